Context: an optimization exercise on an open-source flow, tuned for small area. The choices shown serve that exercise and are no tape-out recipe. Only simulation tests tie the RTL to the original design; equivalence was not proved. Runs are listed by start time; runs that overlapped did not see each other's results, and the first one shown may already differ from the original design. The series may have gaps, and a smaller design here may also do less where the tests do not look. Power figures rest on the tool's default switching activity, not on a simulated workload.

==> flow/design.v <==
module F_pipe_reg (
    input  wire        clk_i,
    input  wire        F_stall_i,
    input  wire        F_bubble_i,
    input  wire [63:0] f_predPC_i,
    output reg  [63:0] F_predPC_o
);
always @(posedge clk_i) begin
    if (F_bubble_i) F_predPC_o <= 64'b0;
    else if (~F_stall_i) F_predPC_o <= f_predPC_i;
end 
endmodule
module fetch_D_pipe_reg(
    input wire        clk_i,
    input wire        D_bubble_i,
    input wire        D_stall_i,
    input wire [63:0] f_PC_i,
    input wire [ 2:0] f_stat_i,
    input wire [ 3:0] f_icode_i,
    input wire [ 3:0] f_ifun_i,
    input wire [ 3:0] f_rA_i,
    input wire [ 3:0] f_rB_i,
    input wire [63:0] f_valC_i,
    input wire [63:0] f_valP_i,
    input wire        f_branch_taken_i,
    output reg [63:0] D_PC_o,
    output reg [ 2:0] D_stat_o,
    output reg [ 3:0] D_icode_o,
    output reg [ 3:0] D_ifun_o,
    output reg [ 3:0] D_rA_o,
    output reg [ 3:0] D_rB_o,
    output reg [63:0] D_valC_o,
    output reg [63:0] D_valP_o,
    output reg        D_branch_taken_o
);
always @(posedge clk_i) begin
    if (D_bubble_i) begin
        D_PC_o    <= 64'b0;
        D_stat_o  <= 3'b0;
        D_icode_o <= 4'H1; 
        D_ifun_o  <= 4'H0;
        D_rA_o    <= 4'b0;
        D_rB_o    <= 4'b0;
        D_valC_o  <= 64'b0;
        D_valP_o  <= 64'b0;
        D_branch_taken_o <= 1'b0;
    end
    else if (~D_stall_i) begin
        D_PC_o    <= f_PC_i;
        D_stat_o  <= f_stat_i;
        D_icode_o <= f_icode_i;
        D_ifun_o  <= f_ifun_i;
        D_rA_o    <= f_rA_i;
        D_rB_o    <= f_rB_i;
        D_valC_o  <= f_valC_i;
        D_valP_o  <= f_valP_i;
        D_branch_taken_o <= f_branch_taken_i;
    end
end
endmodule
module decode_E_pipe_reg (
    input  wire        clk_i,
    input  wire        E_stall_i,
    input  wire        E_bubble_i,
    input  wire [63:0] D_PC_i,
    input  wire [ 2:0] D_stat_i,
    input  wire [ 3:0] D_icode_i,
    input  wire [ 3:0] D_ifun_i,
    input  wire        D_branch_taken_i,
    input  wire [63:0] D_valC_i,
    input  wire [63:0] d_valA_i,
    input  wire [63:0] d_valB_i,
    input  wire [ 3:0] d_dstE_i,
    input  wire [ 3:0] d_dstM_i,
    input  wire [ 3:0] d_srcA_i,
    input  wire [ 3:0] d_srcB_i,
    output reg  [63:0] E_PC_o,
    output reg  [ 2:0] E_stat_o,
    output reg  [ 3:0] E_icode_o,
    output reg  [ 3:0] E_ifun_o,
    output reg         E_branch_taken_o,
    output reg  [63:0] E_valC_o,
    output reg  [63:0] E_valA_o,
    output reg  [63:0] E_valB_o,
    output reg  [ 3:0] E_dstM_o,
    output reg  [ 3:0] E_dstE_o,
    output reg  [ 3:0] E_srcA_o,
    output reg  [ 3:0] E_srcB_o
);
always @(posedge clk_i) begin
    if (E_bubble_i) begin
        E_PC_o    <= 64'b0;
        E_stat_o  <= 3'b0;
        E_icode_o <= 4'H1;
        E_ifun_o  <= 4'b0;
        E_valC_o  <= 64'b0;
        E_valA_o  <= 64'b0;
        E_valB_o  <= 64'b0;
        E_dstM_o  <= 4'HF;
        E_dstE_o  <= 4'HF;
        E_srcA_o  <= 4'HF;
        E_srcB_o  <= 4'HF; 
        E_branch_taken_o <= 1'b0;
    end else if (~E_stall_i) begin
        E_PC_o    <= D_PC_i;
        E_stat_o  <= D_stat_i;
        E_icode_o <= D_icode_i;
        E_ifun_o  <= D_ifun_i;
        E_valC_o  <= D_valC_i;
        E_valA_o  <= d_valA_i;
        E_valB_o  <= d_valB_i;
        E_dstM_o  <= d_dstM_i;
        E_dstE_o  <= d_dstE_i;
        E_srcA_o  <= d_srcA_i;
        E_srcB_o  <= d_srcB_i;
        E_branch_taken_o <= D_branch_taken_i;
    end
end
endmodule
module execute_M_pipe_reg (
    input  wire        clk_i,
    input  wire        M_stall_i,
    input  wire        M_bubble_i,
    input  wire [ 2:0] E_stat_i,
    input  wire [ 3:0] E_icode_i,
    input  wire        E_branch_taken_i,
    input  wire        e_Cnd_i,
    input  wire [63:0] e_valE_i,
    input  wire [63:0] e_valA_i,
    input  wire [ 3:0] e_dstE_i,
    input  wire [ 3:0] E_dstM_i,
    output reg  [ 2:0] M_stat_o,
    output reg  [ 3:0] M_icode_o,
    output reg         M_branch_taken_o,
    output reg         M_Cnd_o,
    output reg  [63:0] M_valE_o,
    output reg  [63:0] M_valA_o,
    output reg  [ 3:0] M_dstE_o,
    output reg  [ 3:0] M_dstM_o
);
always @(posedge clk_i) begin
    if (M_bubble_i) begin
        M_stat_o   <= 3'b0;
        M_icode_o  <= 4'H1;
        M_Cnd_o    <= 1'b0;
        M_valE_o   <= 64'b0;
        M_valA_o   <= 64'b0;
        M_dstE_o   <= 4'HF;
        M_dstM_o   <= 4'HF;
        M_branch_taken_o <= 1'b0;
    end else if (~M_stall_i) begin
        M_stat_o   <= E_stat_i;
        M_icode_o  <= E_icode_i;
        M_Cnd_o    <= e_Cnd_i;
        M_valE_o   <= e_valE_i;
        M_valA_o   <= e_valA_i;
        M_dstE_o   <= e_dstE_i;
        M_dstM_o   <= E_dstM_i;
        M_branch_taken_o <= E_branch_taken_i;
    end
end
endmodule
module memory_W_pipe_reg(
  input wire        clk_i,
  input wire        W_stall_i,
  input wire        W_bubble_i,
  input wire [ 2:0] m_stat_i,
  input wire [ 3:0] M_icode_i,
  input wire [63:0] M_valE_i,
  input wire [63:0] m_valM_i,
  input wire [ 3:0] M_dstE_i,
  input wire [ 3:0] M_dstM_i,
  output reg [ 2:0] W_stat_o,
  output reg [ 3:0] W_icode_o,
  output reg [63:0] W_valE_o,
  output reg [63:0] W_valM_o,
  output reg [ 3:0] W_dstE_o,
  output reg [ 3:0] W_dstM_o 
);
always @(posedge clk_i) begin
  if (W_bubble_i) begin
     W_stat_o  <= 3'b0;
     W_icode_o <= 4'H1;
     W_valE_o  <= 64'b0;
     W_valM_o  <= 64'b0;
     W_dstE_o  <= 4'HF;
     W_dstM_o  <= 4'HF; 
  end
  else if (~W_stall_i) begin
     W_stat_o  <= m_stat_i;
     W_icode_o <= M_icode_i;
     W_valE_o  <= M_valE_i;
     W_valM_o  <= m_valM_i;
     W_dstE_o  <= M_dstE_i;
     W_dstM_o  <= M_dstM_i; 
  end
end
endmodule
module fetch(
  input   wire [63:0] f_PC_i,
  input   wire [79:0] f_instr_i,
  output  wire [3:0]  f_icode_o,
  output  wire [3:0]  f_ifun_o,
  output  wire [3:0]  f_rA_o,
  output  wire [3:0]  f_rB_o,
  output  wire [63:0] f_valC_o,
  output  wire [63:0] f_valP_o,
  output  wire [2:0]  f_stat_o
);
wire [79:0] instr;
wire        instr_valid;
wire        imem_error;
wire        need_regids;
wire        need_valC;
localparam MEM_MAX_SIZE = 2048;
assign instr = f_instr_i;
assign imem_error = (f_PC_i >= MEM_MAX_SIZE);
assign f_icode_o    = instr[7:4];
assign f_ifun_o     = instr[3:0];
assign instr_valid  = (f_icode_o < 4'hC);
assign need_regids  = (f_icode_o == 4'H2) || (f_icode_o == 4'H3) || 
    (f_icode_o == 4'H5) || (f_icode_o == 4'H6) || 
    (f_icode_o == 4'H4) || (f_icode_o == 4'HA) || (f_icode_o == 4'HB);
assign need_valC = (f_icode_o == 4'H3) || (f_icode_o == 4'H4) || 
    (f_icode_o == 4'H5) || (f_icode_o == 4'H7) || (f_icode_o == 4'H8);
assign f_rA_o = need_regids ? instr[15:12] : 4'hF;
assign f_rB_o = need_regids ? instr[11: 8] : 4'hF;    
assign f_valC_o = need_regids ? instr[79:16] : instr[71:8];
assign f_valP_o = f_PC_i + 1 + 8 * need_valC + need_regids;
assign f_stat_o = imem_error ? 3'H3 : 
    ~instr_valid ? 3'H2 : 
    f_icode_o == 4'H0 ? 3'H4 : 3'H1;
endmodule
module select_pc(
    input  wire [ 3:0] M_icode_i,
    input  wire        M_Cnd_i,
    input  wire [63:0] M_valA_i,
    input  wire [63:0] M_valE_i,
    input  wire        M_branch_taken_i,
    input  wire [ 3:0] W_icode_i,
    input  wire [63:0] W_valM_i,
    input  wire [63:0] F_predPC_i,
    output wire [63:0] f_PC_o
);
wire mispredict = M_Cnd_i ^ M_branch_taken_i;
assign f_PC_o = (M_icode_i == 4'H7 && mispredict) ? 
        (M_branch_taken_i ? M_valA_i : M_valE_i) : 
    (W_icode_i == 4'H9) ? W_valM_i : F_predPC_i;
endmodule
module predictor(
  input  wire        clk_i,
  input  wire        rst_n_i,
  input  wire [63:0] f_PC_i,
  input  wire [3:0]  f_icode_i,
  input  wire [63:0] f_valC_i,
  input  wire [63:0] f_valP_i,
  input  wire [63:0] E_PC_i,
  input  wire [3:0]  E_icode_i,
  input  wire        E_branch_taken_i,
  input  wire        e_Cnd_i,
  output wire [63:0] f_predPC_o,
  output wire        f_branch_taken_o
);
wire predict_taken;
wire predict_valid;
wire train_mispredicted;
wire train_valid;
wire train_taken;
assign predict_valid  = (f_icode_i == 4'H7);
assign train_mispredicted = train_valid & (e_Cnd_i ^ E_branch_taken_i);
assign train_valid    = (E_icode_i == 4'H7);
assign train_taken    = E_branch_taken_i ^ train_mispredicted;
assign f_branch_taken_o = predict_taken;
assign f_predPC_o = ((f_icode_i == 4'H7 && predict_taken) || f_icode_i == 4'H8) ? f_valC_i : f_valP_i;
pred_gshare gshare(
  .clk(clk_i),
  .reset(~rst_n_i),
  .predict_valid(predict_valid),
  .train_valid(train_valid),
  .train_taken(train_taken),
  .train_mispredicted(train_mispredicted),
  .f_PC(f_PC_i),
  .E_PC(E_PC_i),
  .predict_taken(predict_taken)
);
endmodule
module pred_gshare (
  input wire        clk,
  input wire        reset,
  input wire        predict_valid,
  input wire        train_valid,
  input wire        train_taken,
  input wire        train_mispredicted,
  input wire [63:0] E_PC,
  input wire [63:0] f_PC,
  output wire predict_taken
);
localparam INDEX_BITS = 7, PHT_SIZE = (1 << INDEX_BITS);
localparam SNT = 2'b00, WNT = 2'b01, WT = 2'b10, ST = 2'b11;
reg [2*PHT_SIZE-1:0] PHT;   
reg [INDEX_BITS-1:0] predict_history, train_history;
wire [INDEX_BITS-1:0] train_pc    = E_PC[0+:INDEX_BITS];
wire [INDEX_BITS-1:0] predict_pc  = f_PC[0+:INDEX_BITS];
always @(posedge clk) begin
  if (reset) begin
    predict_history <= {INDEX_BITS{1'b0}};
  end
  else if (train_valid & train_mispredicted)
    predict_history <= { train_history[INDEX_BITS-2:0], train_taken };
  else if (predict_valid)
    predict_history <= { predict_history[INDEX_BITS-2:0], predict_taken };
end
wire [INDEX_BITS-1:0] train_idx = train_pc ^ train_history;
wire [1:0] train_old = reset ? WNT : PHT[2*train_idx +: 2];
reg  [1:0] train_new;
always @(*) begin
  case (train_old)
    SNT: train_new = (train_valid & train_taken) ? WNT : SNT;
    WNT: train_new = train_valid ? train_taken ? WT : SNT : WNT;
    WT:  train_new = train_valid ? train_taken ? ST : WNT : WT;
    default: train_new = train_valid ? train_taken ? ST : WT : ST;
  endcase
end
integer i;
always @(posedge clk) begin
  for (i = 0; i < PHT_SIZE; i = i + 1)
    if (i == train_idx) PHT[2*i +: 2] <= train_new;
    else if (reset) PHT[2*i +: 2] <= WNT;
  if (reset)
    train_history <= {INDEX_BITS{1'b0}};
  else if (train_valid)
    train_history <= { train_history[INDEX_BITS-2:0], train_taken };
end
wire [INDEX_BITS-1:0] predict_idx = predict_pc ^ predict_history;
assign predict_taken = PHT[2*predict_idx + 1];
endmodule
module decode(
    input  wire        clk_i,
    input  wire [ 3:0] D_icode_i,
    input  wire [ 3:0] D_ifun_i,
    input  wire [ 3:0] D_rA_i,
    input  wire [ 3:0] D_rB_i,
    input  wire [63:0] D_valC_i,
    input  wire [63:0] D_valP_i,
    input  wire [ 3:0] e_dstE_i,
    input  wire [63:0] e_valE_i,
    input  wire [ 3:0] M_dstE_i,
    input  wire [63:0] M_valE_i,
    input  wire [ 3:0] M_dstM_i,
    input  wire [63:0] m_valM_i,
    input  wire [ 3:0] W_dstM_i,
    input  wire [63:0] W_valM_i,
    input  wire [ 3:0] W_dstE_i,
    input  wire [63:0] W_valE_i,
    output wire [63:0] d_valA_o,
    output wire [63:0] d_valB_o,
    output wire [ 3:0] d_dstE_o,
    output wire [ 3:0] d_dstM_o,
    output wire [ 3:0] d_srcA_o,
    output wire [ 3:0] d_srcB_o
);
wire [63:0] d_rvalA;
wire [63:0] d_rvalB;
register_file files(
    .clk_i(clk_i),
    .srcA_i(d_srcA_o),
    .srcB_i(d_srcB_o),
    .dstE_i(W_dstE_i),
    .valE_i(W_valE_i),
    .dstM_i(W_dstM_i),
    .valM_i(W_valM_i),
    .rvalA_o(d_rvalA),
    .rvalB_o(d_rvalB)
);
assign d_srcA_o = (D_icode_i == 4'H2 || D_icode_i == 4'H4 || 
    D_icode_i == 4'H6 || D_icode_i == 4'HA) ? D_rA_i :
    (D_icode_i == 4'H9 || D_icode_i == 4'HB) ? 4'H4 : 4'HF;
assign d_srcB_o = (D_icode_i == 4'H4 || 
        D_icode_i == 4'H6 || D_icode_i == 4'H5) ? D_rB_i :
    (D_icode_i == 4'H8 || D_icode_i == 4'H9 || 
        D_icode_i == 4'HA || D_icode_i == 4'HB) ? 4'H4 : 4'HF;
assign d_dstE_o = (D_icode_i == 4'H6 ||
        D_icode_i == 4'H2 || D_icode_i == 4'H3) ? D_rB_i :
    (D_icode_i == 4'HA || D_icode_i == 4'HB ||
        D_icode_i == 4'H8 || D_icode_i == 4'H9) ? 4'H4 : 4'HF;
assign d_dstM_o = (D_icode_i == 4'H5 || D_icode_i == 4'HB) ? D_rA_i : 4'HF;
assign d_valA_o = (D_icode_i == 4'H8 || D_icode_i == 4'H7) ? D_valP_i :
                d_srcA_o == e_dstE_i ? e_valE_i :
                d_srcA_o == M_dstM_i ? m_valM_i :
                d_srcA_o == M_dstE_i ? M_valE_i :
                d_srcA_o == W_dstM_i ? W_valM_i :
                d_srcA_o == W_dstE_i ? W_valE_i : d_rvalA;
assign d_valB_o = d_srcB_o == e_dstE_i ? e_valE_i :
                d_srcB_o == M_dstM_i ? m_valM_i :
                d_srcB_o == M_dstE_i ? M_valE_i :
                d_srcB_o == W_dstM_i ? W_valM_i :
                d_srcB_o == W_dstE_i ? W_valE_i : d_rvalB;
endmodule
module register_file (
    input  wire         clk_i,
    input  wire [3:0]   srcA_i,
    input  wire [3:0]   srcB_i,
    input  wire [3:0]   dstE_i,
    input  wire [3:0]   dstM_i,
    input  wire [63:0]  valE_i,
    input  wire [63:0]  valM_i,
    output wire [63:0]  rvalA_o,
    output wire [63:0]  rvalB_o
);
reg [63:0] regs[14:0];
assign rvalA_o = srcA_i != 4'HF ? regs[srcA_i] : 64'b0;
assign rvalB_o = srcB_i != 4'HF ? regs[srcB_i] : 64'b0;
always @(posedge clk_i) begin
    if (dstE_i != 4'HF) regs[dstE_i] <= valE_i;
    if (dstM_i != 4'HF) regs[dstM_i] <= valM_i;
end
endmodule
module execute (
  input  wire        clk_i,
  input  wire        rst_n_i,
  input  wire [ 3:0] E_icode_i,
  input  wire [ 3:0] E_ifun_i,
  input  wire [63:0] E_valC_i,
  input  wire [63:0] E_valA_i,
  input  wire [63:0] E_valB_i,
  input  wire [ 3:0] E_dstE_i,
  input  wire [ 3:0] E_dstM_i,
  input  wire [ 3:0] E_srcA_i,
  input  wire [ 3:0] M_dstM_i,
  input  wire [63:0] m_valM_i,
  input  wire [ 2:0] m_stat_i,
  input  wire [ 2:0] W_stat_i,
  output wire        e_Cnd_o,
  output wire [63:0] e_valA_o,
  output wire [63:0] e_valE_o,
  output wire [ 3:0] e_dstE_o,
  output wire [ 3:0] e_dstM_o
);
wire [63:0] aluA, aluB;
wire [3:0]  alu_fun;
wire set_cc;
wire zf, sf, of;
reg [2:0] new_cc, cc;
assign aluA = (E_icode_i == 4'H2 || E_icode_i == 4'H6) ? E_valA_i :
  (E_icode_i == 4'H3 || E_icode_i == 4'H4 ||
      E_icode_i == 4'H5 || E_icode_i == 4'H7)          ? E_valC_i :
  (E_icode_i == 4'H8   || E_icode_i == 4'HA)           ? -8   :
  (E_icode_i == 4'H9    || E_icode_i == 4'HB)            ? 8    : 64'd0;
assign aluB = (E_icode_i == 4'H4 || E_icode_i == 4'H5 ||
  E_icode_i == 4'H6   || E_icode_i == 4'H8 ||
  E_icode_i == 4'HA || E_icode_i == 4'H9  ||
  E_icode_i == 4'HB) ? E_valB_i : 64'd0;
assign alu_fun = (E_icode_i == 4'H6) ? E_ifun_i : 4'H0;
assign e_valA_o = (E_icode_i == 4'H4 || E_icode_i == 4'HA) &&
  E_srcA_i == M_dstM_i ? m_valM_i : E_valA_i;
assign e_valE_o = (alu_fun == 4'H1) ? aluB - aluA :
  (alu_fun == 4'H2) ? aluB & aluA :
  (alu_fun == 4'H3) ? aluB ^ aluA : aluB + aluA;
assign {zf, sf, of} = cc;
assign set_cc = E_icode_i == 4'H6 &&
  ~(m_stat_i == 3'H3 || m_stat_i == 3'H2 || m_stat_i == 3'H4) &&
  ~(W_stat_i == 3'H3 || W_stat_i == 3'H2 || W_stat_i == 3'H4);
always @(*) begin
  new_cc[2] = (e_valE_o == 0) ? 1 : 0;
  new_cc[1] = e_valE_o[63];
  new_cc[0] = (alu_fun == 4'H0) ?
    ~(aluA[63] ^ aluB[63]) & (aluB[63] ^ e_valE_o[63]) :
    (alu_fun == 4'H1) ?
    (aluA[63] ^ aluB[63]) & (aluB[63] ^ e_valE_o[63]) : 0;
end
always @(posedge clk_i) begin
  cc <= ~rst_n_i ? 3'b100 :
        set_cc   ? new_cc : cc;
end
assign e_Cnd_o = (E_ifun_i == 4'H0) ||                  
              (E_ifun_i == 4'H1  && ((sf ^ of) | zf)) ||  
              (E_ifun_i == 4'H2   && (sf ^ of)) ||         
              (E_ifun_i == 4'H3   && zf) ||                
              (E_ifun_i == 4'H4  && ~zf) ||               
              (E_ifun_i == 4'H5  && ~(sf ^ of)) ||        
              (E_ifun_i == 4'H6   && (~(sf ^ of) & ~zf));  
assign e_dstM_o = E_dstM_i;
assign e_dstE_o = ((E_icode_i == 4'H2) && ~e_Cnd_o) ? 4'HF : E_dstE_i;
endmodule
module memory(
  input  wire        clk_i,
  input  wire [ 2:0] M_stat_i,
  input  wire [ 3:0] M_icode_i,
  input  wire [63:0] M_valE_i,
  input  wire [63:0] M_valA_i,
  input  wire [ 3:0] M_dstE_i,
  input  wire [ 3:0] M_dstM_i,
  output wire [63:0] dmem_addr_o,
  output wire [63:0] dmem_wdata_o,
  output wire        dmem_we_o,
  input  wire [63:0] dmem_rdata_i,
  output wire [ 2:0] m_stat_o,
  output wire [63:0] m_valM_o
);
wire        mem_read;
wire        mem_write;
wire        dmem_error;
wire [63:0] addr;
assign mem_read = (M_icode_i == 4'H5) | (M_icode_i == 4'HB) | (M_icode_i == 4'H9);
assign mem_write = (M_icode_i == 4'H4) | (M_icode_i == 4'HA) | (M_icode_i == 4'H8);
assign addr =  (M_icode_i == 4'H4 || M_icode_i == 4'H5 || 
            M_icode_i == 4'HA || M_icode_i == 4'H8) ? M_valE_i : 
            (M_icode_i == 4'HB || M_icode_i == 4'H9) ? M_valA_i : 64'b0;
assign m_stat_o = dmem_error ? 3'H3 : M_stat_i;
localparam MAX_SIZE = 2048;
assign dmem_error = (addr >= MAX_SIZE) ? 1 : 0;
assign dmem_addr_o  = addr;
assign dmem_wdata_o = M_valA_i;
assign dmem_we_o    = mem_write & ~dmem_error;
assign m_valM_o     = (mem_read & ~dmem_error) ? dmem_rdata_i : 64'b0;
endmodule
module pipeline_control (
    input wire [3:0] D_icode_i,
    input wire [3:0] d_srcA_i,
    input wire [3:0] d_srcB_i,
    input wire [3:0] E_icode_i,
    input wire [3:0] E_dstM_i,
    input wire       E_branch_taken_i,
    input wire       e_Cnd_i,
    input wire [3:0] M_icode_i,
    input wire [2:0] m_stat_i,
    input wire [2:0] W_stat_i,
    output wire      F_stall_o,
    output wire      D_stall_o,
    output wire      D_bubble_o,
    output wire      E_bubble_o,
    output wire      M_bubble_o,
    output wire      W_stall_o
);
wire h_load_use;
wire h_ret;
wire h_mispredict;
assign h_load_use = (E_icode_i == 4'H5 || E_icode_i == 4'HB) &&
    (E_dstM_i == d_srcB_i || (E_dstM_i == d_srcA_i && 
    !(D_icode_i == 4'H4 || D_icode_i == 4'HA)));
assign h_ret = D_icode_i == 4'H9 || E_icode_i == 4'H9 || M_icode_i == 4'H9;
assign h_mispredict = (E_icode_i == 4'H7) & (e_Cnd_i ^ E_branch_taken_i);
assign F_stall_o = h_load_use | h_ret;
assign D_bubble_o = h_mispredict | (~h_load_use & h_ret);
assign D_stall_o = h_load_use;
assign E_bubble_o = h_load_use | h_mispredict;
assign M_bubble_o = (m_stat_i == 3'H3 || m_stat_i == 3'H2 || m_stat_i == 3'H4) ||
    (W_stat_i == 3'H3 || W_stat_i == 3'H2 || W_stat_i == 3'H4);
assign W_stall_o = (W_stat_i == 3'H3 || W_stat_i == 3'H2 || W_stat_i == 3'H4);
endmodule
module y86_cpu (
    input  wire        clk,
    input  wire        rst_n,
    output wire [63:0] imem_addr,
    input  wire [79:0] imem_data,
    output wire [63:0] dmem_addr,
    input  wire [63:0] dmem_rdata,
    output wire [63:0] dmem_wdata,
    output wire        dmem_we,
    output wire [ 2:0] stat
);
wire F_bubble, F_stall;
wire D_bubble, D_stall;
wire E_bubble, E_stall;
wire M_bubble, M_stall;
wire W_stall;
wire [63:0] F_predPC;
wire [63:0] f_PC;
wire [ 3:0] f_icode;
wire [ 3:0] f_ifun;
wire [ 3:0] f_rA;
wire [ 3:0] f_rB;
wire [63:0] f_valC;
wire [63:0] f_valP;
wire [63:0] f_predPC;
wire [ 2:0] f_stat;
wire        f_branch_taken;
wire [63:0] D_PC;
wire [ 3:0] D_icode;
wire [ 3:0] D_ifun;
wire [ 3:0] D_rA;
wire [ 3:0] D_rB;
wire [63:0] D_valC;
wire [63:0] D_valP;
wire [63:0] D_predPC;
wire [ 2:0] D_stat;
wire        D_branch_taken;
wire [63:0] d_valA;
wire [63:0] d_valB;
wire [ 3:0] d_dstE;
wire [ 3:0] d_dstM;
wire [ 3:0] d_srcA;
wire [ 3:0] d_srcB;
wire [63:0] E_PC;
wire [ 2:0] E_stat;
wire [ 3:0] E_icode;
wire [ 3:0] E_ifun;
wire        E_branch_taken;
wire [63:0] E_valC;
wire [63:0] E_valA;
wire [63:0] E_valB;
wire [ 3:0] E_dstM;
wire [ 3:0] E_dstE;
wire [ 3:0] E_srcA;
wire [ 3:0] E_srcB;
wire [ 3:0] e_dstE;
wire [63:0] e_valE;
wire        e_Cnd;
wire [63:0] e_valA;
wire [3:0]  M_dstE;
wire [63:0] M_valE;
wire [ 3:0] M_dstM;
wire [ 2:0] M_stat;
wire [ 3:0] M_icode;
wire        M_Cnd;
wire        M_branch_taken;
wire [63:0] M_valA;
wire [63:0] m_valM;
wire [ 2:0] m_stat;
wire [ 3:0] W_dstM;
wire [63:0] W_valM;
wire [ 3:0] W_dstE;
wire [63:0] W_valE;
wire [ 2:0] W_stat;
wire [ 3:0] W_icode;
wire W_bubble = 1'b0;
F_pipe_reg F_preg(
    .clk_i(clk),
    .F_stall_i(F_stall),
    .F_bubble_i(~rst_n),
    .f_predPC_i(f_predPC),
    .F_predPC_o(F_predPC)
);
select_pc Select_PC(
    .F_predPC_i(F_predPC),
    .M_icode_i(M_icode),
    .M_Cnd_i(M_Cnd),
    .M_valA_i(M_valA),
    .M_valE_i(M_valE),
    .M_branch_taken_i(M_branch_taken),
    .W_icode_i(W_icode),
    .W_valM_i(W_valM),
    .f_PC_o(f_PC)
);
predictor PredictPC(
    .clk_i(clk),
    .rst_n_i(rst_n),
    .f_PC_i(f_PC),
    .f_icode_i(f_icode),
    .f_valC_i(f_valC),
    .f_valP_i(f_valP),
    .E_PC_i(E_PC),
    .E_icode_i(E_icode),
    .E_branch_taken_i(E_branch_taken),
    .e_Cnd_i(e_Cnd),
    .f_predPC_o(f_predPC),
    .f_branch_taken_o(f_branch_taken)
);
fetch Fetch(
    .f_PC_i(f_PC),
    .f_instr_i(imem_data),
    .f_icode_o(f_icode),
    .f_ifun_o(f_ifun),
    .f_rA_o(f_rA),
    .f_rB_o(f_rB),
    .f_valC_o(f_valC),
    .f_valP_o(f_valP),
    .f_stat_o(f_stat)
);
fetch_D_pipe_reg D_preg(
    .clk_i(clk),
    .D_stall_i(D_stall),
    .D_bubble_i(~rst_n || D_bubble),
    .f_PC_i(f_PC),
    .f_stat_i(f_stat),
    .f_icode_i(f_icode),
    .f_ifun_i(f_ifun),
    .f_rA_i(f_rA),
    .f_rB_i(f_rB),
    .f_valC_i(f_valC),
    .f_valP_i(f_valP),
    .f_branch_taken_i(f_branch_taken),
    .D_PC_o(D_PC),
    .D_stat_o(D_stat),
    .D_icode_o(D_icode),
    .D_ifun_o(D_ifun),
    .D_rA_o(D_rA),
    .D_rB_o(D_rB),
    .D_valC_o(D_valC),
    .D_valP_o(D_valP),
    .D_branch_taken_o(D_branch_taken)
);
decode Decode(
    .clk_i(clk),
    .D_icode_i(D_icode),
    .D_ifun_i(D_ifun),
    .D_rA_i(D_rA),
    .D_rB_i(D_rB),
    .D_valC_i(D_valC),
    .D_valP_i(D_valP),
    .e_dstE_i(e_dstE),
    .e_valE_i(e_valE),
    .M_dstE_i(M_dstE),
    .M_valE_i(M_valE),
    .m_valM_i(m_valM),
    .M_dstM_i(M_dstM),
    .W_dstM_i(W_dstM),
    .W_valM_i(W_valM),
    .W_dstE_i(W_dstE),
    .W_valE_i(W_valE),
    .d_valA_o(d_valA),
    .d_valB_o(d_valB),
    .d_dstE_o(d_dstE),
    .d_dstM_o(d_dstM),
    .d_srcA_o(d_srcA),
    .d_srcB_o(d_srcB)
);
decode_E_pipe_reg E_preg(
    .clk_i(clk),
    .E_stall_i(1'b0),
    .E_bubble_i(~rst_n || E_bubble),
    .D_PC_i(D_PC),
    .D_stat_i(D_stat),
    .D_icode_i(D_icode),
    .D_ifun_i(D_ifun),
    .D_valC_i(D_valC),
    .D_branch_taken_i(D_branch_taken),
    .d_valA_i(d_valA),
    .d_valB_i(d_valB),
    .d_dstE_i(d_dstE),
    .d_dstM_i(d_dstM),
    .d_srcA_i(d_srcA),
    .d_srcB_i(d_srcB),
    .E_PC_o(E_PC),
    .E_stat_o(E_stat),
    .E_icode_o(E_icode),
    .E_ifun_o(E_ifun),
    .E_valC_o(E_valC),
    .E_valA_o(E_valA),
    .E_valB_o(E_valB),
    .E_dstE_o(E_dstE),
    .E_dstM_o(E_dstM),
    .E_srcA_o(E_srcA),
    .E_srcB_o(E_srcB),
    .E_branch_taken_o(E_branch_taken)
);
execute Execute(
    .clk_i(clk),
    .rst_n_i(rst_n),
    .E_icode_i(E_icode),
    .E_ifun_i(E_ifun),
    .E_valC_i(E_valC),
    .E_valA_i(E_valA),
    .E_valB_i(E_valB),
    .E_dstE_i(E_dstE),
    .E_dstM_i(E_dstM),
    .E_srcA_i(E_srcA),
    .M_dstM_i(M_dstM),
    .m_valM_i(m_valM),
    .m_stat_i(m_stat),
    .W_stat_i(W_stat),
    .e_Cnd_o(e_Cnd),
    .e_valA_o(e_valA),
    .e_valE_o(e_valE),
    .e_dstE_o(e_dstE),
    .e_dstM_o()
);
execute_M_pipe_reg M_preg(
    .clk_i(clk),
    .M_bubble_i(~rst_n || M_bubble),
    .M_stall_i(1'b0),
    .E_stat_i(E_stat),
    .E_icode_i(E_icode),
    .E_branch_taken_i(E_branch_taken),
    .e_Cnd_i(e_Cnd),
    .e_valE_i(e_valE),
    .e_valA_i(e_valA),
    .e_dstE_i(e_dstE),
    .E_dstM_i(E_dstM),
    .M_stat_o(M_stat),
    .M_icode_o(M_icode),
    .M_Cnd_o(M_Cnd),
    .M_valE_o(M_valE),
    .M_valA_o(M_valA),
    .M_dstE_o(M_dstE),
    .M_dstM_o(M_dstM),
    .M_branch_taken_o(M_branch_taken)
);
memory Memory(
    .clk_i(clk),
    .M_stat_i(M_stat),
    .M_icode_i(M_icode),
    .M_valE_i(M_valE),
    .M_valA_i(M_valA),
    .M_dstE_i(M_dstE),
    .M_dstM_i(M_dstM),
    .dmem_addr_o(dmem_addr),
    .dmem_wdata_o(dmem_wdata),
    .dmem_we_o(dmem_we),
    .dmem_rdata_i(dmem_rdata),
    .m_stat_o(m_stat),
    .m_valM_o(m_valM)
);
memory_W_pipe_reg W_preg(
    .clk_i(clk),
    .W_stall_i(W_stall),
    .W_bubble_i(~rst_n || W_bubble),
    .m_stat_i(m_stat),
    .M_icode_i(M_icode),
    .M_valE_i(M_valE),
    .m_valM_i(m_valM),
    .M_dstE_i(M_dstE),
    .M_dstM_i(M_dstM),
    .W_stat_o(W_stat),
    .W_icode_o(W_icode),
    .W_valE_o(W_valE),
    .W_valM_o(W_valM),
    .W_dstE_o(W_dstE),
    .W_dstM_o(W_dstM)
);
pipeline_control Pipeline_Control(
    .D_icode_i(D_icode),
    .d_srcA_i(d_srcA),
    .d_srcB_i(d_srcB),
    .E_icode_i(E_icode),
    .E_dstM_i(E_dstM),
    .E_branch_taken_i(E_branch_taken),
    .e_Cnd_i(e_Cnd),
    .M_icode_i(M_icode),
    .m_stat_i(m_stat),
    .W_stat_i(W_stat),
    .F_stall_o(F_stall),
    .D_stall_o(D_stall),
    .D_bubble_o(D_bubble),
    .E_bubble_o(E_bubble),
    .M_bubble_o(M_bubble),
    .W_stall_o(W_stall)
);
assign imem_addr = f_PC;
assign stat = W_stall ? W_stat : 3'H1;
endmodule
==> flow/run.sh <==
#!/bin/bash
# synth_recipe.tcl (not shown) runs the flow's synth.tcl, then flattens the netlist and writes it again
# the make line also repeats each setting of config.mk as NAME=value (left out here)
make -C /OpenROAD-flow-scripts/flow DESIGN_CONFIG=/design/flow/config.mk WORK_HOME=/design/flow/orfs CLKGATE_MAP_FILE= SYNTH_SCRIPT=/design/flow/synth_recipe.tcl finish
==> flow/config.mk <==
export PLATFORM = sky130hd
export DESIGN_NAME = y86_cpu
export DESIGN_NICKNAME = y86_cpu
export VERILOG_FILES = /design/flow/design.v
export SDC_FILE = /design/flow/constraint.sdc
export NUM_CORES = 4
export LEC_CHECK = 0
export CAP_MARGIN = 20
export CORE_MARGIN = 2
export CORE_UTILIZATION = 40
export SLEW_MARGIN = 20
==> flow/constraint.sdc <==
create_clock -name core_clock -period 10.0 [get_ports {clk}]
set_input_delay 2.0000 -clock core_clock [delete_from_list [all_inputs] [get_ports {clk}]]
set_output_delay 2.0000 -clock core_clock [all_outputs]
set_load 0.01 [all_outputs]
==> flow_summary_export.csv, run 1 <==
group,metric,value,unit
synthesis,ys_seq_elements,1963,
finish,fillCellCount,28000,
min_path,hold_depth,2,
timing,slew_violations,0,
detailed_routing,vias,113000,
placed_design,gp_congestion,1.05,
floorplan,io_pins,342,
detailed_routing,antenna_left,0,
clock_tree,cts_setup_buffers,0,
clock_tree,cts_resized,0,
placed_design,numPortBuffers,341,
synthesis,async_flop_share,0,%
detailed_routing,first_pass_iters,7,
floorplan,die_area,0.302,mm²
clock_tree,htree_levels,4,
synthesis,syn_inst,12600,
synthesis,synth_edf_count,1216,
worst_setup_path,cp-end-kind,"output pin",
detailed_routing,drc_errors,0,
power,powerDensity,235,mW/mm²
power,finalPower,31600,µW
floorplan,initial_core_util,40.2,%
finish,final_nets,12400,
min_path,hp-class,"reg2reg",
timing,max_slew_margin,9.35,%
finish,drive_above_1_share,17.6,%
clock_tree,clock-sinks,1963,
global_routing,grt_max_degree,169,
worst_setup_path,r2r_cells,21,
global_routing,grt.total_usage,39.8,%
timing,setup_viol,0,
clock_tree,root_buffer,"clkbuf_16",
global_routing,grt_pass1_vias,107000,
detailed_routing,first_iter_violations,18000,
detailed_routing,vias_per_cell,6.92,
global_routing,grt_first_pass_wirelength,853,mm
clock_tree,cts_tree,"done",
timing,period_needed,8280,ps
timing,fmax,0.121,GHz
worst_setup_path,startpoint_type,"flop",
synthesis,yosysWarningCount,8,
global_routing,grt.overflow.total,0,
synthesis,ys_top_cells_by_area,"edfxtp_1, dfxtp_1, mux2_2, nand2_1, mux4_2",
synthesis,synth_top_area_cell,"edfxtp_1",
detailed_routing,wl_per_cell,38.3,µm
synthesis,synthFlopType,"edfxtp_1",
floorplan,core_area,0.297,mm²
power,vdd_drop_max,187,µV
synthesis,yosys.cell_count.top_type,"nand2_1",
floorplan,core.rowCount,200,
worst_setup_path,worstPathMaxFanout,45,
job,cap_violations,0,
clock_tree,clock_path_buffers,4,
timing,fin_crit_sh,82.8,%
finish,synthToLayoutAreaGrowth,12.6,%
detailed_routing,drt-total-wl,625,mm
timing,hold_viol,0,
power,leakagePower,0.0475,µW
clock_tree,path_clk_slew,70,ps
synthesis,synthTopCellsByCount,"nand2_1, edfxtp_1, clkbuf_1",
worst_setup_path,critical_path_class,"reg2out",
floorplan,die_w,550,µm
timing,setup-tns-final,0,ps
synthesis,synth_top_area_share,30.7,%
clock_tree,clkLatencyLatePin,980,ps
timing,finClkSkew,90.1,ps
timing,tightest_slew,1350,ps
synthesis,post_synth_num_cell_types,100,
synthesis,syn-num-nets,12800,
worst_setup_path,cp.required,8000,ps
clock_tree,cts_buffers,225,
placed_design,dp_hpwl,423,mm
worst_setup_path,critical_path_arrival,6280,ps
synthesis,synth_area,0.119,mm²
clock_tree,cts_hold_buf,0,
synthesis,syn_area_per_cell,9.48,µm²
outcome,status,"finished clean",
synthesis,seq_area_frac_synth,43.2,%
floorplan,die_h,550,µm
timing,rsz0062_at_grt,"false",
global_routing,grt_antenna_before_repair,39,
-- layout by cell type, fill, tap and decap left out, types with 29 or more instances in the layout --
cell type        netlist  layout
mux4_2               213     213
clkinv_1               1      34
nor2b_1              156     155
nand2b_1              41      39
clkbuf_1            1155      41
a22oi_1              112     112
o311ai_0              37      37
nor4_1                72      59
a221oi_1             320     319
nor3_1               310     284
nand4_1               65      65
nor2_1              1084    1059
o21ai_0              406     392
clkinv_2               0      49
and3_1                48      48
clkbuf_16              0     229
mux2i_1              361     359
dfxtp_1              747     743
o211ai_1              96      96
a311oi_1              44      41
o22ai_1              106     101
a22o_1                90      90
xor2_1                40      38
xnor2_1              115     110
a21oi_1              670     668
mux2_2               974     974
o31ai_1               45      43
and2_1                97      92
clkdlybuf4s50_1        0     340
a221o_1               60      60
ha_1                 130     130
edfxtp_1            1216    1216
a31o_2                29      29
a211oi_1             445     441
inv_1                195     194
diode_2                0      35
buf_4                 10     344
a31oi_1              185     180
nand3_1              554     550
nand2_1             1678    1669
-- critical path: stages (launching register included) --
cell             delay [ps]
dfxtp_2                 310
buf_4                   670
mux2i_1                 290
a2bb2oi_1               910
nand4_1                 370
nor4_1                  400
nand4_1                 880
nor3_1                  750
clkdlybuf4s50_1         640
-- per-stage QoR --
stage	util, %	std cells	setup slack (ps)	instance area [µm²]	hold WS [ps]
3_5_place_dp	42.6	15900	2260	126000	401
4_1_cts	45.2	16300	2090	134000	411
5_1_grt	45.2	16300	1840	134000	427
2_1_floorplan	-	12600	4230	119000	394
3_3_place_gp	42.6	15800	1030	126000	403
6_report	45.2	16300	1720	134000	410
-- final timing paths --
check / start / end / slack (ps)
setup reg to reg: E_preg.E_icode_o[0] / Execute.cc[2] / 1970
setup / recovery: M_preg.M_icode_o[0] / dmem_we / 1720
hold reg to reg: E_preg.E_stat_o[1] / M_preg.M_stat_o[1] / 410
hold / removal: E_preg.E_stat_o[1] / M_preg.M_stat_o[1] / 410
-- cells by family (layout without fill, tap and decap cells) --
group | after synthesis | in the layout | share of synthesized area, %
fa+ha+maj | 133 | 133 | 1.41
compound gates | 2978 | 2978 | 17.2
simple gates | 4219 | 4219 | 15.6
mux | 1551 | 1551 | 16.3
xor+xnor | 161 | 161 | 1.23
buf+inv | 1555 | 1333 | 5.07
other cells | 0 | 35 | 0
flops | 1963 | 1963 | 43.2
-- report_power, final --
group / switching (µW) / internal (µW) / total [µW]
sequential: 901 / 9500 / 10400
combinational: 8970 / 3450 / 12400
clock: 3760 / 4970 / 8730
-- state kept, by name, indices dropped and copies added (netlist names), 7 cells and up --
name and flops:
D_preg.D_PC_o 7, D_preg.D_valC_o 64, D_preg.D_valP_o 64, Decode.files.regs 960
E_preg.E_PC_o 7, E_preg.E_valA_o 64, E_preg.E_valB_o 64, E_preg.E_valC_o 64
F_preg.F_predPC_o 64, M_preg.M_valA_o 64, M_preg.M_valE_o 64, PredictPC.gshare.PHT 256
PredictPC.gshare.predict_history 7, PredictPC.gshare.train_history 7, W_preg.W_valE_o 64, W_preg.W_valM_o 64
-- per-layer routing --
layer  wire length, µm  vias to the layer above  global-route usage [%]  part of all wire, %
li1                  -                    46000                       -                    -
met1            236000                    56100                    51.5                   38
met2            264000                     8846                    58.7                   42
met3             76400                     1978                    10.5                   12
met4             48500                       24                    26.0                  7.8
met5               429                        -                       0                0.069
-- layout make-up --
type / instances / area (µm²) / area share, %
well taps: 3939 / 4930 / 3.67
repair buffers: 719 / 6600 / 4.92
clock inverters: 138 / 1510 / 1.13
clock buffers: 280 / 6020 / 4.49
diodes: 35 / 87.6 / 0.0653
inverters: 196 / 741 / 0.552
flip-flops and latches: 1963 / 51500 / 38.4
multi-input cells: 9042 / 62800 / 46.8
==> inputs of run 2 (changes only) <==
==> flow/design.v (replaced) <==
module y86_cpu (
    input  wire        clk,
    input  wire        rst_n,
    output wire [63:0] imem_addr,
    input  wire [79:0] imem_data,
    output wire [63:0] dmem_addr,
    input  wire [63:0] dmem_rdata,
    output wire [63:0] dmem_wdata,
    output wire        dmem_we,
    output wire [ 2:0] stat
);
localparam [3:0] RNONE = 4'hF, RRSP = 4'h4;
reg         F_rst;                  
reg  [ 3:0] D_icode;
reg         D_adr;                  
reg  [ 3:0] D_ifun, D_rA, D_rB;
reg  [ 3:0] D_srcA, D_srcB;          
reg  [63:0] D_valC, D_valP;
reg         D_selC;                 
reg  [ 6:0] D_PC;
reg         D_bt;
reg  [ 3:0] E_icode;
reg         E_adr;
reg  [ 3:0] E_rA, E_rB;
reg         E_Cnd;                  
reg  [63:0] E_valE, E_valA;
reg         E_ofa, E_b63;           
reg         E_fwdA;                 
reg  [ 6:0] E_PC;
reg         E_bt;
reg  [ 3:0] M_icode;
reg         M_adr;
reg  [ 3:0] M_dstE, M_dstM;
reg  [63:0] M_valE, M_valA;
reg         M_bt, M_mp;
reg         M_hi;                   
reg  [ 1:0] W_st;                   
reg         W_ret;
reg  [63:0] W_val;
reg  [ 2:0] cc;
wire D_halt  = D_icode == 4'H0;
wire D_rrm   = D_icode == 4'H2;
wire D_irm   = D_icode == 4'H3;
wire D_rmm   = D_icode == 4'H4;
wire D_mrm   = D_icode == 4'H5;
wire D_opq   = D_icode == 4'H6;
wire D_jxx   = D_icode == 4'H7;
wire D_call  = D_icode == 4'H8;
wire D_ret   = D_icode == 4'H9;
wire D_push  = D_icode == 4'HA;
wire D_pop   = D_icode == 4'HB;
wire E_rrm   = E_icode == 4'H2;
wire E_irm   = E_icode == 4'H3;
wire E_mrm   = E_icode == 4'H5;
wire E_opq   = E_icode == 4'H6;
wire E_jxx   = E_icode == 4'H7;
wire E_call  = E_icode == 4'H8;
wire E_ret   = E_icode == 4'H9;
wire E_push  = E_icode == 4'HA;
wire E_pop   = E_icode == 4'HB;
wire M_rmm   = M_icode == 4'H4;
wire M_mrm   = M_icode == 4'H5;
wire M_jxx   = M_icode == 4'H7;
wire M_call  = M_icode == 4'H8;
wire M_ret   = M_icode == 4'H9;
wire M_push  = M_icode == 4'HA;
wire M_pop   = M_icode == 4'HB;
wire        mem_read  = M_mrm | M_pop | M_ret;
wire        mem_write = M_rmm | M_push | M_call;
wire        M_selA    = M_pop | M_ret | (M_jxx & M_bt);
wire        M_mem     = mem_read | mem_write;
assign dmem_addr      = ({64{M_mem & M_selA}} & M_valA) | ({64{M_mem & ~M_selA}} & M_valE);
wire        dmem_error = M_mem & M_hi;
assign dmem_we        = mem_write & ~dmem_error;
assign dmem_wdata     = M_valA;
wire        m_rd      = mem_read & ~dmem_error;    
wire [63:0] m_valM    = {64{m_rd}} & dmem_rdata;
wire        m_adr     = M_adr | dmem_error;
wire        m_ins     = M_icode[3] & M_icode[2];
wire        m_hlt     = M_icode == 4'H0;
wire        m_exc     = m_adr | m_ins | m_hlt;
wire        W_exc     = W_st != 2'd0;
wire        e_Cnd = E_Cnd;
wire [2:0]  cc_next;
wire zf = cc_next[2], sf = cc_next[1], of = cc_next[0];
reg  d_Cnd;
always @(*) begin
  case (D_ifun)
    4'H0: d_Cnd = 1'b1;
    4'H1:  d_Cnd = (sf ^ of) | zf;
    4'H2:   d_Cnd = sf ^ of;
    4'H3:   d_Cnd = zf;
    4'H4:  d_Cnd = ~zf;
    4'H5:  d_Cnd = ~(sf ^ of);
    4'H6:   d_Cnd = ~(sf ^ of) & ~zf;
    default: d_Cnd = 1'b0;
  endcase
end
wire [3:0]  E_dstE_raw = (E_opq | E_rrm | E_irm) ? E_rB :
                         (E_push | E_pop | E_call | E_ret) ? RRSP : RNONE;
wire [3:0]  e_dstE  = (E_rrm & ~e_Cnd) ? RNONE : E_dstE_raw;
wire        E_load  = E_mrm | E_pop;
wire [3:0]  E_dstM  = E_load ? E_rA : RNONE;
wire [63:0] e_valA  = ({64{E_fwdA & m_rd}} & dmem_rdata) | ({64{~E_fwdA}} & E_valA);
wire        e_mp    = E_jxx & (e_Cnd ^ E_bt);
wire        set_cc  = E_opq & ~m_exc & ~W_exc;
assign cc_next = ~rst_n ? 3'b100 :
                 set_cc ? {E_valE == 64'd0, E_valE[63], E_ofa & (E_b63 ^ E_valE[63])} : cc;
wire [3:0] d_srcA = D_srcA;
wire [3:0] d_srcB = D_srcB;
reg  [63:0] rf [0:14];
wire [63:0] rfA = (d_srcA == RNONE) ? W_val : rf[d_srcA];
wire [63:0] rfB = (d_srcB == RNONE) ? W_val : rf[d_srcB];
wire E_nz = (E_icode != 4'H0) & (E_icode != 4'H1) & ~(E_icode[3] & E_icode[2]);
wire aP  = D_call | D_jxx;
wire aE  = d_srcA == e_dstE;
wire aMm = d_srcA == M_dstM;
wire aMe = d_srcA == M_dstE;
wire bE  = d_srcB == e_dstE;
wire bMm = d_srcB == M_dstM;
wire bMe = d_srcB == M_dstE;
wire sAP  = aP;
wire sAMm = ~aP & aMm;
wire sAMe = ~aP & ~aMm & aMe;
wire sAR  = ~aP & ~aMm & ~aMe;
wire sAE  = ~aP & aE;
wire sBMm = bMm;
wire sBMe = ~bMm & bMe;
wire sBR  = ~bMm & ~bMe;
wire [63:0] d_valA_o = ({64{sAP}} & D_valP) | ({64{sAMm & m_rd}} & dmem_rdata) |
                       ({64{sAMe}} & M_valE) | ({64{sAR}} & rfA);
wire [63:0] d_valB_o = ({64{sBMm & m_rd}} & dmem_rdata) | ({64{sBMe}} & M_valE) | ({64{sBR}} & rfB);
wire [63:0] E_valEz  = {64{E_nz}} & E_valE;
wire [63:0] d_valA = sAE ? E_valEz : d_valA_o;
wire [63:0] d_valB = bE  ? E_valEz : d_valB_o;
wire        alu_sub = (D_opq & (D_ifun == 4'H1)) | D_call | D_push;
wire        alu_and = D_opq & (D_ifun == 4'H2);
wire        alu_xor = D_opq & (D_ifun == 4'H3);
wire [63:0] aluA = (D_rrm | D_opq) ? d_valA :
                   (D_irm | D_rmm | D_mrm | D_jxx) ? D_valC :
                   (D_call | D_push | D_ret | D_pop) ? 64'd8 : 64'd0;
wire [63:0] aluB = (D_rmm | D_mrm | D_opq | D_call | D_push | D_ret | D_pop) ? d_valB : 64'd0;
wire [63:0] aluAx = aluA ^ {64{alu_sub}};
wire [63:0] alu_p = aluAx ^ aluB;
wire [63:0] alu_g = aluAx & aluB;
reg  [63:0] cg, cp, cgn, cpn;
integer ci, cd;
always @(*) begin
  cg = alu_g; cp = alu_p;
  cg[0] = alu_g[0] | (alu_p[0] & alu_sub);
  for (cd = 1; cd < 64; cd = cd * 2) begin
    cgn = cg; cpn = cp;
    for (ci = 0; ci < 64; ci = ci + 1)
      if ((ci / cd) % 2 == 1) begin
        cgn[ci] = cg[ci] | (cp[ci] & cg[(ci / cd) * cd - 1]);
        cpn[ci] = cp[ci] & cp[(ci / cd) * cd - 1];
      end
    cg = cgn; cp = cpn;
  end
end
wire [63:0] alu_sum = alu_p ^ {cg[62:0], alu_sub};
wire [63:0] d_valE  = alu_and ? alu_g : alu_xor ? alu_p : alu_sum;
wire        d_ofa = (D_ifun[3:1] == 3'd0) & ~(aluAx[63] ^ aluB[63]);
wire h_load_use = E_load & ((E_rA == d_srcB) | ((E_rA == d_srcA) & ~(D_rmm | D_push)));
wire h_ret      = D_ret | E_ret | M_ret;
wire F_stall    = h_load_use | h_ret;
wire D_stall    = h_load_use;
wire D_bubble   = ~rst_n | e_mp | (~h_load_use & h_ret);
wire E_bubble   = ~rst_n | h_load_use | e_mp;
wire M_bubble   = ~rst_n | m_exc | W_exc;
wire W_stall    = W_exc;
wire [63:0] f_PC = ({64{~M_mp & ~F_rst & D_selC}} & D_valC) |
                   ({64{~M_mp & ~F_rst & ~D_selC}} & D_valP) |
                   ({64{M_mp & M_selA}} & M_valA) | ({64{M_mp & ~M_selA}} & M_valE);
assign imem_addr = f_PC;
wire [3:0]  f_icode = imem_data[7:4];
wire [3:0]  f_ifun  = imem_data[3:0];
wire        f_adr   = |f_PC[63:11];
wire        need_regids = (f_icode == 4'H2) || (f_icode == 4'H3) ||
    (f_icode == 4'H5) || (f_icode == 4'H6) ||
    (f_icode == 4'H4) || (f_icode == 4'HA) || (f_icode == 4'HB);
wire        need_valC = (f_icode == 4'H3) || (f_icode == 4'H4) ||
    (f_icode == 4'H5) || (f_icode == 4'H7) || (f_icode == 4'H8);
wire [3:0]  f_srcA = ((f_icode == 4'H2) || (f_icode == 4'H4) || (f_icode == 4'H6) ||
                      (f_icode == 4'HA)) ? imem_data[15:12] :
                     ((f_icode == 4'H9) || (f_icode == 4'HB)) ? RRSP : RNONE;
wire [3:0]  f_srcB = ((f_icode == 4'H4) || (f_icode == 4'H6) || (f_icode == 4'H5)) ? imem_data[11:8] :
                     ((f_icode == 4'H8) || (f_icode == 4'H9) || (f_icode == 4'HA) ||
                      (f_icode == 4'HB)) ? RRSP : RNONE;
wire [63:0] f_valC = need_regids ? imem_data[79:16] : imem_data[71:8];
wire [63:0] f_valP = f_PC + {60'd0, need_valC, 2'b00, 1'b1} + {63'd0, need_regids};
reg  [127:0] PHT1, PHT0;
reg          pht_pend;
reg  [6:0]   predict_history, train_history;
wire       train_valid = E_jxx;
wire       train_mp    = e_mp;
wire       train_taken = E_bt ^ train_mp;
wire [6:0] train_idx   = E_PC ^ train_history;
wire [6:0] predict_idx   = f_PC[6:0] ^ predict_history;
wire       predict_taken = (pht_pend & (predict_idx == train_idx)) ? E_bt : PHT1[predict_idx];
wire       predict_valid = f_icode == 4'H7;
wire       f_selC = (predict_valid & predict_taken) | (f_icode == 4'H8);
wire       t1 = PHT1[train_idx], t0 = PHT0[train_idx];
wire       tn1 = (t1 & t0) | (t1 & train_taken) | (t0 & train_taken);
wire       tn0 = (t1 & ~t0) | (t1 & train_taken) | (~t0 & train_taken);
wire       pw1 = rst_n & (pht_pend ? E_bt : tn1);
wire       pw0 = ~rst_n | (~pht_pend & tn0);
wire       pht_we = train_valid | pht_pend;
always @(posedge clk) begin
  if (~rst_n)
    predict_history <= 7'd0;
  else if (train_mp)
    predict_history <= {train_history[5:0], train_taken};
  else if (predict_valid)
    predict_history <= {predict_history[5:0], predict_taken};
  if (~rst_n)
    train_history <= 7'd0;
  else if (train_valid)
    train_history <= {train_history[5:0], train_taken};
  pht_pend <= ~rst_n & train_valid;
end
genvar gi;
generate
  for (gi = 0; gi < 128; gi = gi + 1) begin : g_pht
    wire hit = pht_we & (train_idx == gi);
    always @(posedge clk) begin
      if (hit | ~rst_n) begin
        PHT1[gi] <= pw1;
        PHT0[gi] <= pw0;
      end
    end
  end
endgenerate
always @(posedge clk) begin
  F_rst <= ~rst_n;
  if (D_bubble) begin
    D_icode <= 4'H1;
    D_adr   <= 1'b0;
    D_srcA  <= RNONE;
    D_srcB  <= RNONE;
  end else if (~D_stall) begin
    D_icode <= f_icode;
    D_adr   <= f_adr;
    D_srcA  <= f_srcA;
    D_srcB  <= f_srcB;
  end
  if (~F_stall) begin
    D_ifun <= f_ifun;
    D_rA   <= imem_data[15:12];
    D_rB   <= imem_data[11:8];
    D_PC   <= f_PC[6:0];
    D_bt   <= predict_taken;
  end
  if (M_ret) begin
    D_valP <= m_valM;
    D_selC <= 1'b0;
  end else if (~F_stall & ~(W_ret & W_exc)) begin
    D_valC <= f_valC;
    D_valP <= f_valP;
    D_selC <= f_selC;
  end
  if (E_bubble) begin
    E_icode <= 4'H1;
    E_adr   <= 1'b0;
  end else begin
    E_icode <= D_icode;
    E_adr   <= D_adr;
  end
  E_Cnd  <= d_Cnd;
  E_rA   <= D_rA;
  E_rB   <= D_rB;
  E_valE <= d_valE;
  E_valA <= d_valA;
  E_ofa  <= d_ofa;
  E_b63  <= aluB[63];
  E_fwdA <= (D_rmm | D_push) & (d_srcA == E_dstM);
  E_PC   <= ~rst_n ? train_idx : D_PC;
  E_bt   <= ~rst_n ? train_taken : D_bt;
  cc <= cc_next;
  if (M_bubble) begin
    M_icode <= 4'H1;
    M_adr   <= 1'b0;
    M_dstE  <= RNONE;
    M_dstM  <= RNONE;
    M_mp    <= 1'b0;
  end else begin
    M_icode <= E_icode;
    M_adr   <= E_adr;
    M_dstE  <= e_dstE;
    M_dstM  <= E_dstM;
    M_mp    <= e_mp;
  end
  M_valE <= E_valE;
  M_valA <= e_valA;
  M_bt   <= E_bt;
  M_hi   <= (E_pop | E_ret) ? (|E_valA[63:11]) : (|E_valE[63:11]);
  if (~rst_n) begin
    W_st  <= 2'd0;
    W_ret <= 1'b0;
  end else if (~W_stall) begin
    W_st  <= m_adr ? 2'd1 : m_ins ? 2'd2 : m_hlt ? 2'd3 : 2'd0;
    W_ret <= M_ret;
  end
  W_val <= ({64{(M_dstM == RNONE) & m_rd}} & dmem_rdata) |
           ({64{(M_dstM != RNONE) & (M_dstE == RNONE)}} & M_valE);
end
wire        rf_we  = rst_n;
wire [63:0] wbus   = ({64{(M_dstM != RNONE) & m_rd}} & dmem_rdata) | ({64{M_dstM == RNONE}} & M_valE);
wire [63:0] wrsp   = ({64{(M_dstM == RRSP) & m_rd}} & dmem_rdata) | ({64{M_dstM != RRSP}} & M_valE);
integer ri;
always @(posedge clk) begin
  for (ri = 0; ri < 15; ri = ri + 1) begin
    if (rf_we && (M_dstE == ri || M_dstM == ri)) begin
      if (ri == RRSP) rf[ri] <= wrsp;
      else            rf[ri] <= wbus;
    end
  end
end
assign stat = (W_st == 2'd1) ? 3'H3 :
              (W_st == 2'd2) ? 3'H2 :
              (W_st == 2'd3) ? 3'H4 : 3'H1;
endmodule
--- a/flow/config.mk
+++ b/flow/config.mk
@@ -7,5 +7,9 @@
 export LEC_CHECK = 0
 export CAP_MARGIN = 20
 export CORE_MARGIN = 2
-export CORE_UTILIZATION = 40
+export CORE_UTILIZATION = 60
+export CTS_BUF_LIST = sky130_fd_sc_hd__clkbuf_16
+export CTS_CLUSTER_DIAMETER = 80
+export CTS_CLUSTER_SIZE = 24
+export SETUP_SLACK_MARGIN = 0.1
 export SLEW_MARGIN = 20
==> run 2 against run 1 <==
Compared with the run above:
- now fails the layout checks on max-capacitance violations
- global-route usage rose by 9.1 points
- hold slack worse by 55 ps
- setup slack better by 330 ps
- synthesized cell count shrank 43%
- total power down 34%
- wire length down 42%
- count of clock-buffer cells in the layout fell by 189
- sequential power up 5%
- die area fell by 53%
==> flow_summary_export.csv, run 2 <==
group,metric,value,unit
global_routing,grt_first_pass_wirelength,495,mm
floorplan,die_w,377,µm
synthesis,syn_inst,7124,
detailed_routing,drt-total-wl,360,mm
clock_tree,cts_resized,0,
worst_setup_path,crit_end,"E_valE[44]",
worst_setup_path,critical_path_arrival,8640,ps
worst_setup_path,r2r_end,"E_valE[44]",
min_path,worstHoldStart,"D_rA[3]",
detailed_routing,vias_per_cell,7.91,
worst_setup_path,r2r-start,"D_srcA[0]",
detailed_routing,wl_per_cell,39.3,µm
worst_setup_path,worstPathMaxFanout,36,
placed_design,dp_hpwl,227,mm
synthesis,synth_edf_count,1364,
clock_tree,cts_buffers,90,
job,cap_violations,1,
synthesis,ys_seq_elements,1761,
global_routing,grt_pass1_vias,66900,
finish,final_cell_area,0.0926,mm²
finish,drive_above_1_share,9.32,%
global_routing,grt_antenna_before_repair,23,
power,vdd_drop_max,537,µV
timing,hold_viol,0,
finish,top_register,"rf",
power,leakagePower,0.0306,µW
outcome,so_faults,"max-capacitance violations",
finish,reg.largest.list,"rf: 960 flops, PHT0: 128 flops, PHT1: 128 flops",
timing,period_needed,7950,ps
floorplan,die_h,377,µm
worst_setup_path,cp_cell_sequence,"or4_2 -> buf_4 -> nand2_4 -> a21oi_1 -> nand4_1 -> o21ai_0 -> a31oi_1 -> a22o_1 -> xor2_1 -> ha_1 -> o21ai_0 -> o31ai_1 -> a41o_1 -> a22oi_1 -> a2111oi_0 -> o21a_1 -> a21o_1 -> a21o_1 -> a41oi_1 -> or4_1 -> nand3_1",
synthesis,yosys.cell_count.top_type,"edfxtp_1",
timing,setup-tns-final,0,ps
floorplan,die_area,0.142,mm²
floorplan,io_pins,342,
clock_tree,clkLatencyLatePin,790,ps
clock_tree,cts_setup_buffers,0,
detailed_routing,antenna_left,0,
power,finalPower,20800,µW
finish,largest_reg_flops,960,
synthesis,synth_area,0.0837,mm²
synthesis,synth_top_area_share,49.0,%
synthesis,post_synth_num_cell_types,93,
clock_tree,clock-sinks,1761,
placed_design,numPortBuffers,341,
clock_tree,root_buffer,"clkbuf_16",
synthesis,seq_area_frac_synth,58.5,%
timing,rsz0062_at_grt,"false",
outcome,status,"failed layout checks",
timing,slew_violations,0,
synthesis,synth_top_area_cell,"edfxtp_1",
synthesis,ys_top_cells_by_area,"edfxtp_1, dfxtp_1, a22oi_1, o21ai_0, a21oi_1",
finish,fillCellCount,10400,
global_routing,grt.overflow.total,0,
detailed_routing,first_pass_iters,13,
synthesis,syn_area_per_cell,11.7,µm²
detailed_routing,vias,72400,
detailed_routing,drc_errors,0,
placed_design,gp_congestion,1.07,
worst_setup_path,r2r_cells,21,
clock_tree,cts_tree,"done",
worst_setup_path,startpoint_type,"flop",
floorplan,core.rowCount,137,
timing,max_slew_margin,0.725,%
finish,final_nets,7422,
timing,whs,356,ps
synthesis,async_flop_share,0,%
worst_setup_path,critical_path_class,"reg2reg",
worst_setup_path,crit_path_max_incr_delay,850,ps
placed_design,place_ws,2640,ps
clock_tree,clock_path_buffers,3,
clock_tree,path_clk_slew,110,ps
floorplan,core_area,0.139,mm²
clock_tree,cts_hold_buf,0,
global_routing,grt.total_usage,49.0,%
detailed_routing,first_iter_violations,16100,
worst_setup_path,cp.required,10690,ps
power,powerDensity,224,mW/mm²
worst_setup_path,cp-end-kind,"flop",
finish,final_cell_mix,"edfxtp_1, a22oi_1, o21ai_0",
timing,fmax,0.126,GHz
timing,setup_viol,0,
worst_setup_path,slowest_stage,"a2111oi_0",
global_routing,grt_max_degree,131,
worst_setup_path,r2r_setup_slack,2050,ps
floorplan,initial_core_util,60.2,%
placed_design,placed_cell_area,0.0897,mm²
timing,layout_setup_ws,2050,ps
synthesis,synthFlopType,"edfxtp_1",
timing,finClkSkew,44.3,ps
synthesis,yosysWarningCount,2,
worst_setup_path,crit_start,"D_srcA[0]",
min_path,hp-class,"reg2reg",
finish,synthToLayoutAreaGrowth,10.7,%
clock_tree,htree_levels,3,
timing,tightest_slew,1480,ps
synthesis,syn-num-nets,7347,
synthesis,synthTopCellsByCount,"edfxtp_1, a22oi_1, clkbuf_1",
timing,fin_crit_sh,79.5,%
finish,final_common_cell,"edfxtp_1",
-- run 2: where the power goes --
group / switching (µW) / internal [µW]
Sequential: 1200 / 9700
Combinational: 3520 / 2070
Clock: 2530 / 1750
-- run 2: worst min-delay path by stage --
stage | depth (start not counted) | slack, ps | end
2_1_floorplan | 0 | 320 | E_rA[0]
6_report | 0 | 360 | E_rA[3]
3_5_place_dp | 0 | 330 | E_rA[3]
4_1_cts | 0 | 360 | E_rB[0]
3_3_place_gp | 0 | 320 | E_rA[0]
5_1_grt | 0 | 360 | E_rA[3]
-- run 2: logic make-up after synthesis --
| group | synth area share (%) |
|---|---|
| fa+ha+maj | 1.22 |
| mux | 5.46 |
| flops | 58.5 |
| xor+xnor | 2.12 |
| buf+inv | 3.34 |
| simple gates | 8.84 |
| compound gates | 20.6 |
-- run 2: per-layer routing --
metal	vias up	part of all wire, %	GRT usage, %
met2	7617	40	66.4
met1	34500	34	64.1
met5	-	0.19	2.50
li1	28600	-	-
met4	28	6.4	24.1
met3	1626	20	25.2
-- run 2: area by class of cell --
| class | count | area, µm² | area share (%) |
|---|---|---|---|
| diodes | 13 | 32.5 | 0.0351 |
| clock buffers | 91 | 2280 | 2.46 |
| clock inverters | 67 | 519 | 0.561 |
| inverters | 117 | 439 | 0.474 |
| multi-input cells | 4646 | 32600 | 35.2 |
| flip-flops and latches | 1761 | 48900 | 52.8 |
| well taps | 1876 | 2350 | 2.53 |
| repair buffers | 583 | 5450 | 5.88 |
-- run 2: stage by stage --
stage	util [%]	cells
global placement	64.5	8979
detailed placement	64.5	8981
finish	66.6	9154
floorplan	-	7124
CTS	66.6	9139
global route	66.6	9144
-- run 2: worst max-delay path, delay by kind of cell (launching register included) --
| family | cells | cell delay, ps |
|---|---|---|
| AO/OA/AOI/OAI | 13 | 4550 |
| buffers and inverters | 1 | 450 |
| adder cells (fa/ha/maj) | 1 | 320 |
| AND/OR/NAND/NOR | 5 | 1510 |
| flip-flops | 1 | 830 |
| XOR/XNOR | 1 | 150 |
==> inputs of run 3 (changes only) <==
--- a/flow/config.mk
+++ b/flow/config.mk
@@ -5,11 +5,11 @@
 export SDC_FILE = /design/flow/constraint.sdc
 export NUM_CORES = 4
 export LEC_CHECK = 0
-export CAP_MARGIN = 20
+export CAP_MARGIN = 35
 export CORE_MARGIN = 2
 export CORE_UTILIZATION = 60
 export CTS_BUF_LIST = sky130_fd_sc_hd__clkbuf_16
 export CTS_CLUSTER_DIAMETER = 80
 export CTS_CLUSTER_SIZE = 24
 export SETUP_SLACK_MARGIN = 0.1
-export SLEW_MARGIN = 20
+export SLEW_MARGIN = 25
==> run 3 against run 2 <==
Compared with the run above:
- the run now finishes clean
- final cell count rose by 0.63%
- hold slack got worse by 2.7 ps
- clock skew fell by 6.7 ps
- final area is 0.53% higher
- area after synthesis did not move
- clock power is essentially flat
- setup slack gained 160 ps
- wire length about the same
- fmax rose by 2.1%
- total power is 0.24% higher
- register-to-register slack better by 160 ps
- count of clock-buffer cells in the layout stayed put
- critical path type unchanged
- highest routed layer unchanged
==> flow_summary_export.csv, run 3 <==
group,metric,value,unit
outcome,status,"finished clean",
synthesis,yosysWarningCount,2,
clock_tree,clkLatencyLatePin,790,ps
clock_tree,cts_tree,"done",
synthesis,post_synth_num_cell_types,93,
timing,max_slew_margin,24.5,%
global_routing,grt.overflow.total,0,
worst_setup_path,cp-end-kind,"flop",
synthesis,synth_top_area_share,49.0,%
synthesis,synth_edf_count,1364,
synthesis,ys_top_cells_by_area,"edfxtp_1, dfxtp_1, a22oi_1, o21ai_0, a21oi_1",
timing,rsz0062_at_grt,"false",
synthesis,synth_mux_area_share,5.46,%
timing,tightest_slew,1120,ps
clock_tree,path_clk_slew,110,ps
synthesis,synthTopCellsByCount,"edfxtp_1, a22oi_1, clkbuf_1",
synthesis,yosys.cell_count.top_type,"edfxtp_1",
synthesis,syn_inst,7124,
global_routing,grt_pass1_vias,66700,
finish,postLayoutCoreUtil,67.0,%
power,vdd_drop_max,534,µV
placed_design,gp_congestion,1.07,
floorplan,core.rowCount,137,
timing,fin_crit_sh,77.9,%
clock_tree,cts_resized,0,
power,powerDensity,223,mW/mm²
power,combPwrFrac,27.2,%
finish,synthToLayoutAreaGrowth,11.3,%
timing,finClkSkew,37.6,ps
global_routing,grt_antenna_before_repair,22,
synthesis,synth_top_area_cell,"edfxtp_1",
finish,largest_reg_flops,960,
worst_setup_path,startpoint_type,"flop",
clock_tree,clock_path_buffers,3,
synthesis,synth_top_family_by_area,"compound AO/OA/AOI/OAI gates",
timing,setup-tns-final,0,ps
synthesis,syn_area_per_cell,11.7,µm²
worst_setup_path,critical_path_class,"reg2reg",
power,internal_power,13600,µW
global_routing,grt_max_degree,129,
finish,final_common_cell,"edfxtp_1",
detailed_routing,drt-total-wl,360,mm
synthesis,async_flop_share,0,%
floorplan,io_pins,342,
synthesis,synthAdderAreaFrac,1.22,%
detailed_routing,vias,72900,
synthesis,ys_seq_elements,1761,
synthesis,synthFlopType,"edfxtp_1",
placed_design,dp.cells,9004,
power,seqPwrFrac,52.3,%
worst_setup_path,worstPathMaxFanout,36,
clock_tree,cts_buffers,90,
floorplan,die_area,0.142,mm²
timing,hold_viol,0,
worst_setup_path,critical_path_arrival,8470,ps
power,pwr-share-clk,20.5,%
clock_tree,cts_hold_buf,0,
finish,final_nets,7478,
detailed_routing,antenna_left,0,
detailed_routing,wl_per_cell,39.0,µm
synthesis,syn-num-nets,7347,
finish,fillCellCount,10400,
finish,final-instance-count-excl-fill,9212,
floorplan,core_area,0.139,mm²
power,swShare,34.8,%
clock_tree,clock-sinks,1761,
synthesis,synth-simple-area-share,8.84,%
finish,regArea,0.0489,mm²
clock_tree,htree_levels,3,
placed_design,numPortBuffers,341,
detailed_routing,vias_per_cell,7.91,
timing,setup_viol,0,
global_routing,grt.total_usage,49.1,%
synthesis,seq_area_frac_synth,58.5,%
power,p_sw,7250,µW
synthesis,synth-compound-area-share,20.6,%
detailed_routing,first_pass_iters,11,
clock_tree,cts_setup_buffers,0,
job,cap_violations,0,
detailed_routing,first_iter_violations,16800,
floorplan,die_w,377,µm
detailed_routing,drc_errors,0,
clock_tree,root_buffer,"clkbuf_16",
placed_design,dp_hpwl,228,mm
power,leakagePower,0.0308,µW
finish,top_register,"rf",
floorplan,die_h,377,µm
worst_setup_path,cp.required,10680,ps
finish,reg.largest.list,"rf: 960 flops, PHT0: 128 flops, PHT1: 128 flops",
floorplan,initial_core_util,60.2,%
timing,fmax,0.128,GHz
finish,drive_above_1_share,10.0,%
synthesis,synth_xor_area_share,2.12,%
min_path,hp-class,"reg2reg",
timing,period_needed,7790,ps
synthesis,synth_area,0.0837,mm²
finish,multi_input_area,0.0326,mm²
global_routing,grt_first_pass_wirelength,495,mm
finish,final_cell_mix,"edfxtp_1, a22oi_1, o21ai_0",
timing,slew_violations,0,
==> run 3: power by group through the flow <==
stage	Sequential (µW)	Clock, µW	Combinational (µW)
after floorplan	10400	0	3200
after global placement	10900	0	5230
after detailed placement	10900	0	5340
after CTS	10800	4230	5360
after global routing	10900	4450	5900
final	10900	4270	5650
==> run 3: kinds of logic after synthesis <==
logic type / Yosys count
AND/OR/NAND/NOR: 1506
flip-flops: 1761
XOR/XNOR: 199
adder cells (fa/ha/maj): 78
buffers and inverters: 717
multiplexers: 332
AO/OA/AOI/OAI: 2531
==> run 3: worst paths after layout <==
kind              startpoint    endpoint  slack (ps)  depth (start not counted)
setup / recovery   D_srcA[1]  E_valE[62]        2210                         22
hold / removal       D_rB[0]     E_rB[0]         350                          0
setup reg to reg   D_srcA[1]  E_valE[62]        2210                         22
hold reg to reg      D_rB[0]     E_rB[0]         350                          0
==> run 3: through the flow <==
step | hold slack [ps] | total power, µW | instance area (µm²) | setup WS [ps]
2_1_floorplan | 323 | 13600 | 83700 | 635
3_3_place_gp | 324 | 16100 | 89700 | 2720
3_5_place_dp | 329 | 16300 | 90000 | 2660
4_1_cts | 355 | 20400 | 92800 | 2600
5_1_grt | 361 | 21300 | 93100 | 1900
6_report | 353 | 20800 | 93100 | 2210
==> run 3: final cells by class <==
cell class	instances	area share (%)
Clock inverter	67	0.555
Clock buffer	91	2.45
Inverter	117	0.472
Tap cell	1876	2.52
Antenna cell	15	0.0403
Timing Repair Buffer	639	6.37
Multi-Input combinational cell	4646	35.1
Sequential cell	1761	52.5
==> run 3: critical path: stages, from the launching register on <==
cell and delay [ps]:
dfxtp_1 840, or4_2 250, buf_4 460, nand2_4 590, buf_4 550, a21oi_1 200, nand4_1 100, o21ai_0 840
a31oi_1 230, a22oi_1 230, xnor2_1 120, ha_1 390, a21o_1 190, a21oi_1 120, o21ai_0 150, o311a_1 340
a311o_1 340, and3_1 190, a211o_1 360, a31o_2 330, a211oi_1 390, mux2i_1 130, a221o_1 260
==> run 3: metal layers <==
metal  up-vias  wire length, µm  part of all wire (%)  GRT usage, %
met5         -              856                  0.24          1.54
met4        34            23500                   6.5          24.9
met3      1613            69700                    19          24.5
met2      7708           142000                    39          66.2
met1     34800           124000                    34          64.7
li1      28700                -                     -             -

re-timing with driven ports:
In the flow no input, the clock included, has a driving cell. The finished layouts below were timed again as built, in two steps.
Step 1, drivers: a clkbuf_16 drives clk and a buf_2 each remaining input, both assumed.
Step 2, shift: input delay + t, output delay - t, t = (earliest + latest rising clock arrival at the registers) / 2. This alone moves slack from input paths to output paths.
Slacks: ideal ports / drivers / drivers and shift; pairs: ideal ports / drivers.
run	shift t [ns]	setup slack, ns	worst register clock-pin slew, ns	pins driven straight from the clock port
run 1	1.047	1.724 / 1.613 / 1.967	0.07 / 0.07	1
run 2	0.845	2.052 / 2.052 / 2.052	0.11 / 0.11	1
run 3	0.862	2.213 / 2.213 / 2.213	0.11 / 0.11	1
